Source: an optimization exercise on an open RTL-to-GDS flow (aim: small area). Production flows keep margins and buffers that such runs may drop. Only simulation tests tie the RTL to the original design; equivalence was not proved. Order is by start time. A run may have started before the one above it ended, and the first run may already hold edits. Not every run is shown, and edits may drop behaviour that the tests do not exercise. The flow treats the clock pin as an ideal source, which a real chip does not have. Power is estimated from default activity; no workload was simulated.

$ cat flow/config.mk
export PLATFORM = sky130hd
export DESIGN_NAME = top
export DESIGN_NICKNAME = top
export VERILOG_FILES = /design/flow/design.v
export SDC_FILE = /design/flow/constraint.sdc
export NUM_CORES = 4
export LEC_CHECK = 0
export CAP_MARGIN = 20
export CORE_MARGIN = 2
export CORE_UTILIZATION = 40
export SLEW_MARGIN = 20
$ cat flow/constraint.sdc
create_clock -name core_clock -period 5.0 [get_ports {pclk}]
set_input_delay 1.0000 -clock core_clock [delete_from_list [all_inputs] [get_ports {pclk}]]
set_output_delay 1.0000 -clock core_clock [all_outputs]
set_load 0.01 [all_outputs]
$ cat flow/design.v
module top 
(  
    input               pclk,
    input               presetn,
    input   [31 : 0]    paddr,
    input   [31 : 0]    pwdata,
    input               psel,
    input               pwrite,
    input               penable,
    output  [31 : 0]    prdata
);
  reg [3:0]  cntrl;  
  reg [31:0] reg1;  
  reg [31:0] reg2;  
  reg [31:0] reg3;  
  reg [31:0] reg4;  
  reg     [31 : 0]    rdata_tmp;    
    always @ (posedge pclk) 
      begin
        if( !presetn ) 
        begin
           cntrl    <= 4'h0;
           reg1     <= 32'h5A5A_5555;
           reg2     <= 32'h1234_9876;
           reg3     <= 32'hA5A5_0000;
           reg4     <= 32'h0000_FFFF;
          rdata_tmp <= 32'h00000000;
        end
        else if( psel && penable && pwrite )
        begin
            case( paddr )
                'h0     : cntrl <= pwdata;
                'h4     : reg1  <= pwdata; 
                'h8     : reg2  <= pwdata;
                'hc     : reg3  <= pwdata;
                'h10    : reg4  <= pwdata;
            endcase
        end
        else if (psel && penable && !pwrite )
         begin
           case( paddr )
                'h0     : rdata_tmp <= {28'h0000000,cntrl};
                'h4     : rdata_tmp <= reg1;
                'h8     : rdata_tmp <= reg2;
                'hc     : rdata_tmp <= reg3;
                'h10    : rdata_tmp <= reg4;
                default : rdata_tmp <= 32'h00000000;
            endcase 
         end      
    end   
assign prdata =  rdata_tmp;
endmodule
$ cat flow/run.sh
#!/bin/bash
# synth_recipe.tcl (not shown) runs the flow's synth.tcl, then flattens the netlist and writes it again
# the make line also repeats each setting of config.mk as NAME=value (left out here)
make -C /OpenROAD-flow-scripts/flow DESIGN_CONFIG=/design/flow/config.mk WORK_HOME=/design/flow/orfs CLKGATE_MAP_FILE= SYNTH_SCRIPT=/design/flow/synth_recipe.tcl finish
==> flow_summary.ini, run 1 <==
[final_layout]
antenna_cells = 0
final_common_cell = dfxtp_1
drive_gt1_share_pct = 7.72
multiInputGateArea_sq_um = 3640
fill_cells = 1621
seq_area_sq_um = 3280
layout_common_cells = 164 x dfxtp_1, 157 x mux2i_1, 143 x nand2_1, 98 x clkdlybuf4s50_1, 86 x nor2b_1
areaGrowthSynthToFinish_pct = 24.2
fin_nets = 885

[grt]
antenna_found_initial = 0
overflow = 0
grt_pass1_wl_um = 30200
grt_max_degree = 104
grt_pass1_vias = 5749
track_usage_pct = 19.8

[logic_synthesis]
netlist-cell-type-count = 32
synth-simple-area-share_pct = 20.2
synth_top_cell_by_area = dfxtp_1
syn-cell-area_sq_um = 7190
synth_compound_area_share_pct = 6.46
synth_xor_area_share_pct = 0
synth_top_area_share_pct = 45.7
syn_avg_cell_area_sq_um = 9.59
yosysSeqAreaShare_pct = 45.7
syn-num-nets = 819
ys_seq_elements = 164
yosysWarnings = 1
synth.area.mux_share_pct = 23.6
synth_top_family_by_area = multiplexers
netlist_instances = 750
synth_area_leaders = dfxtp_1 46%, mux2i_1 22%, nor2b_1 7.5%
synthAdderAreaFrac_pct = 0

[clocking]
ctsResizeCount = 0
hold_buffers = 0
root_buffer = clkbuf_16
cts.sinks = 164
numCtsBuffers = 17
cts_buffer_depth = 2
post-cts-setup-buffer-count = 0
cts_tree = built
cts.htree.levels = 4
clk_pin_slew_worst_paths_ns = 0.06
insertion_delay_ns = 0.43

[sta]
fin_crit_sh_pct = 76.2
finalMaxSlewViolations = 0
period_needed_ns = 3.81
fmax_ghz = 0.263
tns_ns = 0
relSlewSlack_pct = 35.2
fin_skew_ns = 0.0108
final-hold-violation-count = 0
max_slew.worst_pin.slew_ns = 0.970
rsz0062_at_grt = no
setup_violations = 0

[pwr]
power.switching_w = 0.000597
clock_power_share_pct = 48.5
pwr-share-seq_pct = 45.9
p_int_w = 0.00225
total_power_w = 0.00284
switching_share_pct = 21.0
ir_drop_uv = 246
leakagePower_nw = 3.25
powerDensity_nw_per_um2 = 318
comb_power_share_pct = 5.5

[worst_setup_path]
crit_fanout = 24
start_kind = input pin
critical_path_class = input pin to flop
required_ns = 5.34
end_kind = flop
worstPathArrival_ns = 4.15

[routing]
drtAntennaViolNets = 0
drt_wl_total_um = 18900
drt_iter0_drc = 248
wire_per_inst_um = 17.9
num_vias = 5689
vias_per_cell = 5.38
drt_pass1_iterations = 6
drc = 0

[floorplan]
die_h_um = 138
start_util_pct = 40.4
die_w_um = 138
io_pins = 101
core.rowCount = 49
die_area_sq_um = 19100
core_area_sq_um = 17800

[status]
status = finished clean

[flow_run]
cap_violations = 0

[placed_design]
gp_congestion = 0.843
port-buffer-count = 100
dp_hpwl_um = 11900

[hold_path]
hold_path_class = flop to flop
worst paths after layout:
check	cells past startpoint	slack [ns]	to	startpoint
max	6	1.19	reg1[3]	paddr[4]
min	2	0.45	rdata_tmp[30]	rdata_tmp[30]
min reg2reg	2	0.45	rdata_tmp[30]	rdata_tmp[30]
max reg2reg	3	3.79	rdata_tmp[2]	reg2[2]
per-stage QoR:
stage | instances | area (sq um) | hold slack [ns] | utilization (%) | setup slack, ns
2_1_floorplan | 750 | 7190 | 0.431 | - | 1.94
4_1_cts | 1058 | 8930 | 0.456 | 50.2 | 1.26
6_report | 1058 | 8930 | 0.450 | 50.2 | 1.19
5_1_grt | 1058 | 8930 | 0.473 | 50.2 | 1.09
3_3_place_gp | 1026 | 8310 | 0.441 | 46.8 | 0.974
3_5_place_dp | 1026 | 8310 | 0.444 | 46.8 | 0.858
logic make-up after synthesis:
kind of cell,after synthesis
AOI/OAI and AO/OA,66
buffers and inverters,65
DFF,164
muxes,168
and+or+nand+nor,287
per-layer routing:
metal | part of all wire (%) | vias to the layer above | track usage [%] | wire length [um]
li1 | - | 2735 | - | -
met1 | 46 | 2757 | 25.5 | 8730
met2 | 48 | 174 | 33.3 | 9030
met3 | 4.8 | 23 | 4.12 | 912
met4 | 1.4 | 0 | 6.82 | 261
met5 | 0 | - | 0 | 0
area by class of cell:
cell class                 instances  area share, %
inverter                           2         0.0840
multi-input combinational        521           40.8
sequential                       164           36.8
clock buffer                      24           5.28
tap                              229           3.21
timing repair buffer             110           12.2
clock inverter                     8           1.67
flip-flops by register name, indices dropped and copies added, names as in the netlist:
| signal | count |
|---|---|
| reg4 | 32 |
| reg2 | 32 |
| cntrl | 4 |
| reg1 | 32 |
| reg3 | 32 |
| rdata_tmp | 32 |
synth_stat cells (all sizes together):
| cell type | count |
|---|---|
| mux2 | 11 |
| a21boi | 1 |
| o21ai | 32 |
| nand2b | 1 |
| a222oi | 8 |
| nor4 | 14 |
| or3b | 1 |
| and4 | 3 |
| clkbuf | 45 |
| dfxtp | 164 |
| mux2i | 157 |
| and2 | 1 |
| nor2 | 1 |
| buf | 18 |
| a211oi | 2 |
| nand3 | 1 |
| a221oi | 23 |
| nor2b | 86 |
| and3 | 3 |
| nor3 | 22 |
| or2 | 3 |
| nand4 | 4 |
| nand2 | 143 |
| inv | 2 |
| or4 | 4 |
critical path: stages:
cell	delay [ns]
clkdlybuf4s50_1	0.63
or4_4	0.82
nor4_1	0.51
and3_2	0.69
buf_12	0.27
mux2i_1	0.22
power by group through the flow:
stage	combinational (W)	sequential [W]	clock, W
final	0.000158	0.00131	0.00138
after CTS	0.000158	0.00131	0.00141
after detailed placement	0.000157	0.00134	0
after floorplan	0.0000804	0.00134	0
after global placement	0.000155	0.00134	0
after global routing	0.000169	0.00131	0.00146
==> inputs of run 2 (changes only) <==
==> flow/design.v (replaced) <==
module top
(
    input               pclk,
    input               presetn,
    input   [31 : 0]    paddr,
    input   [31 : 0]    pwdata,
    input               psel,
    input               pwrite,
    input               penable,
    output  [31 : 0]    prdata
);
  reg [3:0]  cntrl;
  reg [31:0] reg1;
  reg [31:0] reg2;
  reg [31:0] reg3;
  reg [31:0] reg4;
  reg [2:0]  rsel;
  wire       hit = (paddr[31:5] == 27'd0) && (paddr[1:0] == 2'd0);
  wire [2:0] idx = paddr[4:2];
  always @(posedge pclk) begin
    if (!presetn) begin
      cntrl <= 4'h0;
      reg1  <= 32'h5A5A_5555;
      reg2  <= 32'h1234_9876;
      reg3  <= 32'hA5A5_0000;
      reg4  <= 32'h0000_FFFF;
    end else if (psel && penable && pwrite) begin
      case (paddr)
        'h0  : cntrl <= pwdata[3:0];
        'h4  : reg1  <= pwdata;
        'h8  : reg2  <= pwdata;
        'hc  : reg3  <= pwdata;
        'h10 : reg4  <= pwdata;
      endcase
    end
  end
  always @(posedge pclk) begin
    if (psel && penable) begin
      rsel[2] <= hit && (idx >= 3'd1) && (idx <= 3'd4);
      rsel[1] <= (idx == 3'd3) || (idx == 3'd4);
      rsel[0] <= hit ? ((idx == 3'd0) || (idx == 3'd2) || (idx == 3'd4)) : 1'b0;
    end
  end
  reg [31:0] rd;
  always @(*) begin
    case (rsel)
      3'b100:  rd = reg1;
      3'b101:  rd = reg2;
      3'b110:  rd = reg3;
      3'b111:  rd = reg4;
      3'b001:  rd = {28'h0, cntrl};
      default: rd = 32'h0;
    endcase
  end
  assign prdata = rd;
endmodule
==> run 2 against run 1 <==
Maximum frequency is 8.0% lower. Core utilization is 2.0 points higher. Worst hold slack better by 0.0046 ns. Area after synthesis is 12% lower. Register-to-register slack better by 0.52 ns. Global-route usage is 0.18 points lower. Critical endpoint is now prdata[26]. Die area is 12% lower. Setup slack worse by 0.33 ns. Design area is 10% lower.
==> flow_summary.ini, run 2 <==
[clocking]
cts.htree.levels = 4
cts_buffer_depth = 2
cts.sinks = 135
root_buffer = clkbuf_16
ctsResizeCount = 0
clk_pin_slew_worst_paths_ns = 0.05
numCtsBuffers = 17
insertion_delay_ns = 0.42
post-cts-setup-buffer-count = 0
hold_buffers = 0
cts_tree = built

[grt]
antenna_found_initial = 0
grt_pass1_wl_um = 25200
track_usage_pct = 19.6
overflow = 0
grt_pass1_vias = 4920
grt_max_degree = 92

[sta]
fin_skew_ns = 0
period_needed_ns = 4.14
finalMaxSlewViolations = 0
fin_crit_sh_pct = 82.8
max_slew.worst_pin.slew_ns = 0.973
final-hold-violation-count = 0
setup_violations = 0
timing.hold.ws_ns = 0.455
fmax_ghz = 0.242
tns_ns = 0
rsz0062_at_grt = no
relSlewSlack_pct = 34.8

[floorplan]
core_area_sq_um = 15300
die_w_um = 129
io_pins = 101
die_h_um = 129
die_area_sq_um = 16800
core.rowCount = 45
start_util_pct = 41.1

[pwr]
total_power_w = 0.00259
leakagePower_nw = 3.11
powerDensity_nw_per_um2 = 324
ir_drop_uv = 242

[placed_design]
dp_hpwl_um = 9980
port-buffer-count = 100
dpl-instance-area_sq_um = 7410
gp_congestion = 0.760
dp_cells = 904

[status]
status = finished clean

[logic_synthesis]
yosysMostFrequentCell = mux2i_1
syn_avg_cell_area_sq_um = 9.98
syn-cell-area_sq_um = 6300
ys_seq_elements = 135
ys_async_sr_fraction_pct = 0
synth_top_area_share_pct = 42.0
synthTopCellsByCount = 140 x mux2i_1, 132 x dfxtp_1, 119 x nand2_1
synth_top_cell_by_area = dfxtp_1
syn-num-nets = 700
synth_area_leaders = dfxtp_1 42%, mux2i_1 22%, nor2b_1 8.5%
yosysWarnings = 1
synthFlopType = dfxtp_1
synth_edf_count = 3
netlist_instances = 631
netlist-cell-type-count = 34
yosysSeqAreaShare_pct = 43.4

[final_layout]
fin_nets = 781
areaGrowthSynthToFinish_pct = 27.1
fill_cells = 1373
final_cells = 935
final_common_cell = mux2i_1
drive_gt1_share_pct = 7.73
layout_common_cells = 140 x mux2i_1, 132 x dfxtp_1, 119 x nand2_1, 99 x clkdlybuf4s50_1, 86 x nor2b_1
fin_area_sq_um = 8010
antenna_cells = 0

[worst_setup_path]
start_kind = flop
required_ns = 4.00
worstPathArrival_ns = 3.14
r2r-start = reg2[21]
r2r_cells = 2
critical_path_class = flop to output pin
crit_fanout = 20
end_kind = output pin
reg2reg_slack_ns = 4.31
timing.rr.end = reg2[21]

[hold_path]
min_to = reg1[7]
hold_path_class = flop to flop
min_from = reg1[7]
min_path_cells = 2

[routing]
num_vias = 4847
vias_per_cell = 5.18
drtAntennaViolNets = 0
drc = 0
drt_iter0_drc = 322
wire_per_inst_um = 16.8
drt_wl_total_um = 15700
drt_pass1_iterations = 4

[flow_run]
cap_violations = 0
## run 2: cell types whose count changed in the layout (fill, tap and decap cells not counted), moves of 8 or more
cell	previous run	this run
mux2_2	11	0
o21ai_0	31	8
dfxtp_1	164	132
a222oi_1	8	0
a221o_1	0	28
a22o_1	0	29
mux2i_1	157	140
nand2_1	143	119
nor4_1	11	0
nor3_1	21	2
a221oi_1	23	0
## run 2: how the worst max path moves through the flow
| stage | start | end | slack [ns] | cells past startpoint |
|---|---|---|---|---|
| after floorplan | rsel[0] | prdata[10] | 2.39 | 6 |
| after global placement | rsel[1] | prdata[26] | 1.30 | 5 |
| after detailed placement | rsel[1] | prdata[26] | 1.31 | 5 |
| after CTS | rsel[1] | prdata[26] | 0.85 | 5 |
| after global routing | rsel[1] | prdata[30] | 0.68 | 5 |
| final | rsel[1] | prdata[26] | 0.86 | 5 |
## run 2: cells by family after synthesis
| kind of cell | share of synthesized area [%] |
|---|---|
| xor+xnor | 0.139 |
| simple gates | 21.1 |
| flops | 43.4 |
| compound gates | 9.24 |
| mux | 22.3 |
| buf+inv | 3.89 |
## run 2: layer usage
metal / GRT usage [%] / vias up / routed length [um]
li1: - / 2378 / -
met4: 5.63 / 0 / 184
met2: 33.0 / 105 / 7530
met3: 5.37 / 15 / 703
met1: 24.9 / 2349 / 7270
met5: 0 / - / 0
## run 2: per-stage QoR
step	setup WS [ns]	util, %
final	0.860	52.3
after global routing	0.681	52.3
after CTS	0.854	52.3
after detailed placement	1.31	48.4
after global placement	1.30	48.4
after floorplan	2.39	-
## run 2: area by class of cell
cell class	count	area, sq um	share of cell area (%)
clock inverters	7	91.3	1.14
multi-input cells	447	3340	41.7
flip-flops and latches	135	2730	34.1
well taps	211	264	3.30
clock buffers	24	502	6.27
repair buffers	111	1080	13.5
## run 2: where the power goes
group          leakage (nW)  switching [W]  internal, W
combinational          1.73       0.000114     0.000134
sequential             1.09     0.00000570      0.00108
clock                 0.289       0.000459     0.000796
## run 2: worst max-delay path, stage by stage, from the launching register on
cell and delay, ns:
edfxtp_1 0.64, and3b_1 0.95, buf_4 0.33, a22o_1 0.15
a221o_1 0.11, clkdlybuf4s50_1 0.54
==> inputs of run 3 (changes only) <==
--- a/flow/design.v
+++ b/flow/design.v
@@ -17,23 +17,17 @@
   reg [2:0]  rsel;
   wire       hit = (paddr[31:5] == 27'd0) && (paddr[1:0] == 2'd0);
   wire [2:0] idx = paddr[4:2];
-  always @(posedge pclk) begin
-    if (!presetn) begin
-      cntrl <= 4'h0;
-      reg1  <= 32'h5A5A_5555;
-      reg2  <= 32'h1234_9876;
-      reg3  <= 32'hA5A5_0000;
-      reg4  <= 32'h0000_FFFF;
-    end else if (psel && penable && pwrite) begin
-      case (paddr)
-        'h0  : cntrl <= pwdata[3:0];
-        'h4  : reg1  <= pwdata;
-        'h8  : reg2  <= pwdata;
-        'hc  : reg3  <= pwdata;
-        'h10 : reg4  <= pwdata;
-      endcase
-    end
-  end
+  wire       wr  = psel && penable && pwrite && hit;
+  wire en0 = !presetn || (wr && idx == 3'd0);
+  wire en1 = !presetn || (wr && idx == 3'd1);
+  wire en2 = !presetn || (wr && idx == 3'd2);
+  wire en3 = !presetn || (wr && idx == 3'd3);
+  wire en4 = !presetn || (wr && idx == 3'd4);
+  always @(posedge pclk) if (en0) cntrl <= presetn ? pwdata[3:0] : 4'h0;
+  always @(posedge pclk) if (en1) reg1  <= presetn ? pwdata : 32'h5A5A_5555;
+  always @(posedge pclk) if (en2) reg2  <= presetn ? pwdata : 32'h1234_9876;
+  always @(posedge pclk) if (en3) reg3  <= presetn ? pwdata : 32'hA5A5_0000;
+  always @(posedge pclk) if (en4) reg4  <= presetn ? pwdata : 32'h0000_FFFF;
   always @(posedge pclk) begin
     if (psel && penable) begin
       rsel[2] <= hit && (idx >= 3'd1) && (idx <= 3'd4);
--- a/flow/config.mk
+++ b/flow/config.mk
@@ -8,4 +8,6 @@
 export CAP_MARGIN = 20
 export CORE_MARGIN = 2
 export CORE_UTILIZATION = 40
+export CTS_BUF_LIST = sky130_fd_sc_hd__clkbuf_4 sky130_fd_sc_hd__clkbuf_8
+export CTS_CLUSTER_SIZE = 30
 export SLEW_MARGIN = 20
==> run 3 against run 2 <==
Still clean. Sequential share of layout area grew 23 points. Global-route usage decreased by 3.3 points. Final cell count fell by 33%. Via count decreased by 33%. Largest cell class is now flip-flops and latches.
==> flow_summary.ini, run 3 <==
[status]
status = finished clean

[final_layout]
drive_gt1_share_pct = 13.0
fin_area_sq_um = 7130
final_common_cell = edfxtp_1
fin_nets = 502
areaGrowthSynthToFinish_pct = 29.2
antenna_cells = 0
layout_common_cells = 135 x edfxtp_1, 99 x clkdlybuf4s50_1, 33 x and2_1, 32 x nand2b_1, 28 x a22o_1

[hold_path]
hold_path_class = input pin to flop

[clocking]
hold_buffers = 0
root_buffer = clkbuf_8
numCtsBuffers = 17
cts.htree.levels = 4
clk_pin_slew_worst_paths_ns = 0.07
cts_buffer_depth = 2
cts.sinks = 135
post-cts-setup-buffer-count = 0
cts_tree = built
ctsResizeCount = 0

[logic_synthesis]
syn-cell-area_sq_um = 5520
netlist-cell-type-count = 35
synth_top_cell_by_area = edfxtp_1
synthAdderAreaFrac_pct = 0
synth_top_family_by_area = compound AO/OA/AOI/OAI gates
yosysMostFrequentCell = edfxtp_1
synth_xor_area_share_pct = 0.159
syn_avg_cell_area_sq_um = 17.0
synth-simple-area-share_pct = 10.3
synth_top_area_share_pct = 73.5
ys_async_sr_fraction_pct = 0
yosysWarnings = 1
ys_seq_elements = 135
synth_edf_count = 135
synth_compound_area_share_pct = 11.6
netlist_instances = 325
yosysSeqAreaShare_pct = 73.5
synth_area_leaders = edfxtp_1 74%, a22o_1 4.4%, and2_1 3.7%
synthTopCellsByCount = 135 x edfxtp_1, 33 x and2_1, 32 x nand2b_1
syn-num-nets = 394
synthFlopType = edfxtp_1
synth.area.mux_share_pct = 1.63

[routing]
wire_per_inst_um = 18.1
num_vias = 3236
drt_wl_total_um = 11200
drc = 0
drt_pass1_iterations = 4
drtAntennaViolNets = 0
vias_per_cell = 5.20
drt_iter0_drc = 288

[sta]
fmax_ghz = 0.256
period_needed_ns = 3.90
finalMaxSlewViolations = 0
final-hold-violation-count = 0
tns_ns = 0
setup_violations = 0
timing.hold.ws_ns = 1.20
max_slew.worst_pin.slew_ns = 0.755
setup_ws_ns = 1.10
relSlewSlack_pct = 49.6
rsz0062_at_grt = no
fin_crit_sh_pct = 78.0

[floorplan]
die_h_um = 121
die_area_sq_um = 14700
core_area_sq_um = 13300
die_w_um = 121
io_pins = 101
core.rowCount = 42
start_util_pct = 41.3

[worst_setup_path]
crit_fanout = 16
critical_path_class = flop to output pin
slowest_delay_ns = 0.69
end_kind = output pin
worstPathArrival_ns = 2.90
critPathSlowestCell = edfxtp_1
required_ns = 4.00
start_kind = flop
cp_cell_sequence = and3_1 -> buf_4 -> a221o_1 -> clkdlybuf4s50_1

[grt]
grt_pass1_vias = 3406
grt_pass1_wl_um = 17800
grt-busiest-layer = met2
antenna_found_initial = 0
overflow = 0
grt_max_degree = 39
met3_usage_pct = 5.40
grt.met2_usage_pct = 26.3
met1_usage_pct = 21.0
track_usage_pct = 16.3

[pwr]
clock_power_share_pct = 35.8
comb_power_share_pct = 11.8
powerDensity_nw_per_um2 = 367
pwr-share-seq_pct = 52.4
switching_share_pct = 20.6
p_int_w = 0.00208
power.switching_w = 0.000540
ir_drop_uv = 141
leakagePower_nw = 2.46

[placed_design]
pre_cts_ws_ns = 1.45
gp_congestion = 0.748
port-buffer-count = 100
dp_hpwl_um = 6900
dpl-instance-area_sq_um = 6710

[flow_run]
cap_violations = 0
## run 3: cell count changes after synthesis, moves of 28 or more
cell	delta
edfxtp_1	+132
mux2i_1	-137
clkbuf_1	-28
nand2_1	-116
and2_1	+32
nand2b_1	+31
dfxtp_1	-132
nor2b_1	-86
## run 3: power by group through the flow
stage	clock network, W	registers [W]	logic (W)
after detailed placement	0	0.00140	0.000314
after global placement	0	0.00139	0.000313
after global routing	0.00101	0.00138	0.000336
final	0.000937	0.00137	0.000310
after floorplan	0	0.00139	0.000155
after CTS	0.000960	0.00137	0.000316
## run 3: layer usage
layer | wire, um | share of wire, %
met2 | 5490 | 49
met3 | 732 | 6.5
met5 | 0 | 0
met4 | 35 | 0.31
met1 | 4990 | 44
## run 3: cell type report
type                       count  area [sq um]
clock buffer                  21           264
clock inverter                11           155
fill                        1166          6220
inverter                       1          3.75
multi-input combinational    169          1370
sequential                   135          4050
tap                          176           220
timing repair buffer         109          1060
## run 3: kinds of logic (layout without fill, tap and decap cells)
group           count (synthesis)  after routing
flops                         135            135
simple gates                   91             91
buf+inv                        21            142
compound gates                 70             70
mux                             7              7
xor+xnor                        1              1
## run 3: path summary, 6_finish.rpt
check  cells past startpoint  slack (ns)     from         end
max                        4        1.10  rsel[1]  prdata[31]
min                        2        1.20  presetn    reg1[30]
## run 3: metrics by stage
stage	util, %	cells	total power, W
6_report	53.4	622	0.00262
5_1_grt	53.4	622	0.00272
4_1_cts	53.4	622	0.00265
3_5_place_dp	50.3	590	0.00171
3_3_place_gp	50.3	590	0.00170
2_1_floorplan	-	325	0.00154
## run 3: critical path, delay by kind of cell (launching register included)
family	cells	cell delay (ns)
compound gates	1	0.22
buf+inv	2	0.91
simple gates	1	0.65
flops	1	0.69
==> inputs of run 4 (changes only) <==
--- a/flow/config.mk
+++ b/flow/config.mk
@@ -8,6 +8,4 @@
 export CAP_MARGIN = 20
 export CORE_MARGIN = 2
 export CORE_UTILIZATION = 40
-export CTS_BUF_LIST = sky130_fd_sc_hd__clkbuf_4 sky130_fd_sc_hd__clkbuf_8
-export CTS_CLUSTER_SIZE = 30
 export SLEW_MARGIN = 20
==> run 4 against run 3 <==
Still clean on timing, DRC and antenna. Design area grew 2.5%. Maximum frequency fell by 0.38%. Clock power is 33% higher. Worst hold slack better by 0.0073 ns. Sequential power about the same. Critical path type unchanged.
==> flow_summary.ini, run 4 <==
[grt]
grt_max_degree = 39
track_usage_pct = 16.4
grt_pass1_wl_um = 17900
antenna_found_initial = 0
overflow = 0
grt_pass1_vias = 3428

[clocking]
cts_tree = built
cts.htree.levels = 4
ctsResizeCount = 0
hold_buffers = 0
cts_buffer_depth = 2
cts.sinks = 135
post-cts-setup-buffer-count = 0
numCtsBuffers = 17
clk_pin_slew_worst_paths_ns = 0.05
root_buffer = clkbuf_16

[logic_synthesis]
synthFlopType = edfxtp_1
yosysMostFrequentCell = edfxtp_1
ys_async_sr_fraction_pct = 0
synth_top_area_share_pct = 73.5
synth_top_cell_by_area = edfxtp_1
yosysWarnings = 1
yosysSeqAreaShare_pct = 73.5
syn_avg_cell_area_sq_um = 17.0
syn-cell-area_sq_um = 5520
ys_seq_elements = 135
synthTopCellsByCount = 135 x edfxtp_1, 33 x and2_1, 32 x nand2b_1
syn-num-nets = 394
synth_edf_count = 135
netlist-cell-type-count = 35
netlist_instances = 325
synth_area_leaders = edfxtp_1 74%, a22o_1 4.4%, and2_1 3.7%

[worst_setup_path]
end_kind = output pin
start_kind = flop
worstPathArrival_ns = 2.91
required_ns = 4.00
critical_path_class = flop to output pin
crit_fanout = 16

[pwr]
comb_power_share_pct = 10.6
switching_share_pct = 20.0
p_int_w = 0.00235
powerDensity_nw_per_um2 = 401
power.switching_w = 0.000586
pwr-share-seq_pct = 46.8
leakagePower_nw = 2.54
ir_drop_uv = 225
clock_power_share_pct = 42.6

[floorplan]
core.rowCount = 42
io_pins = 101
die_area_sq_um = 14700
die_h_um = 121
start_util_pct = 41.3
core_area_sq_um = 13300
die_w_um = 121

[routing]
met3_length_um = 677
drt_wl_total_um = 11400
drtAntennaViolNets = 0
drc = 0
drt_iter0_drc = 254
drt_pass1_iterations = 5
wl_met2_um = 5370
num_vias = 3289
met1_length_um = 5230
top_layer_used = met4
vias_per_cell = 5.29
wire_per_inst_um = 18.3

[final_layout]
fill_cells = 1147
seq_area_sq_um = 4050
antenna_cells = 0
drive_gt1_share_pct = 12.1
layout_common_cells = 135 x edfxtp_1, 99 x clkdlybuf4s50_1, 33 x and2_1, 32 x nand2b_1, 28 x a22o_1
areaGrowthSynthToFinish_pct = 32.4
fin_nets = 502
multiInputGateArea_sq_um = 1370
final_common_cell = edfxtp_1
fin_area_sq_um = 7300

[sta]
max_slew.worst_pin.slew_ns = 0.744
period_needed_ns = 3.91
fin_crit_sh_pct = 78.3
setup_violations = 0
rsz0062_at_grt = no
final-hold-violation-count = 0
tns_ns = 0
fmax_ghz = 0.255
relSlewSlack_pct = 50.4
finalMaxSlewViolations = 0

[hold_path]
hold_path_class = input pin to flop

[placed_design]
gp_congestion = 0.748
dpl-instance-area_sq_um = 6710
dp_hpwl_um = 6900
port-buffer-count = 100

[flow_run]
cap_violations = 0

[status]
status = finished clean
## run 4: final timing paths
| path | from | endpoint | slack [ns] | depth (start not counted) |
|---|---|---|---|---|
| worst max-delay path | rsel[1] | prdata[31] | 1.09 | 4 |
| worst min-delay path | presetn | reg3[24] | 1.21 | 2 |
## run 4: power by group through the flow
stage	sequential, W	combinational, W	clock (W)
final	0.00137	0.000311	0.00125
after global routing	0.00138	0.000336	0.00132
after CTS	0.00137	0.000316	0.00127
after detailed placement	0.00140	0.000314	0
after global placement	0.00139	0.000313	0
after floorplan	0.00139	0.000155	0
## run 4: area by class of cell
cell class	instances	share of cell area (%)
clock inverter	11	2.12
tap	176	3.01
timing repair buffer	109	14.6
clock buffer	21	6.03
sequential	135	55.5
inverter	1	0.0514
multi-input combinational	169	18.7
## run 4: kinds of logic (layout without fill, tap and decap cells)
kind of cell           after synthesis  in the layout  synth area share [%]
multiplexers                         7              7                  1.63
AO/OA/AOI/OAI                       70             70                  11.6
flip-flops                         135            135                  73.5
XOR/XNOR                             1              1                 0.159
AND/OR/NAND/NOR                     91             91                  10.3
buffers and inverters               21            142                  2.81
## run 4: worst max-delay path, cell delays in order (launching register included)
cell	delay [ns]
edfxtp_1	0.70
and3_1	0.68
buf_4	0.36
a221o_1	0.21
clkdlybuf4s50_1	0.55
## run 4: metal layers
layer / vias to the layer above / global-route usage (%)
met4: 0 / 4.53
met5: - / 0
met2: 106 / 26.7
li1: 1542 / -
met1: 1630 / 20.9
met3: 11 / 5.55
## run 4: per-stage QoR
| step | std cells | hold WS [ns] | power, W | utilization [%] | worst slack [ns] |
|---|---|---|---|---|---|
| detailed placement | 590 | 1.65 | 0.00171 | 50.3 | 1.45 |
| finish | 622 | 1.21 | 0.00293 | 54.7 | 1.09 |
| global placement | 590 | 1.63 | 0.00170 | 50.3 | 1.48 |
| global route | 622 | 1.25 | 0.00304 | 54.7 | 0.937 |
| CTS | 622 | 1.21 | 0.00296 | 54.7 | 1.00 |
| floorplan | 325 | 1.18 | 0.00154 | - | 0.518 |
==> inputs of run 5 (changes only) <==
==> flow/design.v (replaced) <==
module top
(
    input               pclk,
    input               presetn,
    input   [31 : 0]    paddr,
    input   [31 : 0]    pwdata,
    input               psel,
    input               pwrite,
    input               penable,
    output  [31 : 0]    prdata
);
  localparam [31:0] RST1 = 32'h5A5A_5555;
  localparam [31:0] RST2 = 32'h1234_9876;
  localparam [31:0] RST3 = 32'hA5A5_0000;
  localparam [31:0] RST4 = 32'h0000_FFFF;
  reg [3:0]  cntrl;
  reg [31:0] reg1;
  reg [31:0] reg2;
  reg [31:0] reg3;
  reg [31:0] reg4;
  reg [3:0]  wrt;
  reg [2:0]  rsel;
  wire       hit = (paddr[31:5] == 27'd0) && (paddr[1:0] == 2'd0);
  wire [2:0] idx = paddr[4:2];
  wire       wr  = psel && penable && pwrite && hit;
  always @(posedge pclk) begin
    if (!presetn) begin
      cntrl <= 4'h0;
      wrt   <= 4'h0;
    end else if (wr) begin
      case (idx)
        3'd0: cntrl  <= pwdata[3:0];
        3'd1: wrt[0] <= 1'b1;
        3'd2: wrt[1] <= 1'b1;
        3'd3: wrt[2] <= 1'b1;
        3'd4: wrt[3] <= 1'b1;
        default: ;
      endcase
    end
  end
  always @(posedge pclk) if (wr && idx == 3'd1) reg1 <= pwdata;
  always @(posedge pclk) if (wr && idx == 3'd2) reg2 <= pwdata;
  always @(posedge pclk) if (wr && idx == 3'd3) reg3 <= pwdata;
  always @(posedge pclk) if (wr && idx == 3'd4) reg4 <= pwdata;
  always @(posedge pclk) begin
    if (psel && penable) begin
      rsel[2] <= hit && (idx >= 3'd1) && (idx <= 3'd4);
      rsel[1] <= (idx == 3'd3) || (idx == 3'd4);
      rsel[0] <= hit ? ((idx == 3'd0) || (idx == 3'd2) || (idx == 3'd4)) : 1'b0;
    end
  end
  wire       s0 = (rsel == 3'b001);
  wire [3:0] s;
  assign s[0] = (rsel == 3'b100);
  assign s[1] = (rsel == 3'b101);
  assign s[2] = (rsel == 3'b110);
  assign s[3] = (rsel == 3'b111);
  wire [3:0] sv = s & wrt;
  wire [3:0] rv = s & ~wrt;
  wire [31:0] rd = ({32{sv[0]}} & reg1) | ({32{sv[1]}} & reg2)
                 | ({32{sv[2]}} & reg3) | ({32{sv[3]}} & reg4)
                 | ({32{rv[0]}} & RST1) | ({32{rv[1]}} & RST2)
                 | ({32{rv[2]}} & RST3) | ({32{rv[3]}} & RST4)
                 | {28'h0, {4{s0}} & cntrl};
  assign prdata = rd;
endmodule
--- a/flow/config.mk
+++ b/flow/config.mk
@@ -8,4 +8,6 @@
 export CAP_MARGIN = 20
 export CORE_MARGIN = 2
 export CORE_UTILIZATION = 40
+export CTS_BUF_LIST = sky130_fd_sc_hd__clkbuf_4 sky130_fd_sc_hd__clkbuf_8
+export CTS_CLUSTER_SIZE = 30
 export SLEW_MARGIN = 20
==> run 5 against run 4 <==
Via count grew 4.0%. Sequential share of layout area grew 3.4 points. Final cell count grew 3.2%. Highest routed layer unchanged.
==> flow_summary.ini, run 5 <==
[status]
status = finished clean

[hold_path]
min_from = cntrl[0]
hold_path_class = flop to flop
min_path_cells = 2
min_to = cntrl[0]

[pwr]
comb_power_share_pct = 6.7
p_int_w = 0.00181
clock_power_share_pct = 37.3
pwr-share-seq_pct = 56.0
switching_share_pct = 20.5
power.switching_w = 0.000467
ir_drop_uv = 155
leakagePower_nw = 2.29
powerDensity_nw_per_um2 = 327

[final_layout]
fin_nets = 522
fill_cells = 1126
final_util_pct = 52.9
drive_gt1_share_pct = 11.6
multiInputGateArea_sq_um = 1140
final_common_cell = edfxtp_1
areaGrowthSynthToFinish_pct = 30.5
final_cells = 642
seq_area_sq_um = 4090
layout_common_cells = 131 x edfxtp_1, 100 x clkdlybuf4s50_1, 43 x nand2_1, 24 x a222oi_1
antenna_cells = 0

[worst_setup_path]
worstPathArrival_ns = 3.32
start_kind = flop
reg2reg_slack_ns = 4.30
r2r_cells = 1
crit_fanout = 19
cp_cell_sequence = nor3b_1 -> and2_1 -> buf_4 -> nand2_1 -> nand3_1 -> clkdlybuf4s50_1
slowest_delay_ns = 0.71
end_kind = output pin
r2r-start = wrt[1]
timing.rr.end = wrt[1]
critical_path_class = flop to output pin
required_ns = 4.00
critPathSlowestCell = nor3b_1

[logic_synthesis]
synth_top_cell_by_area = edfxtp_1
syn-num-nets = 403
yosysWarnings = 1
synth_edf_count = 131
netlist_instances = 334
synthFlopType = edfxtp_1
synthTopCellsByCount = 131 x edfxtp_1, 43 x nand2_1, 24 x a222oi_1
netlist-cell-type-count = 40
syn-cell-area_sq_um = 5330
syn_avg_cell_area_sq_um = 16.0
synth_top_area_share_pct = 73.8
ys_async_sr_fraction_pct = 0
ys_seq_elements = 139
yosysMostFrequentCell = edfxtp_1
yosysSeqAreaShare_pct = 76.8
synth_area_leaders = edfxtp_1 74%, a222oi_1 4.5%, nand2_1 3.0%

[clocking]
numCtsBuffers = 17
hold_buffers = 0
post-cts-setup-buffer-count = 0
clk_pin_slew_worst_paths_ns = 0.07
cts.sinks = 139
ctsResizeCount = 0
insertion_delay_ns = 0.43
cts.htree.levels = 4
root_buffer = clkbuf_8
cts_buffer_depth = 2
cts_tree = built

[placed_design]
gp_congestion = 0.789
pre_cts_ws_ns = 1.13
port-buffer-count = 100
dp_cells = 610
dp_hpwl_um = 7610

[sta]
fin_skew_ns = 0
fin_crit_sh_pct = 86.4
period_needed_ns = 4.32
max_slew.worst_pin.slew_ns = 0.855
relSlewSlack_pct = 42.4
final-hold-violation-count = 0
rsz0062_at_grt = no
setup_violations = 0
tns_ns = 0
setup_ws_ns = 0.682
timing.hold.ws_ns = 0.462
finalMaxSlewViolations = 0
fmax_ghz = 0.232

[routing]
vias_per_cell = 5.33
drtAntennaViolNets = 0
num_vias = 3420
wire_per_inst_um = 18.1
drt_pass1_iterations = 5
drc = 0
drt_wl_total_um = 11600
drt_iter0_drc = 320

[floorplan]
core.rowCount = 42
die_w_um = 119
core_area_sq_um = 13100
start_util_pct = 40.6
io_pins = 101
die_h_um = 119
die_area_sq_um = 14300

[grt]
grt_max_degree = 26
track_usage_pct = 17.0
overflow = 0
grt_pass1_wl_um = 18100
grt_pass1_vias = 3464
antenna_found_initial = 0

[flow_run]
cap_violations = 0
-- run 5: metal layers --
layer | wire (um) | up-vias | track usage (%) | part of all wire [%]
li1 | - | 1605 | - | -
met1 | 5120 | 1678 | 22.2 | 44
met2 | 5640 | 126 | 27.4 | 49
met3 | 733 | 11 | 5.22 | 6.3
met4 | 125 | 0 | 5.22 | 1.1
met5 | 0 | - | 0 | 0
-- run 5: cell families (layout without fill, tap and decap cells) --
kind of cell | Yosys count | count (layout) | synth area share (%)
AND/OR/NAND/NOR | 106 | 106 | 10.4
AO/OA/AOI/OAI | 67 | 67 | 9.81
multiplexers | 4 | 4 | 0.751
flip-flops | 139 | 139 | 76.8
buffers and inverters | 18 | 150 | 2.18
-- run 5: how the worst max path moves through the flow --
| stage | from | cells past startpoint | to |
|---|---|---|---|
| 4_1_cts | rsel[1] | 6 | prdata[0] |
| 5_1_grt | rsel[1] | 6 | prdata[31] |
| 6_report | rsel[1] | 6 | prdata[0] |
| 2_1_floorplan | paddr[6] | 5 | reg4[0] |
| 3_5_place_dp | rsel[1] | 6 | prdata[0] |
| 3_3_place_gp | rsel[1] | 6 | prdata[0] |
-- run 5: stage by stage --
step,area [sq um],power [W]
6_report,6960,0.00228
5_1_grt,6960,0.00236
4_1_cts,6960,0.00230
3_5_place_dp,6580,0.00146
3_3_place_gp,6580,0.00145
2_1_floorplan,5330,0.00134
-- run 5: worst max-delay path, delay by kind of cell (launching register included) --
| family | cells | cell delay (ns) |
|---|---|---|
| buf+inv | 2 | 0.91 |
| flops | 1 | 0.58 |
| simple gates | 4 | 1.38 |
-- run 5: area by class of cell --
cell class | instances | share of cell area (%)
clock buffer | 19 | 3.58
clock inverter | 13 | 1.83
inverter | 3 | 0.162
multi-input combinational | 177 | 16.4
sequential | 139 | 58.9
tap | 176 | 3.17
timing repair buffer | 115 | 16.0
-- run 5: power groups by stage --
stage	logic, W	clock network, W	registers (W)
after floorplan	0.0000410	0	0.00130
after global placement	0.000153	0	0.00130
after detailed placement	0.000154	0	0.00130
after CTS	0.000155	0.000867	0.00127
after global routing	0.000165	0.000917	0.00127
final	0.000153	0.000849	0.00127
==> inputs of run 6 (changes only) <==
==> flow/flow/run.sh (new file) <==
#!/bin/bash
# Standard ORFS layout (standard.sh, unchanged synthesis), with two changes:
#  - ports are buffered with the smallest buffer, sky130_fd_sc_hd__buf_1;
#  - CTS uses small clock buffers, larger sink clusters and no dummy loads.
set -euo pipefail
export BUFFER_PORTS_ARGS="-buffer_cell sky130_fd_sc_hd__buf_1"
export CTS_ARGS="-sink_clustering_enable -repair_clock_nets -dont_use_dummy_load -buf_list {sky130_fd_sc_hd__clkbuf_4 sky130_fd_sc_hd__clkbuf_8} -sink_clustering_size 30"
bash standard.sh > standard.log 2>&1
==> flow/standard.sh (new file) <==
#!/bin/bash
# synth_recipe.tcl (not shown) runs the flow's synth.tcl, then flattens the netlist and writes it again
# the make line also repeats each setting of config.mk as NAME=value (left out here)
make -C /OpenROAD-flow-scripts/flow DESIGN_CONFIG=/design/flow/config.mk WORK_HOME=/design/flow/orfs CLKGATE_MAP_FILE= SYNTH_SCRIPT=/design/flow/synth_recipe.tcl "${@:-finish}"
--- a/flow/config.mk
+++ b/flow/config.mk
@@ -8,6 +8,4 @@
 export CAP_MARGIN = 20
 export CORE_MARGIN = 2
 export CORE_UTILIZATION = 40
-export CTS_BUF_LIST = sky130_fd_sc_hd__clkbuf_4 sky130_fd_sc_hd__clkbuf_8
-export CTS_CLUSTER_SIZE = 30
 export SLEW_MARGIN = 20
removed: flow/run.sh
==> run 6 against run 5 <==
Setup slack improved by 0.33 ns. Non-clock buffer count fell by 4. Synthesized cell count stayed put. Wire length is essentially flat. Count of clock-buffer cells in the layout shrank 2. Clock skew unchanged. Flip-flop and latch count stayed put. Critical path type unchanged.
==> flow_summary.ini, run 6 <==
[status]
status = finished clean

[floorplan]
io_pins = 101
die_h_um = 119
core.rowCount = 42
start_util_pct = 40.6
die_w_um = 119
die_area_sq_um = 14300
core_area_sq_um = 13100

[final_layout]
final_common_cell = edfxtp_1
fin_nets = 518
areaGrowthSynthToFinish_pct = 15.5
final_util_pct = 46.9
drive_gt1_share_pct = 7.83
multiInputGateArea_sq_um = 1140
seq_area_sq_um = 4090
layout_common_cells = 131 x edfxtp_1, 100 x buf_1, 43 x nand2_1, 24 x a222oi_1
fill_cells = 1218
antenna_cells = 0

[routing]
met1_length_um = 5080
drtAntennaViolNets = 0
vias_per_cell = 5.43
drt_pass1_iterations = 5
drc = 0
wl_met2_um = 5770
met3_length_um = 723
top_layer_used = met4
num_vias = 3382
wire_per_inst_um = 18.7
drt_wl_total_um = 11600
drt_iter0_drc = 363

[clocking]
cts_buffer_depth = 2
clk_pin_slew_worst_paths_ns = 0.06
ctsResizeCount = 0
hold_buffers = 0
cts_tree = built
cts.htree.levels = 4
root_buffer = clkbuf_8
post-cts-setup-buffer-count = 0
insertion_delay_ns = 0.41
numCtsBuffers = 17
cts.sinks = 139

[logic_synthesis]
yosysMostFrequentCell = edfxtp_1
netlist_instances = 334
syn-cell-area_sq_um = 5330
syn_avg_cell_area_sq_um = 16.0
ys_async_sr_fraction_pct = 0
netlist-cell-type-count = 40
syn-num-nets = 403
synth_top_area_share_pct = 73.8
synth_area_leaders = edfxtp_1 74%, a222oi_1 4.5%, nand2_1 3.0%
synthTopCellsByCount = 131 x edfxtp_1, 43 x nand2_1, 24 x a222oi_1
synthFlopType = edfxtp_1
synth_top_cell_by_area = edfxtp_1
yosysWarnings = 1
yosysSeqAreaShare_pct = 76.8
synth_edf_count = 131
ys_seq_elements = 139

[hold_path]
min_from = cntrl[0]
min_to = cntrl[0]
min_path_cells = 2
hold_path_class = flop to flop

[worst_setup_path]
start_kind = flop
timing.rr.end = wrt[1]
r2r-start = wrt[1]
cp_cell_sequence = nor3b_1 -> and2_1 -> buf_4 -> a222oi_1 -> nand2_1 -> buf_1
worstPathArrival_ns = 2.99
reg2reg_slack_ns = 4.27
r2r_cells = 1
crit_fanout = 17
required_ns = 4.00
end_kind = output pin
critPathSlowestCell = nor3b_1
critical_path_class = flop to output pin
slowest_delay_ns = 0.66

[placed_design]
dp_hpwl_um = 7560
port-buffer-count = 100
gp_congestion = 0.742

[pwr]
ir_drop_uv = 136
powerDensity_nw_per_um2 = 325
leakagePower_nw = 1.93

[grt]
grt_pass1_vias = 3446
track_usage_pct = 17.2
grt_max_degree = 33
overflow = 0
grt_pass1_wl_um = 18400
antenna_found_initial = 0

[sta]
fin_skew_ns = 0
setup_violations = 0
fin_crit_sh_pct = 79.7
final-hold-violation-count = 0
fmax_ghz = 0.251
rsz0062_at_grt = no
finalMaxSlewViolations = 0
max_slew.worst_pin.slew_ns = 0.781
period_needed_ns = 3.99
relSlewSlack_pct = 47.9
tns_ns = 0

[flow_run]
cap_violations = 0
==> run 6: cell counts after synthesis <==
No cell type changed its count.
==> run 6: worst max-delay path: cells and delay by family, from the launching register on <==
kind / cells / cell delay [ns]
and+or+nand+nor: 3 / 1.35
DFF: 1 / 0.58
buffers and inverters: 2 / 0.52
AOI/OAI and AO/OA: 1 / 0.10
==> run 6: worst max path at each step <==
| stage | slack (ns) | end | startpoint | depth (start not counted) |
|---|---|---|---|---|
| finish | 1.01 | prdata[16] | rsel[1] | 6 |
| global route | 0.74 | prdata[23] | rsel[1] | 6 |
| CTS | 0.97 | prdata[16] | rsel[1] | 6 |
| detailed placement | 1.42 | prdata[16] | rsel[1] | 6 |
| global placement | 1.45 | prdata[16] | rsel[1] | 6 |
| floorplan | 0.37 | reg4[0] | paddr[6] | 5 |
==> run 6: logic make-up after synthesis <==
group	synth area share [%]
flops	76.8
compound gates	9.81
mux	0.751
buf+inv	2.18
simple gates	10.4
==> run 6: layer usage <==
metal	vias up	track usage, %
met1	1659	22.8
met4	0	6.18
met5	-	0
met3	2	5.46
met2	140	26.8
li1	1581	-
==> run 6: final cells by class <==
class	instances	area share [%]
multi-input combinational	177	18.5
tap	176	3.58
clock buffer	17	3.80
inverter	3	0.183
sequential	139	66.5
timing repair buffer	111	7.44
==> run 6: where the power goes <==
group | total [W] | internal (W) | switching [W]
clock | 0.000629 | 0.000299 | 0.000330
sequential | 0.00128 | 0.00127 | 0.00000493
combinational | 0.0000921 | 0.0000324 | 0.0000597
total | 0.00200 | 0.00160 | 0.000395
==> run 6: stage by stage <==
stage | worst slack, ns | total power (W) | area (sq um) | instances | hold WS, ns
6_report | 1.01 | 0.00200 | 6160 | 623 | 0.462
2_1_floorplan | 0.374 | 0.00134 | 5330 | 334 | 0.434
3_5_place_dp | 1.42 | 0.00140 | 5920 | 606 | 0.456
4_1_cts | 0.965 | 0.00202 | 6160 | 623 | 0.463
5_1_grt | 0.741 | 0.00209 | 6160 | 623 | 0.492
3_3_place_gp | 1.45 | 0.00139 | 5920 | 606 | 0.445
==> inputs of run 7 (changes only) <==
==> flow/flow/run.sh (replaced) <==
#!/bin/bash
# Standard ORFS layout (standard.sh, with the standard flow's synthesis script), with these changes:
#  - ports are buffered with the smallest buffer, sky130_fd_sc_hd__buf_1;
#  - CTS uses small clock buffers, larger sink clusters and no dummy loads.
# Each tool's output is in orfs/logs; make's output is in standard.log.
set -euo pipefail
here=$(pwd)
rm -rf "$here/scripts_local"
cp -r "$FLOW_HOME/scripts" "$here/scripts_local"
cp "$here/flow/abc_area.script" "$here/scripts_local/abc_area.script"
export SCRIPTS_DIR="$here/scripts_local"
export BUFFER_PORTS_ARGS="-buffer_cell sky130_fd_sc_hd__buf_1"
export CTS_ARGS="-sink_clustering_enable -repair_clock_nets -dont_use_dummy_load -buf_list {sky130_fd_sc_hd__clkbuf_4 sky130_fd_sc_hd__clkbuf_8} -sink_clustering_size 30"
bash standard.sh > standard.log 2>&1
==> flow/flow/abc_area.script (new file) <==
&get -n
&st
&syn2
&dch -f
&nf -p -F 10 -A 10 -a -R 1000
&put
topo
dnsize -c
--- a/flow/config.mk
+++ b/flow/config.mk
@@ -5,6 +5,7 @@
 export SDC_FILE = /design/flow/constraint.sdc
 export NUM_CORES = 4
 export LEC_CHECK = 0
+export ABC_AREA = 1
 export CAP_MARGIN = 20
 export CORE_MARGIN = 2
 export CORE_UTILIZATION = 40
==> run 7 against run 6 <==
Still clean on timing, DRC and antenna. First-iteration DRC count down 20%. Via count decreased by 4.7%. Combinational power increased by 2.7%. Area after synthesis fell by 5.3%. Critical path depth unchanged. Non-clock buffer count down 2. Flip-flop and latch count stayed put. Sequential power barely moved. Largest power group unchanged.
==> flow_summary.ini, run 7 <==
[placed_design]
dp_hpwl_um = 6900
dpl-instance-area_sq_um = 5750
gp_congestion = 0.732
port-buffer-count = 100

[clocking]
numCtsBuffers = 17
clk_pin_slew_worst_paths_ns = 0.06
insertion_delay_ns = 0.42
cts.sinks = 139
cts_tree = built
cts.htree.levels = 4
hold_buffers = 0
cts_buffer_depth = 2
post-cts-setup-buffer-count = 0
root_buffer = clkbuf_8
ctsResizeCount = 0

[routing]
drtAntennaViolNets = 0
wire_per_inst_um = 18.9
drc = 0
vias_per_cell = 5.42
drt_pass1_iterations = 5
drt_iter0_drc = 290
num_vias = 3223
drt_wl_total_um = 11200

[flow_run]
cap_violations = 0

[logic_synthesis]
synthTopCellsByCount = 131 x edfxtp_1, 34 x nand2_1, 28 x a222oi_1
yosysSeqAreaShare_pct = 81.1
syn-num-nets = 366
netlist_instances = 297
synth_top_cell_by_area = edfxtp_1
syn_avg_cell_area_sq_um = 17.0
yosysMostFrequentCell = edfxtp_1
ys_seq_elements = 139
syn-cell-area_sq_um = 5050
yosysWarnings = 1
netlist-cell-type-count = 23
ys_async_sr_fraction_pct = 0
synth_area_leaders = edfxtp_1 78%, a222oi_1 5.6%, dfxtp_1 3.2%
synth_edf_count = 131
synthFlopType = edfxtp_1
synth_top_area_share_pct = 77.9

[hold_path]
min_path_cells = 2
hold_path_class = flop to flop
min_to = cntrl[1]
min_from = cntrl[1]

[worst_setup_path]
r2r_cells = 1
required_ns = 4.00
r2r-start = wrt[0]
timing.rr.end = wrt[0]
critical_path_class = flop to output pin
worstPathArrival_ns = 2.73
end_kind = output pin
reg2reg_slack_ns = 4.37
start_kind = flop
crit_fanout = 21

[sta]
relSlewSlack_pct = 26.9
fin_skew_ns = 0
final-hold-violation-count = 0
finalMaxSlewViolations = 0
period_needed_ns = 3.73
rsz0062_at_grt = no
max_slew.worst_pin.slew_ns = 1.09
timing.hold.ws_ns = 0.486
fmax_ghz = 0.268
fin_crit_sh_pct = 74.7
setup_violations = 0
tns_ns = 0

[final_layout]
fin_area_sq_um = 6030
final_common_cell = edfxtp_1
layout_common_cells = 131 x edfxtp_1, 100 x buf_1, 34 x nand2_1, 28 x a222oi_1, 17 x clkbuf_8
antenna_cells = 0
fin_nets = 494
areaGrowthSynthToFinish_pct = 19.5
multiInputGateArea_sq_um = 1010
final_util_pct = 48.4
fill_cells = 1077
seq_area_sq_um = 4090
drive_gt1_share_pct = 8.27

[floorplan]
core_area_sq_um = 12500
die_w_um = 116
start_util_pct = 40.5
io_pins = 101
die_area_sq_um = 13500
core.rowCount = 41
die_h_um = 116

[grt]
grt_pass1_vias = 3215
overflow = 0
grt_pass1_wl_um = 16800
antenna_found_initial = 0
grt_max_degree = 34
track_usage_pct = 17.3

[pwr]
total_power_w = 0.00201
ir_drop_uv = 197
powerDensity_nw_per_um2 = 332
leakagePower_nw = 1.86

[status]
status = finished clean
==> run 7: where the power goes <==
group	total (W)	internal (W)	leakage, nW	switching, W
Sequential	0.00128	0.00127	1.24	0.00000319
Combinational	0.0000946	0.0000313	0.503	0.0000633
Clock	0.000635	0.000299	0.122	0.000336
Total	0.00201	0.00160	1.86	0.000403
==> run 7: logic make-up (layout without fill, tap and decap cells) <==
| kind of cell | after synthesis | count (layout) | share of synthesized area (%) |
|---|---|---|---|
| buffers and inverters | 0 | 126 | 0 |
| AO/OA/AOI/OAI | 63 | 63 | 9.82 |
| XOR/XNOR | 1 | 1 | 0.174 |
| flip-flops | 139 | 139 | 81.1 |
| AND/OR/NAND/NOR | 94 | 94 | 8.90 |
==> run 7: area by class of cell <==
cell class              instances  area share [%]
repair buffers                109            7.88
multi-input cells             158            16.8
flip-flops and latches        139            67.9
well taps                     172            3.57
clock buffers                  17            3.88
==> run 7: worst max-delay path: stages, from the launching register on <==
cell      delay (ns)
edfxtp_1        0.53
nand2_1         0.13
nor3b_2         0.76
buf_4           0.40
a222oi_1        0.15
nand3_1         0.17
buf_1           0.16
==> run 7: routing by layer <==
| layer | up-vias | wire length (um) | global-route usage (%) | part of all wire, % |
|---|---|---|---|---|
| li1 | 1501 | - | - | - |
| met1 | 1586 | 4690 | 20.7 | 42 |
| met2 | 121 | 5660 | 29.5 | 50 |
| met3 | 15 | 706 | 5.76 | 6.3 |
| met4 | 0 | 154 | 5.79 | 1.4 |
| met5 | - | 0 | 0 | 0 |
==> run 7: worst max-delay path by stage <==
stage / from / end / slack (ns) / cells after the start
after global placement: paddr[6] / reg3[18] / 1.66 / 6
after global routing: rsel[1] / prdata[5] / 0.98 / 6
after detailed placement: paddr[6] / reg3[18] / 1.60 / 6
final: rsel[1] / prdata[5] / 1.27 / 6
after floorplan: paddr[28] / reg1[0] / -0.68 / 5
after CTS: rsel[1] / prdata[20] / 1.22 / 5
==> run 7: stage by stage <==
| step | std cells | setup WS (ns) |
|---|---|---|
| 5_1_grt | 595 | 0.980 |
| 4_1_cts | 593 | 1.22 |
| 3_5_place_dp | 576 | 1.60 |
| 2_1_floorplan | 297 | -0.678 |
| 3_3_place_gp | 576 | 1.66 |
| 6_report | 595 | 1.27 |
==> inputs of run 8 (changes only) <==
--- a/flow/flow/run.sh
+++ b/flow/flow/run.sh
@@ -10,5 +10,5 @@
 cp "$here/flow/abc_area.script" "$here/scripts_local/abc_area.script"
 export SCRIPTS_DIR="$here/scripts_local"
 export BUFFER_PORTS_ARGS="-buffer_cell sky130_fd_sc_hd__buf_1"
-export CTS_ARGS="-sink_clustering_enable -repair_clock_nets -dont_use_dummy_load -buf_list {sky130_fd_sc_hd__clkbuf_4 sky130_fd_sc_hd__clkbuf_8} -sink_clustering_size 30"
+export CTS_ARGS="-sink_clustering_enable -repair_clock_nets -dont_use_dummy_load -buf_list {sky130_fd_sc_hd__clkbuf_4} -sink_clustering_size 30"
 bash standard.sh > standard.log 2>&1
==> run 8 against run 7 <==
Highest routed layer unchanged. Clock skew unchanged. Synthesized cell count unchanged. Register-to-register slack about the same. Critical path type unchanged. Largest cell class unchanged. Wire length about the same. Core utilization decreased by 0.85 points. First-iteration DRC count decreased by 4.5%. Area after synthesis unchanged.
==> flow_summary.ini, run 8 <==
[status]
status = finished clean

[hold_path]
hold_path_class = flop to flop

[final_layout]
areaGrowthSynthToFinish_pct = 17.4
antenna_cells = 0
seq_area_sq_um = 4090
drive_gt1_share_pct = 8.27
layout_common_cells = 131 x edfxtp_1, 100 x buf_1, 34 x nand2_1, 28 x a222oi_1, 17 x clkbuf_4
multiInputGateArea_sq_um = 1010
final_common_cell = edfxtp_1
final_util_pct = 47.5
fill_cells = 1106
fin_nets = 494

[clocking]
clk_pin_slew_worst_paths_ns = 0.09
ctsResizeCount = 0
cts_buffer_depth = 2
cts.htree.levels = 4
cts_tree = built
insertion_delay_ns = 0.50
post-cts-setup-buffer-count = 0
root_buffer = clkbuf_4
numCtsBuffers = 17
hold_buffers = 0
cts.sinks = 139

[logic_synthesis]
synth_edf_count = 131
yosysSeqAreaShare_pct = 81.1
yosysMostFrequentCell = edfxtp_1
syn-num-nets = 366
ys_seq_elements = 139
netlist_instances = 297
synthFlopType = edfxtp_1
syn_avg_cell_area_sq_um = 17.0
synthTopCellsByCount = 131 x edfxtp_1, 34 x nand2_1, 28 x a222oi_1
synth_top_cell_by_area = edfxtp_1
yosysWarnings = 1
ys_async_sr_fraction_pct = 0
netlist-cell-type-count = 23
synth_area_leaders = edfxtp_1 78%, a222oi_1 5.6%, dfxtp_1 3.2%
syn-cell-area_sq_um = 5050
synth_top_area_share_pct = 77.9

[routing]
num_vias = 3192
vias_per_cell = 5.36
drt_wl_total_um = 11200
drt_iter0_drc = 277
drc = 0
wire_per_inst_um = 18.8
drt_pass1_iterations = 6
drtAntennaViolNets = 0

[sta]
timing.hold.ws_ns = 0.492
setup_violations = 0
fmax_ghz = 0.261
period_needed_ns = 3.84
fin_crit_sh_pct = 76.7
relSlewSlack_pct = 25.3
final-hold-violation-count = 0
max_slew.worst_pin.slew_ns = 1.11
fin_skew_ns = 0
tns_ns = 0
rsz0062_at_grt = no
finalMaxSlewViolations = 0

[worst_setup_path]
critPathSlowestCell = nor3b_2
critical_path_class = flop to output pin
start_kind = flop
cp_cell_sequence = nand2_1 -> nor3b_2 -> buf_4 -> a222oi_1 -> nand3_1 -> buf_1
worstPathArrival_ns = 2.84
end_kind = output pin
crit_fanout = 21
slowest_delay_ns = 0.75
required_ns = 4.00

[grt]
grt_max_degree = 34
grt_pass1_wl_um = 16800
overflow = 0
antenna_found_initial = 0
grt_pass1_vias = 3188
track_usage_pct = 17.2

[pwr]
leakagePower_nw = 1.82
powerDensity_nw_per_um2 = 310
ir_drop_uv = 230

[floorplan]
die_w_um = 116
core_area_sq_um = 12500
die_h_um = 116
io_pins = 101
start_util_pct = 40.5
core.rowCount = 41
die_area_sq_um = 13500

[placed_design]
gp_congestion = 0.732
port-buffer-count = 100
dp_hpwl_um = 6900

[flow_run]
cap_violations = 0
-- run 8: worst max-delay path: cells and delay by family, from the launching register on --
family,cells,cell delay [ns]
buf+inv,2,0.57
compound gates,1,0.15
simple gates,3,1.05
flops,1,0.54
-- run 8: kinds of logic after synthesis --
logic type	count (synthesis)	share of synthesized area, %
xor+xnor	1	0.174
compound gates	63	9.82
flops	139	81.1
simple gates	94	8.90
-- run 8: final timing paths --
path	start	endpoint	slack, ns	cells after the start
worst max register to register	wrt[0]	wrt[0]	4.37	1
worst min register to register	cntrl[1]	cntrl[1]	0.49	2
worst max-delay path	rsel[1]	prdata[5]	1.16	6
worst min-delay path	cntrl[1]	cntrl[1]	0.49	2
-- run 8: area by class of cell --
| type | instances | area share (%) |
|---|---|---|
| Tap cell | 172 | 3.63 |
| Multi-Input combinational cell | 158 | 17.1 |
| Clock buffer | 17 | 2.15 |
| Timing Repair Buffer | 109 | 8.02 |
| Sequential cell | 139 | 69.1 |
-- run 8: metal layers --
layer	routed length (um)	track usage, %	up-vias
met2	5640	29.3	116
li1	-	-	1506
met4	167	6.98	0
met3	709	4.67	16
met5	0	0	-
met1	4690	20.7	1554
-- run 8: report_power, final --
group          switching (W)  internal [W]  leakage, nW
sequential        0.00000322       0.00127         1.24
clock               0.000316      0.000155       0.0782
combinational      0.0000635     0.0000313        0.503
total               0.000382       0.00146         1.82
-- run 8: through the flow --
step | power [W] | setup WS, ns | area, sq um | cells
2_1_floorplan | 0.00134 | -0.678 | 5050 | 297
3_3_place_gp | 0.00139 | 1.66 | 5750 | 576
3_5_place_dp | 0.00140 | 1.60 | 5750 | 576
4_1_cts | 0.00186 | 1.11 | 5880 | 593
5_1_grt | 0.00192 | 0.864 | 5930 | 595
6_report | 0.00184 | 1.16 | 5930 | 595
==> inputs of run 9 (changes only) <==
==> flow/flow/run.sh (replaced) <==
#!/bin/bash
# Standard ORFS layout (standard.sh, with the standard flow's synthesis script), with these changes:
#  - ports are buffered with the smallest buffer, sky130_fd_sc_hd__buf_1;
#  - CTS uses small clock buffers, larger sink clusters and no dummy loads;
set -euo pipefail
here=$(pwd)
rm -rf "$here/scripts_local"
cp -r "$FLOW_HOME/scripts" "$here/scripts_local"
cp "$here/flow/abc_area.script" "$here/scripts_local/abc_area.script"
export SCRIPTS_DIR="$here/scripts_local"
export BUFFER_PORTS_ARGS="-buffer_cell sky130_fd_sc_hd__buf_1"
export CTS_ARGS="-sink_clustering_enable -repair_clock_nets -dont_use_dummy_load -buf_list {sky130_fd_sc_hd__clkbuf_4} -sink_clustering_size 30"
# the platform's don't-use list, plus the large buffers
platform_dont_use=$(make -s -C "$FLOW_HOME" DESIGN_CONFIG="$here/config.mk" WORK_HOME="$here/orfs" print-DONT_USE_CELLS | sed -n 's/^DONT_USE_CELLS: //p')
[[ -n "$platform_dont_use" ]]
dont_use="$platform_dont_use sky130_fd_sc_hd__buf_6 sky130_fd_sc_hd__buf_8 sky130_fd_sc_hd__buf_12 sky130_fd_sc_hd__buf_16 sky130_fd_sc_hd__bufbuf_8 sky130_fd_sc_hd__bufbuf_16"
bash standard.sh "DONT_USE_CELLS=$dont_use" finish > standard.log 2>&1
==> run 9 against run 8 <==
Still clean on timing, DRC and antenna. Maximum frequency up 3.5%. Clock skew unchanged. Power about the same. Synthesized cell count is the same. Wire length decreased by 0.76%. Critical path type unchanged. Largest cell class unchanged.
==> flow_summary.ini, run 9 <==
[status]
status = finished clean

[logic_synthesis]
synth_top_cell_by_area = edfxtp_1
ys_seq_elements = 139
netlist_instances = 297
synthTopCellsByCount = 131 x edfxtp_1, 34 x nand2_1, 28 x a222oi_1
synth_xor_area_share_pct = 0.174
synth_edf_count = 131
yosysWarnings = 1
synth_top_area_share_pct = 77.9
synth-simple-area-share_pct = 8.90
synth_top_family_by_area = compound AO/OA/AOI/OAI gates
syn_avg_cell_area_sq_um = 17.0
netlist-cell-type-count = 23
synthAdderAreaFrac_pct = 0
synth_compound_area_share_pct = 9.82
yosysMostFrequentCell = edfxtp_1
synthFlopType = edfxtp_1
syn-num-nets = 366
synth_area_leaders = edfxtp_1 78%, a222oi_1 5.6%, dfxtp_1 3.2%
yosysSeqAreaShare_pct = 81.1
syn-cell-area_sq_um = 5050
synth.area.mux_share_pct = 0
ys_async_sr_fraction_pct = 0

[routing]
wire_per_inst_um = 18.6
num_vias = 3193
vias_per_cell = 5.34
drt_pass1_iterations = 7
drc = 0
drt_iter0_drc = 264
drtAntennaViolNets = 0
drt_wl_total_um = 11100

[hold_path]
min_from = wrt[3]
hold_path_class = flop to flop

[sta]
max_slew.worst_pin.slew_ns = 1.05
fin_crit_sh_pct = 74.1
period_needed_ns = 3.71
rsz0062_at_grt = no
fmax_ghz = 0.270
relSlewSlack_pct = 29.9
setup_ws_ns = 1.29
fin_skew_ns = 0
finalMaxSlewViolations = 0
final-hold-violation-count = 0
setup_violations = 0

[worst_setup_path]
end_kind = output pin
critical_path_class = flop to output pin
crit_path_start = rsel[1]
crit_fanout = 18
reg2reg_slack_ns = 4.38
required_ns = 4.00
cp_cell_sequence = nand2_1 -> nor3b_2 -> buf_1 -> a222oi_1 -> nand2_1 -> buf_1
crit_buf_inv = 2
slowest_delay_ns = 0.75
start_kind = flop
r2r-start = wrt[0]
critPathSlowestCell = buf_1
crit_family = buffers and inverters
worstPathArrival_ns = 2.71

[final_layout]
layout_common_cells = 131 x edfxtp_1, 105 x buf_1, 34 x nand2_1, 28 x a222oi_1, 17 x clkbuf_4
areaGrowthSynthToFinish_pct = 16.6
fill_cells = 1107
multiInputGateArea_sq_um = 1010
seq_area_sq_um = 4090
fin_nets = 497
drive_gt1_share_pct = 7.75
antenna_cells = 0
final_common_cell = edfxtp_1
fin_area_sq_um = 5890

[floorplan]
io_pins = 101
core_area_sq_um = 12500
die_h_um = 116
die_area_sq_um = 13500
die_w_um = 116
core.rowCount = 41
start_util_pct = 40.5

[pwr]
powerDensity_nw_per_um2 = 312
ir_drop_uv = 186
leakagePower_nw = 1.81

[placed_design]
gp_congestion = 0.793
pre_cts_ws_ns = 1.51
port-buffer-count = 100
dp_hpwl_um = 6940
dpl-instance-area_sq_um = 5760

[clocking]
post-cts-setup-buffer-count = 0
hold_buffers = 0
cts_tree = built
ctsResizeCount = 0
numCtsBuffers = 17
clk_pin_slew_worst_paths_ns = 0.10
cts.sinks = 139
root_buffer = clkbuf_4
insertion_delay_ns = 0.49
cts_buffer_depth = 2
cts.htree.levels = 4

[grt]
grt_max_degree = 34
grt_pass1_vias = 3136
track_usage_pct = 17.6
overflow = 0
antenna_found_initial = 0
grt_pass1_wl_um = 17300
grt-busiest-layer = met2
met3_usage_pct = 5.09
grt.met2_usage_pct = 28.9
met1_usage_pct = 22.4

[flow_run]
cap_violations = 0
==> run 9: cell counts after synthesis <==
No cell type changed its count.
==> run 9: per-layer routing <==
| metal | wire length [um] | part of all wire, % |
|---|---|---|
| met3 | 625 | 5.6 |
| met4 | 91 | 0.82 |
| met1 | 4890 | 44 |
| met5 | 0 | 0 |
| met2 | 5520 | 50 |
==> run 9: path summary, 6_finish.rpt <==
path	end	cells past startpoint
worst max-delay path	prdata[7]	6
worst min-delay path	wrt[3]	1
worst min register to register	wrt[3]	1
worst max register to register	wrt[0]	1
==> run 9: logic make-up (layout without fill, tap and decap cells) <==
logic type,after synthesis,after routing
xor+xnor,1,1
compound gates,63,63
simple gates,94,94
flops,139,139
buf+inv,0,129
==> run 9: final cells by class <==
| cell class | count | area share [%] |
|---|---|---|
| sequential | 139 | 69.6 |
| tap | 172 | 3.66 |
| multi-input combinational | 158 | 17.2 |
| clock buffer | 17 | 2.17 |
| timing repair buffer | 112 | 7.38 |
==> run 9: through the flow <==
stage	instances	utilization, %	total power [W]	setup TNS (ns)	hold WS (ns)
finish	598	47.2	0.00184	0	0.492
global route	598	47.2	0.00192	0	0.523
CTS	598	47.2	0.00186	0	0.494
detailed placement	581	46.2	0.00140	0	0.468
global placement	581	46.2	0.00139	0	0.464
floorplan	297	-	0.00134	-44.30	0.455
==> run 9: power by group <==
part	internal [W]	switching, W
combinational	0.0000313	0.0000632
sequential	0.00127	0.00000322
clock	0.000156	0.000315
total	0.00146	0.000381
==> inputs of run 10 (changes only) <==
--- a/flow/design.v
+++ b/flow/design.v
@@ -44,17 +44,15 @@
   always @(posedge pclk) if (wr && idx == 3'd4) reg4 <= pwdata;
   always @(posedge pclk) begin
     if (psel && penable) begin
-      rsel[2] <= hit && (idx >= 3'd1) && (idx <= 3'd4);
-      rsel[1] <= (idx == 3'd3) || (idx == 3'd4);
-      rsel[0] <= hit ? ((idx == 3'd0) || (idx == 3'd2) || (idx == 3'd4)) : 1'b0;
+      rsel <= !hit ? 3'b111 : idx;
     end
   end
-  wire       s0 = (rsel == 3'b001);
+  wire       s0 = (rsel == 3'b000);
   wire [3:0] s;
-  assign s[0] = (rsel == 3'b100);
-  assign s[1] = (rsel == 3'b101);
-  assign s[2] = (rsel == 3'b110);
-  assign s[3] = (rsel == 3'b111);
+  assign s[0] = (rsel == 3'b001);
+  assign s[1] = (rsel == 3'b010);
+  assign s[2] = (rsel == 3'b011);
+  assign s[3] = (rsel == 3'b100);
   wire [3:0] sv = s & wrt;
   wire [3:0] rv = s & ~wrt;
   wire [31:0] rd = ({32{sv[0]}} & reg1) | ({32{sv[1]}} & reg2)
--- a/flow/flow/run.sh
+++ b/flow/flow/run.sh
@@ -2,6 +2,10 @@
 # Standard ORFS layout (standard.sh, with the standard flow's synthesis script), with these changes:
 #  - ports are buffered with the smallest buffer, sky130_fd_sc_hd__buf_1;
 #  - CTS uses small clock buffers, larger sink clusters and no dummy loads;
+#  - the floorplan step removes synthesis buffers (there are none) instead of
+#    running repair_timing, which upsized gates against wire-load-model slews
+#    of the high-fanout enable nets that placement then buffers anyway.
+# Each tool's output is in orfs/logs; make's output is in standard.log.
 set -euo pipefail
 here=$(pwd)
 rm -rf "$here/scripts_local"
@@ -14,4 +18,4 @@
 platform_dont_use=$(make -s -C "$FLOW_HOME" DESIGN_CONFIG="$here/config.mk" WORK_HOME="$here/orfs" print-DONT_USE_CELLS | sed -n 's/^DONT_USE_CELLS: //p')
 [[ -n "$platform_dont_use" ]]
 dont_use="$platform_dont_use sky130_fd_sc_hd__buf_6 sky130_fd_sc_hd__buf_8 sky130_fd_sc_hd__buf_12 sky130_fd_sc_hd__buf_16 sky130_fd_sc_hd__bufbuf_8 sky130_fd_sc_hd__bufbuf_16"
-bash standard.sh "DONT_USE_CELLS=$dont_use" finish > standard.log 2>&1
+bash standard.sh "DONT_USE_CELLS=$dont_use" REMOVE_ABC_BUFFERS=1 finish > standard.log 2>&1
==> run 10 against run 9 <==
Maximum frequency decreased by 2.6%. Critical endpoint is now prdata[28]. Setup slack got worse by 0.10 ns. Largest cell class unchanged. Non-clock buffer count decreased by 2. Sequential share of layout area increased by 0.31 points.
==> flow_summary.ini, run 10 <==
[pwr]
powerDensity_nw_per_um2 = 311
leakagePower_nw = 1.82
ir_drop_uv = 170

[final_layout]
drive_gt1_share_pct = 7.13
final_cells = 589
final_common_cell = edfxtp_1
areaGrowthSynthToFinish_pct = 16.4
layout_common_cells = 131 x edfxtp_1, 103 x buf_1, 36 x nand2_1, 30 x a222oi_1, 17 x clkbuf_4
fin_nets = 492
fill_cells = 1070
antenna_cells = 0

[routing]
num_vias = 3151
wire_per_inst_um = 18.5
drt_iter0_drc = 281
vias_per_cell = 5.35
drc = 0
drt_pass1_iterations = 6
drtAntennaViolNets = 0
drt_wl_total_um = 10900

[floorplan]
die_area_sq_um = 13500
start_util_pct = 41.4
io_pins = 101
die_h_um = 116
core_area_sq_um = 12200
core.rowCount = 40
die_w_um = 116

[placed_design]
port-buffer-count = 100
gp_congestion = 0.698
dp_hpwl_um = 6530
dp_cells = 571
pre_cts_ws_ns = 1.32

[clocking]
numCtsBuffers = 17
cts_tree = built
post-cts-setup-buffer-count = 0
root_buffer = clkbuf_4
cts.htree.levels = 4
cts_buffer_depth = 2
cts.sinks = 139
clk_pin_slew_worst_paths_ns = 0.08
hold_buffers = 0
insertion_delay_ns = 0.47
ctsResizeCount = 0

[grt]
track_usage_pct = 17.1
grt_max_degree = 34
grt_pass1_wl_um = 16700
grt_pass1_vias = 3149
overflow = 0
antenna_found_initial = 0

[sta]
max_slew.worst_pin.slew_ns = 0.957
relSlewSlack_pct = 35.3
fmax_ghz = 0.263
rsz0062_at_grt = no
setup_ws_ns = 1.19
final-hold-violation-count = 0
setup_violations = 0
tns_ns = 0
fin_skew_ns = 0
period_needed_ns = 3.81
fin_crit_sh_pct = 76.1
finalMaxSlewViolations = 0

[worst_setup_path]
crit_family = simple AND/OR/NAND/NOR gates
end_kind = output pin
critPathSlowestCell = nor4bb_4
critical_path_class = flop to output pin
worstPathArrival_ns = 2.81
slowest_delay_ns = 0.90
required_ns = 4.00
crit_fanout = 19
cp_cell_sequence = nor4bb_4 -> buf_4 -> a222oi_1 -> nand3_1 -> buf_1
crit_buf_inv = 2
start_kind = flop

[logic_synthesis]
synth_top_cell_by_area = edfxtp_1
netlist_instances = 294
ys_async_sr_fraction_pct = 0
yosysWarnings = 1
synth_top_area_share_pct = 78.1
syn-cell-area_sq_um = 5030
ys_seq_elements = 139
synth_edf_count = 131
synthFlopType = edfxtp_1
netlist-cell-type-count = 21
synthTopCellsByCount = 131 x edfxtp_1, 36 x nand2_1, 30 x a222oi_1
yosysMostFrequentCell = edfxtp_1
synth_area_leaders = edfxtp_1 78%, a222oi_1 6.0%, dfxtp_1 3.2%
syn_avg_cell_area_sq_um = 17.1
yosysSeqAreaShare_pct = 81.3

[hold_path]
hold_path_class = flop to flop

[flow_run]
cap_violations = 0

[status]
status = finished clean
run 10: cell types whose count changed in the layout (fill, tap and decap cells not counted), sizes merged, moves of 2 or more:
cell | before | now
a222oi | 28 | 30
a22oi | 9 | 5
and3 | 0 | 2
buf | 111 | 109
nand2 | 34 | 36
nand3 | 15 | 13
nor3 | 5 | 3
nor3b | 3 | 0
nor4bb | 1 | 3
or3 | 0 | 3
run 10: final cells by class:
cell class	instances	area (sq um)	share of cell area, %
clock buffers	17	128	2.18
multi-input cells	155	992	16.9
flip-flops and latches	139	4090	69.9
well taps	168	210	3.59
repair buffers	110	435	7.43
run 10: stage by stage:
| step | hold slack [ns] | cell area (sq um) | util [%] | power, W |
|---|---|---|---|---|
| final | 0.488 | 5860 | 48.2 | 0.00182 |
| after CTS | 0.492 | 5850 | 48.1 | 0.00184 |
| after floorplan | 0.455 | 5030 | - | 0.00133 |
| after global routing | 0.509 | 5860 | 48.2 | 0.00189 |
| after detailed placement | 0.474 | 5720 | 47.0 | 0.00138 |
| after global placement | 0.464 | 5720 | 47.0 | 0.00138 |
run 10: report_power, final:
part	switching [W]	total, W	internal [W]
sequential	0.00000365	0.00127	0.00127
combinational	0.0000529	0.0000809	0.0000280
clock	0.000310	0.000466	0.000156
run 10: cells by family (layout without fill, tap and decap cells):
family | Yosys count | count (layout) | synth area share (%)
DFF | 139 | 139 | 81.3
and+or+nand+nor | 95 | 95 | 9.22
AOI/OAI and AO/OA | 60 | 60 | 9.47
buffers and inverters | 0 | 127 | 0
run 10: path summary, 6_finish.rpt:
path	cells after the start	slack, ns	to	start
hold reg to reg	2	0.49	cntrl[1]	cntrl[1]
setup / recovery	5	1.19	prdata[28]	rsel[0]
setup reg to reg	1	4.38	wrt[0]	wrt[0]
hold / removal	2	0.49	cntrl[1]	cntrl[1]
run 10: layer usage:
metal | routed length [um] | vias up | track usage (%) | part of all wire (%)
met5 | 0 | - | 0 | 0
met3 | 729 | 5 | 4.36 | 6.7
li1 | - | 1490 | - | -
met2 | 5570 | 118 | 28.5 | 51
met4 | 59 | 0 | 5.56 | 0.54
met1 | 4550 | 1538 | 22.1 | 42
==> inputs of run 11 (changes only) <==
--- a/flow/flow/run.sh
+++ b/flow/flow/run.sh
@@ -2,6 +2,8 @@
 # Standard ORFS layout (standard.sh, with the standard flow's synthesis script), with these changes:
 #  - ports are buffered with the smallest buffer, sky130_fd_sc_hd__buf_1;
 #  - CTS uses small clock buffers, larger sink clusters and no dummy loads;
+#  - logic gates are used only in their smallest sizes, so that repair buffers
+#    a high-fanout net (a 5 um2 buf_2) instead of upsizing its driver;
 #  - the floorplan step removes synthesis buffers (there are none) instead of
 #    running repair_timing, which upsized gates against wire-load-model slews
 #    of the high-fanout enable nets that placement then buffers anyway.
@@ -17,5 +19,8 @@
 # the platform's don't-use list, plus the large buffers
 platform_dont_use=$(make -s -C "$FLOW_HOME" DESIGN_CONFIG="$here/config.mk" WORK_HOME="$here/orfs" print-DONT_USE_CELLS | sed -n 's/^DONT_USE_CELLS: //p')
 [[ -n "$platform_dont_use" ]]
-dont_use="$platform_dont_use sky130_fd_sc_hd__buf_6 sky130_fd_sc_hd__buf_8 sky130_fd_sc_hd__buf_12 sky130_fd_sc_hd__buf_16 sky130_fd_sc_hd__bufbuf_8 sky130_fd_sc_hd__bufbuf_16"
-bash standard.sh "DONT_USE_CELLS=$dont_use" REMOVE_ABC_BUFFERS=1 finish > standard.log 2>&1
+dont_use="$platform_dont_use sky130_fd_sc_hd__buf_4 sky130_fd_sc_hd__buf_6 sky130_fd_sc_hd__buf_8 sky130_fd_sc_hd__buf_12 sky130_fd_sc_hd__buf_16 sky130_fd_sc_hd__bufbuf_8 sky130_fd_sc_hd__bufbuf_16"
+for f in a2111o a2111oi a211o a211oi a21bo a21boi a21o a21oi a221o a221oi a222oi a22o a22oi a2bb2o a2bb2oi a311o a311oi a31o a31oi a32o a32oi a41o a41oi and2 and2b and3 and3b and4 and4b and4bb nand2 nand2b nand3 nand3b nand4 nand4b nand4bb nor2 nor2b nor3 nor3b nor4 nor4b nor4bb o2111a o2111ai o211a o211ai o21a o21ai o21ba o21bai o221a o221ai o22a o22ai o2bb2a o2bb2ai o311a o311ai o31a o31ai o32a o32ai o41a o41ai or2 or2b or3 or3b or4 or4b or4bb mux2 mux2i mux4 xor2 xnor2 xor3 xnor3; do
+  for n in 2 4 8; do dont_use="$dont_use sky130_fd_sc_hd__${f}_$n"; done
+done
+bash standard.sh "DONT_USE_CELLS=$dont_use" REMOVE_ABC_BUFFERS=1 "POST_CTS_TCL=$here/flow/postcts.tcl" finish > standard.log 2>&1
==> flow/flow/postcts.tcl (new file) <==
estimate_parasitics -placement
set limit 0.1
set upsized 0
foreach inst [get_cells clkbuf_*] {
  if {[get_property $inst ref_name] ne "sky130_fd_sc_hd__clkbuf_4"} { continue }
  if {[get_name $inst] eq "clkbuf_0_pclk"} { continue }
  set out [get_pins -of_objects $inst -filter "direction == output"]
  set net [get_nets -of_objects $out]
  set worst 0
  foreach p [get_pins -of_objects $net -filter "direction == input"] {
    foreach e {rise fall} {
      set s [get_property $p slew_max_$e]
      if {$s > $worst} { set worst $s }
    }
  }
  if {$worst > $limit} {
    puts "post-cts: [get_name $inst] worst sink slew $worst > $limit, upsizing to clkbuf_8"
    replace_cell $inst sky130_fd_sc_hd__clkbuf_8
    incr upsized
  }
}
puts "post-cts: upsized $upsized clock buffers"
if {$upsized} {
  detailed_placement
  check_placement -verbose
  estimate_parasitics -placement
}
set ms 0
foreach p [all_registers -clock_pins] { foreach e {rise fall} { set s [get_property $p slew_max_$e]; if {$s > $ms} {set ms $s} } }
puts "post-cts: worst flip-flop clock-pin slew $ms"
==> run 11 against run 10 <==
Still clean on timing, DRC and antenna. Sequential power barely moved. Global-route usage grew 0.098 points. Power increased by 1.5%. Maximum frequency down 0.12%. Area after synthesis unchanged. Clock power rose by 6.2%. Via count grew 2.0%. Count of clock-buffer cells in the layout unchanged. Non-clock buffer count is 7 higher. Critical endpoint is now prdata[13]. Largest power group unchanged. Highest routed layer unchanged.
==> flow_summary.ini, run 11 <==
[status]
status = finished clean

[logic_synthesis]
ys_seq_elements = 139
yosysSeqAreaShare_pct = 81.3
netlist-cell-type-count = 21
synth_edf_count = 131
synth_top_cell_by_area = edfxtp_1
syn_avg_cell_area_sq_um = 17.1
syn-cell-area_sq_um = 5030
yosysWarnings = 1
yosysMostFrequentCell = edfxtp_1
netlist_instances = 294
synth_area_leaders = edfxtp_1 78%, a222oi_1 6.0%, dfxtp_1 3.2%
synthTopCellsByCount = 131 x edfxtp_1, 36 x nand2_1, 30 x a222oi_1
synthFlopType = edfxtp_1
ys_async_sr_fraction_pct = 0
synth_top_area_share_pct = 78.1

[floorplan]
die_h_um = 116
die_area_sq_um = 13500
die_w_um = 116
core.rowCount = 40
io_pins = 101
core_area_sq_um = 12200
start_util_pct = 41.4

[sta]
timing.hold.ws_ns = 0.493
fin_skew_ns = 0
relSlewSlack_pct = 38.6
fmax_ghz = 0.262
setup_violations = 0
setup_ws_ns = 1.19
max_slew.worst_pin.slew_ns = 0.909
tns_ns = 0
period_needed_ns = 3.81
final-hold-violation-count = 0
rsz0062_at_grt = no
finalMaxSlewViolations = 0
fin_crit_sh_pct = 76.2

[routing]
drt_wl_total_um = 11100
wire_per_inst_um = 18.6
vias_per_cell = 5.39
drt_iter0_drc = 298
drc = 0
drt_pass1_iterations = 5
num_vias = 3213
drtAntennaViolNets = 0

[placed_design]
gp_congestion = 0.736
dp_cells = 578
pre_cts_ws_ns = 1.35
dp_hpwl_um = 6950
port-buffer-count = 100

[pwr]
ir_drop_uv = 215
total_power_w = 0.00185
leakagePower_nw = 1.84
powerDensity_nw_per_um2 = 316

[worst_setup_path]
reg2reg_slack_ns = 4.38
worstPathArrival_ns = 2.81
critical_path_class = flop to output pin
cp_cell_sequence = and4b_1 -> buf_2 -> a222oi_1 -> nand2_1 -> buf_1
start_kind = flop
required_ns = 4.00
end_kind = output pin
slowest_delay_ns = 0.89
crit_fanout = 20
crit_family = simple AND/OR/NAND/NOR gates
critPathSlowestCell = and4b_1
crit_buf_inv = 2

[grt]
overflow = 0
track_usage_pct = 17.2
grt_max_degree = 34
grt_pass1_wl_um = 16700
antenna_found_initial = 0
grt_pass1_vias = 3320

[final_layout]
seq_area_sq_um = 4090
fin_nets = 499
final_common_cell = edfxtp_1
final_cells = 596
fill_cells = 1090
multiInputGateArea_sq_um = 941
drive_gt1_share_pct = 6.31
antenna_cells = 0
layout_common_cells = 131 x edfxtp_1, 107 x buf_1, 36 x nand2_1, 30 x a222oi_1, 17 x nor2_1
areaGrowthSynthToFinish_pct = 16.1

[clocking]
clk_pin_slew_worst_paths_ns = 0.09
insertion_delay_ns = 0.51
cts_tree = built
cts.sinks = 139

[hold_path]
hold_path_class = flop to flop

[flow_run]
cap_violations = 0
run 11: cell counts after synthesis:
Identical to the previous run, type by type.
run 11: stage by stage:
stage	util (%)	cell area (sq um)
global route	48.0	5840
finish	48.0	5840
floorplan	-	5030
detailed placement	46.8	5690
global placement	46.8	5690
run 11: cell families after synthesis:
kind of cell | share of synthesized area [%]
DFF | 81.3
AOI/OAI and AO/OA | 9.47
and+or+nand+nor | 9.22
run 11: final timing paths:
check,startpoint,end,cells after the start
worst max-delay path,rsel[2],prdata[13],5
worst min register to register,cntrl[1],cntrl[1],2
worst max register to register,wrt[0],wrt[0],1
worst min-delay path,cntrl[1],cntrl[1],2
run 11: metal layers:
| layer | GRT usage, % | wire length, um |
|---|---|---|
| met5 | 0 | 0 |
| met1 | 20.7 | 4650 |
| met3 | 6.59 | 746 |
| met4 | 5.40 | 135 |
| met2 | 28.7 | 5580 |
run 11: tightest hold or removal path: stages, from the launching register on:
cell and delay [ns]:
dfxtp_1 0.34, nor2_1 0.05, nor2_1 0.08
run 11: power by group:
part	switching, W	internal [W]
logic	0.0000529	0.0000274
registers	0.00000271	0.00127
clock network	0.000315	0.000180
run 11: area by class of cell:
| cell class | count | share of cell area [%] |
|---|---|---|
| clock buffer | 17 | 2.51 |
| multi-input combinational | 155 | 16.1 |
| sequential | 139 | 70.1 |
| tap | 168 | 3.60 |
| timing repair buffer | 117 | 7.73 |

## re-timing with driven ports
Ports are ideal in the flow. The routed layouts listed here were re-timed in OpenROAD. Step 1 assumes that a clkbuf_16 drives the clock port and a buf_2 every other input. Step 2 also shifts input and output timing later by t, the mid clock arrival at the registers, as if the neighbouring blocks saw the same clock. Slacks: no drivers / after step 1 / after step 2; pairs: no drivers / after step 1.
run	shift t [ns]	setup slack, ns	worst slew at a driven data input, ns
run 1	0.466	1.191 / 1.209 / 0.744	0.04
run 2	0.459	0.860 / 0.818 / 1.277	0.06
run 3	0.445	1.100 / 1.067 / 1.512	0.05
run 4	0.441	1.085 / 1.047 / 1.488	0.05
run 5	0.459	0.682 / 0.648 / 1.106	0.05
run 6	0.445	1.014 / 0.979 / 1.424	0.05
run 7	0.450	1.265 / 1.234 / 1.684	0.06
run 8	0.532	1.164 / 1.135 / 1.666	0.06
run 9	0.522	1.294 / 1.263 / 1.521	0.05
run 10	0.502	1.194 / 1.161 / 1.482	0.06
run 11	0.530	1.190 / 1.158 / 1.400	0.05
After both steps every run listed still meets setup and hold. The setup slack of run 1, which loses most, moves by +0.018 ns with the drivers and by -0.447 ns with both steps.
